Context: an optimization exercise on an open-source flow, tuned for small area and a short achievable clock period. The choices shown serve that exercise and are no tape-out recipe. RTL that was checked went through simulation tests only; none was proved equivalent to the original. The runs stand in the order in which they began. Some may have run side by side, so a run need not build on the results above it, and the first need not be the original design. The series may have gaps, and a smaller design here may also do less where the tests do not look. No functional check of the RTL was part of run 2. No activity file was given, so power comes from the tool's default toggle rates.

==> design/flow/run.sh <==
#!/bin/bash
# synth_recipe.tcl (not shown) runs the flow's synth.tcl, then flattens the netlist and writes it again
# the make line also repeats each setting of config.mk as NAME=value (left out here)
make -C /OpenROAD-flow-scripts/flow DESIGN_CONFIG=/design/flow/config.mk WORK_HOME=/design/flow/orfs CLKGATE_MAP_FILE= SYNTH_SCRIPT=/design/flow/synth_recipe.tcl finish
==> design/flow/config.mk <==
export PLATFORM = sky130hd
export DESIGN_NAME = mips_single_cycle
export DESIGN_NICKNAME = mips_single_cycle
export VERILOG_FILES = /design/flow/design.v
export SDC_FILE = /design/flow/constraint.sdc
export NUM_CORES = 4
export LEC_CHECK = 0
export CAP_MARGIN = 20
export CORE_MARGIN = 2
export CORE_UTILIZATION = 40
export SLEW_MARGIN = 20
==> design/flow/constraint.sdc <==
create_clock -name core_clock -period 12.0 [get_ports {clk}]
set_input_delay 2.4000 -clock core_clock [delete_from_list [all_inputs] [get_ports {clk}]]
set_output_delay 2.4000 -clock core_clock [all_outputs]
set_load 0.01 [all_outputs]
==> design/flow/design.v <==
package definitions;
typedef enum logic[5:0]{
 RTYPE = 6'b000000,
 ADDI = 6'b000001,
 SUBI = 6'b000010,
 ANDI = 6'b000011,
 ORI = 6'b000100,
 XORI = 6'b000101,
 LUI = 6'b000110,
 LLI = 6'b000111,
 LWR = 6'b001000,
 SWR = 6'b001001,
 LWI = 6'b001010,
 SWI = 6'b001011,
 BEQ = 6'b001100,
 BNE = 6'b001101,
 J = 6'b001110,
 JAL = 6'b001111,
 RET = 6'b010000, 
 BNEG = 6'b010001  
} opcode;
typedef enum logic[3:0]{
 ALU_ADD = 4'b0000,
 ALU_SUB = 4'b0001,
 ALU_AND = 4'b0010,
 ALU_OR = 4'b0011,
 ALU_XOR = 4'b0100,
 ALU_SLL = 4'b0101,
 ALU_SRL = 4'b0110,
 ALU_SLA = 4'b0111,
 ALU_SRA = 4'b1000,
 ALU_LUI = 4'b1001,
 ALU_LLI = 4'b1010,
 ALU_NOT = 4'b1011,  
 ALU_Z = 4'b1111  
} operation;
endpackage
import definitions::*;
module controller
		#(parameter FUNC_SIZE=6)
		(input logic [5:0] op,
		 input logic[FUNC_SIZE-1:0] func,
		 output logic rf_we,
		 output logic sel_op_a,
		 output logic sel_op_b,
		 output logic zero_or_sign,
		 output logic [1:0] rd_sel,
		 output logic [1:0] rf_data_sel,
		 output logic mem_ad_sel,
		 output logic dm_we,
		 output logic beq,
		 output logic bne,
		 output logic[2:0] pc_sel,  
		 output logic rs_sel
		 );
always_comb
begin
	case(op)
		RTYPE:
		begin
			sel_op_b = 0;
			rf_we = 1;
			if(func==5 || func==6 || func==7 || func==8)
				sel_op_a = 1;
			else
				sel_op_a = 0;
			zero_or_sign=0;
			rd_sel = 0;
			rf_data_sel = 0;
			dm_we = 0;
			mem_ad_sel = 0;
			beq = 0;
			bne = 0;
			pc_sel = 0;
			rs_sel = 0;
		end
		ADDI:
		begin
			sel_op_a = 0;
			sel_op_b = 1;
			rf_we = 1;
			zero_or_sign = 1;
			rd_sel = 1;
			rf_data_sel = 0;
			dm_we = 0;
			mem_ad_sel = 0;
			beq = 0;
			bne = 0;
			pc_sel = 0;
			rs_sel = 0;
		end
		SUBI:
		begin
			sel_op_a = 0;
			sel_op_b = 1;
			rf_we = 1;
			zero_or_sign = 1;
			rd_sel = 1;
			rf_data_sel = 0;
			dm_we = 0;
			mem_ad_sel = 0;
			beq = 0;
			bne = 0;
			pc_sel = 0;
			rs_sel = 0;
		end
		ANDI:
		begin
			sel_op_a = 0;
			sel_op_b = 1;
			rf_we = 1;
			zero_or_sign = 0;
			rd_sel = 1;
			rf_data_sel = 0;
			dm_we = 0;
			mem_ad_sel = 0;
			beq = 0;
			bne = 0;
			pc_sel = 0;
			rs_sel = 0;
		end
		ORI:
		begin
			sel_op_a = 0;
			sel_op_b = 1;
			rf_we = 1;
			zero_or_sign = 0;
			rd_sel = 1;
			rf_data_sel = 0;
			dm_we = 0;
			mem_ad_sel = 0;
			beq = 0;
			bne = 0;
			pc_sel = 0;
			rs_sel = 0;
		end
		XORI:
		begin
			sel_op_a = 0;
			sel_op_b = 1;
			rf_we = 1;
			zero_or_sign = 0;
			rd_sel = 1;
			rf_data_sel = 0;
			dm_we = 0;
			mem_ad_sel = 0;
			beq = 0;
			bne = 0;
			pc_sel = 0;
			rs_sel = 0;
		end
		LUI:
		begin
			sel_op_a = 0;
			sel_op_b = 1;
			rf_we = 1;
			zero_or_sign = 0;  
			rd_sel = 1;
			rf_data_sel = 0;
			dm_we = 0;
			mem_ad_sel = 0;
			beq = 0;
			bne = 0;
			pc_sel = 0;
			rs_sel = 0;
		end
		LLI:
		begin
			sel_op_a = 0;
			sel_op_b = 1;
			rf_we = 1;
			zero_or_sign = 0;  
			rd_sel = 1;
			rf_data_sel = 0;
			dm_we = 0;
			mem_ad_sel = 0;
			beq = 0;
			bne = 0;
			pc_sel = 0;
			rs_sel = 0;
		end
		LWR:
		begin
			sel_op_a = 0;
			sel_op_b = 0;
			rf_we = 1;
			zero_or_sign = 0;
			rd_sel = 1;
			rf_data_sel = 1;
			dm_we = 0;
			mem_ad_sel = 0;
			beq = 0;
			bne = 0;
			pc_sel = 0;
			rs_sel = 0;
		end
		SWR:
		begin
			sel_op_a = 0;
			sel_op_b = 0;
			rf_we = 0;
			zero_or_sign = 0;
			rd_sel = 0;
			rf_data_sel = 0;
			dm_we = 1;
			mem_ad_sel = 0;
			beq = 0;
			bne = 0;
			pc_sel = 0;
			rs_sel = 0;
		end
		LWI:
		begin
			sel_op_a = 0;
			sel_op_b = 0;
			rf_we = 1;
			zero_or_sign = 0;
			rd_sel = 1;
			rf_data_sel = 1;
			dm_we = 0;
			mem_ad_sel = 1;
			beq = 0;
			bne = 0;
			pc_sel = 0;
			rs_sel = 0;
		end
		SWI:
		begin
			sel_op_a = 0;
			sel_op_b = 0;
			rf_we = 0;
			zero_or_sign = 0;
			rd_sel = 0;
			rf_data_sel = 0;
			dm_we = 1;
			mem_ad_sel = 1;
			beq = 0;
			bne = 0;
			pc_sel = 0;
			rs_sel = 0;
		end
		BEQ:
		begin
			sel_op_a = 0;
			sel_op_b = 0;
			rf_we = 0;
			zero_or_sign = 0;
			rd_sel = 0;
			rf_data_sel = 0;
			dm_we = 0;
			mem_ad_sel = 0;
			beq = 1;
			bne = 0;
			pc_sel = 1;
			rs_sel = 0;
		end
		BNE:
		begin
			sel_op_a = 0;
			sel_op_b = 0;
			rf_we = 0;
			zero_or_sign = 0;
			rd_sel = 0;
			rf_data_sel = 0;
			dm_we = 0;
			mem_ad_sel = 0;
			beq = 0;
			bne = 1;
			pc_sel = 1;
			rs_sel = 0;
		end
		J:
		begin
			sel_op_a = 0;
			sel_op_b = 0;
			rf_we = 0;
			zero_or_sign = 0;
			rd_sel = 0;
			rf_data_sel = 0;
			dm_we = 0;
			mem_ad_sel = 0;
			beq = 0;
			bne = 0;
			pc_sel = 2;
			rs_sel = 0;
		end
		JAL:
		begin
			sel_op_a = 0;
			sel_op_b = 0;
			rf_we = 1;
			zero_or_sign = 0;
			rd_sel = 2;
			rf_data_sel = 2;
			dm_we = 0;
			mem_ad_sel = 0;
			beq = 0;
			bne = 0;
			pc_sel = 2;
			rs_sel = 0;
		end
		RET:
		begin
			sel_op_a = 0;
			sel_op_b = 0;
			rf_we = 0;
			zero_or_sign = 0;
			rd_sel = 0;
			rf_data_sel = 0;
			dm_we = 0;
			mem_ad_sel = 0;
			beq = 0;
			bne = 0;
			pc_sel = 3;
			rs_sel = 1;
		end
		BNEG:
		begin
			sel_op_a = 0;
			sel_op_b = 0;
			rf_we = 0;
			zero_or_sign = 0;
			rd_sel = 0;
			rf_data_sel = 0;
			dm_we = 0;
			mem_ad_sel = 0;
			beq = 0;
			bne = 0;
			pc_sel = 4;
			rs_sel = 0;
		end
		default:
		begin
			sel_op_a = 0;
			sel_op_b = 0;
			rf_we = 0;
			zero_or_sign = 0;
			rd_sel = 0;
			rf_data_sel = 0;
			dm_we = 0;
			mem_ad_sel = 0;
			beq = 0;
			bne = 0;
			pc_sel = 0;
			rs_sel = 0;
		end
	endcase
end
endmodule
import definitions::*;
module instruction_decoder
	#(parameter FUNC_SIZE=6)
	 (input logic [5:0] op,
	  input logic[FUNC_SIZE-1:0] func,
	  output logic [3:0] alu_op
	 );
always_comb
begin
	case(op)
		RTYPE:
		begin
			alu_op = func[3:0];
		end
		ADDI:
		begin
			alu_op = ALU_ADD;  
		end
		SUBI:
		begin
			alu_op = ALU_SUB;  
		end
		ANDI:
		begin
			alu_op = ALU_AND;  
		end
		ORI:
		begin
			alu_op = ALU_OR;  
		end
		XORI:
		begin
			alu_op = ALU_XOR;  
		end
		LUI:
		begin
			alu_op = ALU_LUI;  
		end
		LLI:
		begin
			alu_op = ALU_LLI;  
		end
		LWR:
		begin
			alu_op = ALU_Z;
		end
		SWR:
		begin
			alu_op = ALU_Z;
		end
		LWI:
		begin
			alu_op = ALU_Z;
		end
		SWI:
		begin
			alu_op = ALU_Z;
		end
		BEQ:
		begin
			alu_op = ALU_SUB;  
		end
		BNE:
		begin
			alu_op = ALU_SUB;  
		end
		J:
		begin
			alu_op = ALU_Z;  
		end
		JAL:
		begin
			alu_op = ALU_Z;  
		end
		RET:
		begin
			alu_op = ALU_Z;  
		end
		BNEG:
		begin
			alu_op = ALU_ADD;  
		end
		default:
			alu_op = ALU_Z;
	endcase	
end
endmodule
import definitions::*;
module alu
	#(parameter DATA_SIZE=32)
	 (input logic signed[DATA_SIZE-1:0] a,
	  input logic signed[DATA_SIZE-1:0] b,
	  input logic [3:0] op,
	  output logic signed[DATA_SIZE-1:0] r,
	  output logic z, 
	  output logic n  
	);
always_comb
begin
	case(op)
		ALU_ADD: r = a + b;
		ALU_SUB: r = a - b;
		ALU_AND: r = a & b;
		ALU_OR: r = a | b;
		ALU_XOR: r = a ^ b;
		ALU_SLL: r = b << a;
		ALU_SRL: r = b >> a;
		ALU_SLA: r = b <<< a;
		ALU_SRA: r = b >>> a;
		ALU_LUI: r = {b[15:0],16'b0};
		ALU_LLI: r = {16'b0,b[15:0]};
		ALU_NOT: r = ~a;
		default: r = 0;
	endcase
	z = (r==0) ? 1'b1 : 1'b0;
	n = r[DATA_SIZE-1];
end
endmodule
module extender(input logic [4:0] sa,
		input logic [15:0] imm,
		input logic zero_or_sign,
		output logic [31:0] ext_sa,
		output logic [31:0] ext_imm 
		);
always_comb 
begin 
	if(sa[4]==0)
		ext_sa = {27'b0,sa[4:0]};
	else	
		ext_sa = {27'b1,sa[4:0]};
	if(zero_or_sign)  
	begin
		if(imm[15]==0)
			ext_imm = {16'b0,imm[15:0]};
		else	
			ext_imm = {16'hffff,imm[15:0]};	
	end
	else  
	begin
		ext_imm = {16'b0,imm[15:0]};
	end
end
endmodule
module regfile
	#(parameter DATA_SIZE=32, parameter SELEC_SIZE=5, parameter ADDRESSES=32)
	 (input logic[SELEC_SIZE-1:0] rs,
	  input logic[SELEC_SIZE-1:0] rt,
	  input logic[SELEC_SIZE-1:0] rd,
	  input logic[DATA_SIZE-1:0] D,
	  input logic we,
	  input logic clk,
	  output logic[DATA_SIZE-1:0] Qs,
	  output logic[DATA_SIZE-1:0] Qt
	 );
logic [DATA_SIZE-1:0] mem [ADDRESSES-1:0];
always_ff@(posedge clk) 
begin
    if(we)
    begin
        if(rd != 0)
		mem[rd] <= D;
    end
end
always_comb 
begin
    Qs = (rs == 0) ? '0 : mem[rs];
    Qt = (rt == 0) ? '0 : mem[rt];
end
endmodule
import definitions::*;
module mips_single_cycle
	#(parameter INS_SIZE=32)
	 (input logic clk,
	  input logic rst,  
	  input logic[INS_SIZE-1:0] instruction,
	  input logic[31:0] dm_q,
	  output logic dm_we,
	  output logic [15:0] dm_address,
	  output logic [31:0] dm_d,
	  output logic [31:0] pc_out
	 );
logic [5:0] ins_op;
logic[4:0] ins_rs;
logic[4:0] ins_rt;
logic[4:0] ins_rd;
logic[4:0] ins_sa;
logic[5:0] ins_func;
logic[15:0] ins_imm;
logic [3:0] alu_op;
logic rf_we;
logic sel_op_a;
logic sel_op_b;
logic zero_or_sign;
logic [1:0]rd_sel;
logic [1:0]rf_data_sel;
logic mem_ad_sel;
logic[31:0] operandA;
logic[31:0] operandB;
logic[31:0] result;
logic zero;
logic[31:0] ext_sa;
logic[31:0] ext_imm;
logic[31:0] Qs;
logic[31:0] Qt;
logic[31:0] D;
logic[4:0] rd;
logic beq;
logic bne;
logic[31:0] next_pc;
logic[31:0] pc;
logic[2:0] pc_sel;
logic[25:0] ins_addr;
logic rs_sel;
logic [4:0]rs;
logic negative;
logic dm_we_ctrl;
controller controller0
		(.op(ins_op),
		 .func(ins_func),
		 .rf_we(rf_we),
		 .sel_op_a(sel_op_a),
		 .sel_op_b(sel_op_b),
		 .zero_or_sign(zero_or_sign),
		 .rd_sel(rd_sel),
		 .rf_data_sel(rf_data_sel),
		 .mem_ad_sel(mem_ad_sel),
		 .dm_we(dm_we_ctrl),
		 .beq(beq),
		 .bne(bne),
		 .pc_sel(pc_sel),
		 .rs_sel(rs_sel)
		 );
regfile regfile0
	 (.rs(rs),
	  .rt(ins_rt),
	  .rd(rd),
	  .D(D),
	  .we(rf_we & ~rst),
	  .clk(clk),
	  .Qs(Qs),
	  .Qt(Qt)
	 );
alu alu0
	 (.a(operandA),
	  .b(operandB),
	  .op(alu_op),
	  .r(result),
	  .z(zero),
	  .n(negative)
	);
extender extender0
	(.sa(ins_sa),
	 .imm(ins_imm),
	 .zero_or_sign(zero_or_sign),
	 .ext_sa(ext_sa),
	 .ext_imm(ext_imm) 
	);
instruction_decoder instruction_decoder0
	 (.op(ins_op),
	  .func(ins_func),
	  .alu_op(alu_op)
	 );
always_comb
begin
	ins_op = instruction[31:26];
	ins_rs = instruction[25:21];
	ins_rt = instruction[20:16];
	ins_rd = instruction[15:11];
	ins_sa = instruction[10:6];
	ins_func = instruction[5:0];
	ins_imm = instruction[15:0];
	ins_addr = instruction[25:0];
	operandA = (sel_op_a) ? ext_sa : Qs;
	operandB = (sel_op_b) ? ext_imm : Qt;
	dm_address = (mem_ad_sel) ? ins_imm : Qs;
	rs = (rs_sel) ? 5'd31 : ins_rs; 
	dm_d = Qt;
	dm_we = dm_we_ctrl & ~rst;
	pc_out = pc;
	case(rd_sel)
		0:
		begin
			rd = ins_rd;
		end
		1:
		begin
			rd = ins_rt;
		end
		2:
		begin
			rd = 5'd31;
		end
		default:
		begin
			rd = ins_rd;
		end
	endcase
	case(rf_data_sel)
		0:
		begin
			D = result;
		end
		1:
		begin
			D = dm_q;
		end
		2:
		begin
			D = pc+1;
		end
		default:
		begin
			D =  result;
		end
	endcase 
	case(pc_sel)
		0:
		begin
			next_pc = pc +1;
		end
		1:
		begin
			if(beq)
			begin
				if(zero)
					next_pc = {16'b0,ins_imm};
				else
					next_pc = pc+1;
			end
			else
			begin
				if(bne)
				begin
					if(~(zero))
						next_pc = {16'b0,ins_imm};
					else
						next_pc = pc+1;
				end
				else
					next_pc = pc+1;
			end
		end
		2:
		begin
			next_pc = {6'b0,ins_addr};
		end
		3:
		begin
			next_pc = Qs;
		end
		4:  
		begin
			if(negative)
				next_pc = {16'b0,ins_imm};
			else
				next_pc = pc+1;
		end
		default:
			next_pc = pc+1;
	endcase
end
always_ff@(posedge clk)
begin
	if (rst)
		pc <= '0;
	else
		pc <= next_pc;
end
endmodule
==> results of run 1 <==
-- registers in the layout, summed over array words and instances, names as in the netlist --
signal,count
pc,32
regfile0.mem,1024
-- cells in the mapped netlist (22+ instances only) --
cell      number  area, µm²
edfxtp_1    1024      30700
mux2i_1      440       4400
nor2_1       378       1420
nand2_1      319       1200
mux4_2       294       6620
a21oi_1      260       1300
o21ai_0      226       1130
a22oi_1      174       1310
clkbuf_1     172        646
buf_2        133        666
nand3_1      122        611
ha_1         101       1260
inv_1         95        357
o22ai_1       85        532
mux2_2        81        912
a211oi_1      74        556
a221oi_1      73        639
nor3_1        71        355
xnor2_1       68        596
o211ai_1      51        383
o221ai_1      45        394
buf_1         43        161
nand2b_1      43        269
a31oi_1       39        244
buf_4         38        285
dfxtp_1       32        641
nand4_1       32        200
and2_1        31        194
and3_1        31        194
a21o_1        28        210
o21a_1        26        195
o32a_1        24        240
nor4_1        22        138
-- per-stage QoR --
| step | power, µW | hold slack, ns | setup WS, ns | utilization |
|---|---|---|---|---|
| 3_5_place_dp | 6770 | 0.612 | 0.389 | 0.441 |
| 4_1_cts | 10200 | 0.626 | 1.14 | 0.464 |
| 6_report | 10300 | 0.629 | 0.936 | 0.465 |
| 5_1_grt | 10500 | 0.666 | 0.731 | 0.464 |
| 3_3_place_gp | 6780 | 0.605 | 0.631 | 0.441 |
| 2_1_floorplan | 5610 | 0.487 | 1.66 | - |
-- logic make-up (layout without fill, tap and decap cells) --
group | Yosys count | in the layout
adder cells (fa/ha/maj) | 102 | 102
buffers and inverters | 512 | 857
other | 1 | 47
AO/OA/AOI/OAI | 1353 | 1353
XOR/XNOR | 81 | 81
AND/OR/NAND/NOR | 1187 | 1187
flip-flops | 1056 | 1056
multiplexers | 817 | 817
-- cell type report --
type                    count  area (µm²)
inverters                 108         410
clock inverters            67         813
clock buffers             130        2790
flip-flops and latches   1056       31400
multi-input cells        3572       29700
well taps                2058        2570
diodes                     15        37.5
repair buffers            552        4810
fillers                 14000       83500
-- metal layers --
| metal | global-route usage | wire [µm] | vias up |
|---|---|---|---|
| met5 | 0 | 83 | - |
| met4 | 0.297 | 29500 | 12 |
| met3 | 0.109 | 38800 | 1250 |
| met2 | 0.577 | 138000 | 4432 |
| met1 | 0.459 | 108000 | 26700 |
| li1 | - | - | 21000 |
-- path summary, 6_finish.rpt --
kind | startpoint | endpoint | slack [ns]
worst max register to register | regfile0.mem[31][4]$_DFFE_PP_ | pc[16]$_SDFF_PP0_ | 2.67
worst max-delay path | instruction[20] | pc[16]$_SDFF_PP0_ | 0.94
worst min register to register | pc[0]$_SDFF_PP0_ | pc[0]$_SDFF_PP0_ | 0.63
worst min-delay path | pc[0]$_SDFF_PP0_ | pc[0]$_SDFF_PP0_ | 0.63
-- power groups by stage --
stage / Sequential (µW) / Clock, µW / Combinational, µW
5_1_grt: 4240 / 3640 / 2640
3_3_place_gp: 4310 / 0 / 2460
3_5_place_dp: 4310 / 0 / 2460
2_1_floorplan: 4310 / 0 / 1300
6_report: 4240 / 3500 / 2580
4_1_cts: 4230 / 3510 / 2460
==> results.cfg, run 1 <==
[power]
p_leak_uw = 0.0254
clkPwrFrac = 0.339
p_seq_frac = 0.411
switching_share = 0.319
powerDensity_nw_per_um2 = 142
pwr-share-comb = 0.250
peakVddDrop_v = 0.000130
p_sw_uw = 3290
intPower_uw = 7020

[placed_design]
dp.cells = 7346
routabilityCongestion = 1.12
dpl.hpwl_um = 216000
place_area_um2 = 68800
portBuffers = 146

[synth]
synth_fa_ha_area_frac = 0.0204
synth-xor-area-share = 0.0114
async_reset_ff_frac = 0
synth_cells = 5109
synth_ff_type = edfxtp_1
synth_top_family_by_area = multiplexers
ys_seq_area_frac = 0.500
yosys.cell_types.count = 117
ys_seq_elements = 1056
synth_edf_count = 1024
yosys.area_share.simple = 0.0903
synthMuxAreaShare = 0.191
synth.avg_cell_area_um2 = 12.3
synth_warnings = 6
synth_area_um2 = 62800
synth_compound_area_frac = 0.149

[detailed_routing]
drt_iter0_markers = 8409
vias = 53400
antenna_left = 0
vias_per_cell = 7.06
dr.pass1.iters = 8
drc_errors = 0
wl_um = 315000
wire_per_inst_um = 41.6

[worst_setup_path]
ff2ff_path_depth = 33
cp-end-kind = register
crit_cells = 34
critPathBufInv = 6
cp_common_cell = buf_4
cp.required_ns = 12.63
crit_family = simple AND/OR/NAND/NOR gates
worst-path-max-fanout = 22
cp_slowest_cell = clkdlybuf4s50_1
slowest_delay_ns = 0.69
start_kind = primary input
cp.arrival_ns = 11.69
path_class = in2reg

[die]
die_area_um2 = 160000
ioPinCount = 147
die_y_um = 400
die_w_um = 400
fp-row-count = 145
core_area_um2 = 156000
initial_core_util = 0.403

[timing]
max_freq_mhz = 90.4
slew_headroom = 0.180
finalCriticalPeriod_ns = 11.06
fin_crit_sh = 0.922
finClkSkew_ns = 0.0435
worstMarginPinSlew_ns = 1.23
hold_viol_final = 0
finalSetupViolCount = 0
final_max_slew_viol_count = 0
finalSetupTns_ns = 0
rsz0062_at_grt = no

[worst_hold_path]
min-delay-path-class = reg2reg
holdPathStages = 1

[cts]
clock_latency_ns = 0.75
root_buffer = clkbuf_16
cts.htree.levels = 3
postCtsHoldBufs = 0
cts.sinks = 1056
cts_buffer_depth = 3
cts_tree = built
clk_pin_slew_worst_paths_ns = 0.06
cts_made_buffers = 107
post_cts_buffers = 0
post_cts_resized = 0

[global_route]
grt_max_degree = 102
antenna_found_initial = 20
track_usage = 0.382
globalRoute.totalOverflow = 0
grt_pass1_vias = 50300
grt_pass1_wl_um = 425000

[final_layout]
area_growth_pct = 15.4
drive_gt1_frac = 0.203
final_common_cell = edfxtp_1
fin_cells = 7558
final_cell_mix = 1024 x edfxtp_1, 439 x mux2i_1, 385 x buf_4
final_nets = 5565
final_cell_area_um2 = 72500

[status]
status = finished clean

[job]
maxCapViolations = 0
==> inputs of run 2 (changes only) <==
==> design/flow/design.v (replaced) <==
package definitions;
typedef enum logic[5:0]{
 RTYPE = 6'b000000,
 ADDI = 6'b000001,
 SUBI = 6'b000010,
 ANDI = 6'b000011,
 ORI = 6'b000100,
 XORI = 6'b000101,
 LUI = 6'b000110,
 LLI = 6'b000111,
 LWR = 6'b001000,
 SWR = 6'b001001,
 LWI = 6'b001010,
 SWI = 6'b001011,
 BEQ = 6'b001100,
 BNE = 6'b001101,
 J = 6'b001110,
 JAL = 6'b001111,
 RET = 6'b010000, 
 BNEG = 6'b010001  
} opcode;
typedef enum logic[3:0]{
 ALU_ADD = 4'b0000,
 ALU_SUB = 4'b0001,
 ALU_AND = 4'b0010,
 ALU_OR = 4'b0011,
 ALU_XOR = 4'b0100,
 ALU_SLL = 4'b0101,
 ALU_SRL = 4'b0110,
 ALU_SLA = 4'b0111,
 ALU_SRA = 4'b1000,
 ALU_LUI = 4'b1001,
 ALU_LLI = 4'b1010,
 ALU_NOT = 4'b1011,  
 ALU_Z = 4'b1111  
} operation;
endpackage
module rf_rd_bit
	 (input  logic [31:1] sel,
	  input  logic [31:1] d,
	  output logic        q
	 );
assign q = |(sel & d);
endmodule
module mips_single_cycle
	#(parameter INS_SIZE=32)
	 (input logic clk,
	  input logic rst,  
	  input logic[INS_SIZE-1:0] instruction,
	  input logic[31:0] dm_q,
	  output logic dm_we,
	  output logic [15:0] dm_address,
	  output logic [31:0] dm_d,
	  output logic [31:0] pc_out
	 );
logic [5:0]  op;
logic [4:0]  rs, rt, rd, sa;
logic [5:0]  func;
logic [15:0] imm;
assign op   = instruction[31:26];
assign rs   = instruction[25:21];
assign rt   = instruction[20:16];
assign rd   = instruction[15:11];
assign sa   = instruction[10:6];
assign func = instruction[5:0];
assign imm  = instruction[15:0];
logic op_r, op_imm, op_lw, op_sw, op_beq, op_bne, op_j, op_jal, op_ret, op_bneg;
logic sext, rf_we;
always_comb begin
	op_r    = (op == 6'd0);
	op_imm  = (op >= 6'd1) && (op <= 6'd7);
	op_lw   = (op == 6'd8) || (op == 6'd10);
	op_sw   = (op == 6'd9) || (op == 6'd11);
	op_beq  = (op == 6'd12);
	op_bne  = (op == 6'd13);
	op_j    = (op == 6'd14);
	op_jal  = (op == 6'd15);
	op_ret  = (op == 6'd16);
	op_bneg = (op == 6'd17);
	sext    = (op == 6'd1) || (op == 6'd2);
	rf_we   = op_r | op_imm | op_lw | op_jal;
end
logic [31:1][31:0] regs;
logic [31:0] qs, qt, wd;
logic [4:0]  wa;
logic [31:0] rs_oh, rt_oh, wa_oh;
assign wa = op_r ? rd : (op_jal ? 5'd31 : rt);
always_comb begin
	for (int i = 0; i < 32; i++) begin
		rs_oh[i] = (rs == i[4:0]);
		rt_oh[i] = (rt == i[4:0]);
		wa_oh[i] = (wa == i[4:0]);
	end
end
logic [31:0][31:1] col;  
always_comb
	for (int b = 0; b < 32; b++)
		for (int i = 1; i < 32; i++)
			col[b][i] = regs[i][b];
for (genvar b = 0; b < 32; b++) begin : g_rd
	rf_rd_bit u_s (.sel(rs_oh[31:1]), .d(col[b]), .q(qs[b]));
	rf_rd_bit u_t (.sel(rt_oh[31:1]), .d(col[b]), .q(qt[b]));
end
always_ff @(posedge clk) begin
	for (int i = 1; i < 32; i++)
		if (rf_we && !rst && wa_oh[i])
			regs[i] <= wd;
end
logic [3:0]  f;
logic [31:0] b, bx, sum, alu, sh_in, sh_out, sh_rev;
logic        sub, shamt_sel, sh_big, sh_left, sh_fill;
logic [4:0]  amt;
always_comb begin
	case (op[2:0])
		3'd1: f = 4'd0;   
		3'd2: f = 4'd1;   
		3'd3: f = 4'd2;   
		3'd4: f = 4'd3;   
		3'd5: f = 4'd4;   
		3'd6: f = 4'd9;   
		3'd7: f = 4'd10;  
		default: f = 4'd0;
	endcase
	if (op_r)
		f = func[3:0];
end
assign b   = (op_r | op_bneg) ? qt : {{16{imm[15] & sext}}, imm};
assign sub = (f == 4'd1) & ~op_bneg;
assign bx  = sub ? ~b : b;
assign sum = qs + bx + {31'd0, sub};
assign shamt_sel = op_r && (func == 6'd5 || func == 6'd6 || func == 6'd7 || func == 6'd8);
assign amt    = shamt_sel ? sa : qs[4:0];
assign sh_big = shamt_sel ? sa[4] : (|qs[31:5]);
assign sh_left = (f == 4'd5) || (f == 4'd7);
assign sh_fill = (f == 4'd8) & qt[31];
always_comb begin
	for (int i = 0; i < 32; i++)
		sh_in[i] = sh_left ? qt[31-i] : qt[i];
	sh_out = sh_in;
	if (amt[0]) sh_out = {{1{sh_fill}},  sh_out[31:1]};
	if (amt[1]) sh_out = {{2{sh_fill}},  sh_out[31:2]};
	if (amt[2]) sh_out = {{4{sh_fill}},  sh_out[31:4]};
	if (amt[3]) sh_out = {{8{sh_fill}},  sh_out[31:8]};
	if (amt[4]) sh_out = {{16{sh_fill}}, sh_out[31:16]};
	if (sh_big) sh_out = {32{sh_fill}};
	for (int i = 0; i < 32; i++)
		sh_rev[i] = sh_out[31-i];
end
always_comb begin
	case (f)
		4'd0, 4'd1: alu = sum;
		4'd2:       alu = qs & b;
		4'd3:       alu = qs | b;
		4'd4:       alu = qs ^ b;
		4'd5, 4'd7: alu = sh_rev;
		4'd6, 4'd8: alu = sh_out;
		4'd9:       alu = {b[15:0], 16'h0000};
		4'd10:      alu = {16'h0000, b[15:0]};
		4'd11:      alu = ~qs;
		default:    alu = '0;
	endcase
end
logic [31:0] pc, pc1, next_pc;
assign pc1 = pc + 32'd1;
assign wd  = op_lw ? dm_q : (op_jal ? pc1 : alu);
logic taken, eq;
assign eq    = (qs == qt);
assign taken = (op_beq & eq) | (op_bne & ~eq) | (op_bneg & sum[31]);
always_comb begin
	if (taken)
		next_pc = {16'h0000, imm};
	else if (op_j | op_jal)
		next_pc = {6'b0, instruction[25:0]};
	else if (op_ret)
		next_pc = regs[31];
	else
		next_pc = pc1;
end
always_ff @(posedge clk) begin
	if (rst)
		pc <= '0;
	else
		pc <= next_pc;
end
assign pc_out     = pc;
assign dm_we      = op_sw & ~rst;
assign dm_d       = qt;
assign dm_address = op[1] ? imm : qs[15:0];
endmodule
--- a/design/flow/config.mk
+++ b/design/flow/config.mk
@@ -11 +11,2 @@
 export SLEW_MARGIN = 20
+export SYNTH_HIERARCHICAL = 1
==> results.cfg, run 2 <==
[die]
die_area_um2 = 135000
fp-row-count = 133
die_y_um = 367
ioPinCount = 147
initial_core_util = 0.402
die_w_um = 367
core_area_um2 = 131000

[detailed_routing]
vias_per_cell = 7.15
wire_per_inst_um = 41.3
drc_errors = 0
vias = 46100
antenna_left = 0
wl_um = 266000
dr.pass1.iters = 10
drt_iter0_markers = 8480

[power]
p_seq_frac = 0.439
pwr-share-comb = 0.218
p_leak_uw = 0.0201
intPower_uw = 6570
clkPwrFrac = 0.343
switching_share = 0.312
p_sw_uw = 2990
peakVddDrop_v = 0.000135
powerDensity_nw_per_um2 = 155

[global_route]
grt_max_degree = 61
grt_pass1_wl_um = 359000
antenna_found_initial = 39
globalRoute.totalOverflow = 0
grt_pass1_vias = 42500
track_usage = 0.384

[synth]
synthTopCellsByArea = edfxtp_1 57%, a22oi_1 11%, ha_1 2.4%
synth_most_common_cell = edfxtp_1
synth_ff_type = edfxtp_1
synth.avg_cell_area_um2 = 12.3
ys_seq_elements = 1024
synth_area_um2 = 52600
yosys.cell_types.count = 101
synth.top_cell.area_share = 0.566
synth_edf_count = 992
async_reset_ff_frac = 0
ys_top_cells_by_count = 992 x edfxtp_1, 780 x a22oi_1, 240 x nor2_1, 207 x nand2_1, 203 x nand3_1
synth_warnings = 7
synth_cells = 4270
ys_seq_area_frac = 0.578
synth_top_area_cell = edfxtp_1

[job]
maxCapViolations = 0

[final_layout]
final_cell_mix = 992 x edfxtp_1, 780 x a22oi_1, 218 x buf_4
fin_cells = 6445
register_area_um2 = 30400
final_nets = 4764
largest_reg_flops = 992
post-route-util = 0.472
multiInputGateArea_um2 = 22000
final_cell_area_um2 = 61800
top_regs = regs: 992 flops, pc: 32 flops
area_growth_pct = 17.4
n_fill_cell = 11800
drive_gt1_frac = 0.136
final_common_cell = edfxtp_1
top_register = regs

[cts]
cts_made_buffers = 106
root_buffer = clkbuf_16
postCtsHoldBufs = 0
clock_latency_ns = 0.75
cts_buffer_depth = 3
post_cts_resized = 0
cts.htree.levels = 3
clk_pin_slew_worst_paths_ns = 0.06
post_cts_buffers = 0
cts.sinks = 1024
cts_tree = built

[timing]
hold_viol_final = 0
fin_crit_sh = 0.846
rsz0062_at_grt = no
finalSetupViolCount = 0
max_freq_mhz = 98.5
slew_headroom = 0.196
worstMarginPinSlew_ns = 1.20
finClkSkew_ns = 0.0713
final_max_slew_viol_count = 0
finalSetupTns_ns = 0
finalCriticalPeriod_ns = 10.15

[worst_setup_path]
critPathBufInv = 4
path_cells = clkdlybuf4s50_1 > buf_4 > or3_1 > nor2_2 > buf_4 > a22oi_1 > nand4_1 > or4_1 > mux2i_1 > xnor2_1 > ha_1 > nand3_1 > or3_1 > a211o_1 > a31oi_1 > nor2_1 > o31ai_1 > a21boi_0 > xnor2_1 > a221oi_1 > a21oi_4 > buf_4
cp.required_ns = 12.39
cp.arrival_ns = 10.54
cp-end-kind = register
slowest_delay_ns = 1.08
start_kind = primary input
cp_slowest_cell = clkdlybuf4s50_1
cp_common_cell = buf_4
crit_family = compound AO/OA/AOI/OAI gates
path_class = in2reg
worst-path-max-fanout = 32

[status]
status = finished clean

[placed_design]
place_area_um2 = 58300
dp.cells = 6240
dpl.hpwl_um = 188000
portBuffers = 146
routabilityCongestion = 1.05

[worst_hold_path]
min-delay-path-class = reg2reg
[run 2: worst reg2reg max path, stage by stage, from the launching register on]
cell,delay (ns)
edfxtp_1,0.50
a22oi_1,0.24
nand4_1,0.36
or4_1,0.88
mux2i_1,0.69
xnor2_1,0.15
ha_1,0.53
nand3_1,0.12
or3_1,0.42
a211o_1,0.39
a31oi_1,0.27
nor2_1,0.10
o31ai_1,0.62
a21boi_0,0.25
xnor2_1,0.21
a221oi_1,0.40
a21oi_4,0.09
buf_4,0.27
[run 2: modules after synthesis (local to each module, per instance)]
| module | cell area (µm²) | flops+latches |
|---|---|---|
| mips_single_cycle | 42800 | 1024 |
| rf_rd_bit | 154 | 0 |
[run 2: final timing paths]
check                                    startpoint                   to  slack (ns)  depth (start not counted)
worst max-delay path                instruction[20]  regs[474]$_DFFE_PP_        1.85                         22
worst min-delay path            regs[987]$_DFFE_PP_    pc[27]$_SDFF_PP0_        0.69                          2
worst max register to register  regs[973]$_DFFE_PP_  regs[474]$_DFFE_PP_        5.12                         17
worst min register to register  regs[987]$_DFFE_PP_    pc[27]$_SDFF_PP0_        0.69                          2
[run 2: metrics by stage]
stage               power [µW]  worst slack [ns]  hold slack, ns
finish                    9560              1.85           0.687
global route              9750              1.80           0.714
CTS                       9490              2.15           0.682
detailed placement        6250              1.49           0.674
global placement          6250              1.50           0.662
floorplan                 5180             0.965           0.594
[run 2: logic make-up (layout without fill, tap and decap cells)]
group,after synthesis,after routing,share of synthesized area
AOI/OAI and AO/OA,1621,1621,0.237
xor gates and xnor gates,121,121,0.0204
adders and majority gates,103,103,0.0246
buffers and inverters,243,649,0.0192
DFF,1024,1024,0.578
muxes,76,76,0.0163
other,0,14,0
and+or+nand+nor,1082,1082,0.104
[run 2: power groups by stage]
stage / Combinational, µW / Sequential, µW / Clock (µW)
finish: 2080 / 4200 / 3280
detailed placement: 1980 / 4270 / 0
CTS: 1990 / 4200 / 3310
global route: 2110 / 4200 / 3440
floorplan: 903 / 4280 / 0
global placement: 1980 / 4270 / 0
[run 2: area by class of cell]
class,count,area share
Sequential cell,1024,0.492
Multi-Input combinational cell,3003,0.356
Timing Repair Buffer,377,0.0549
Clock buffer,129,0.0450
Tap cell,1755,0.0355
Clock inverter,60,0.0105
Inverter,83,0.00504
Antenna cell,14,0.000567
[run 2: routing by layer]
layer | up-vias | wire, µm | track usage
met5 | - | 178 | 0
met4 | 24 | 21700 | 0.253
met3 | 763 | 35400 | 0.117
met2 | 3730 | 110000 | 0.549
met1 | 22900 | 98300 | 0.501
li1 | 18600 | - | -
==> inputs of run 3 (changes only) <==
==> design/flow/design.v (replaced) <==
package definitions;
typedef enum logic[5:0]{
 RTYPE = 6'b000000,
 ADDI = 6'b000001,
 SUBI = 6'b000010,
 ANDI = 6'b000011,
 ORI = 6'b000100,
 XORI = 6'b000101,
 LUI = 6'b000110,
 LLI = 6'b000111,
 LWR = 6'b001000,
 SWR = 6'b001001,
 LWI = 6'b001010,
 SWI = 6'b001011,
 BEQ = 6'b001100,
 BNE = 6'b001101,
 J = 6'b001110,
 JAL = 6'b001111,
 RET = 6'b010000, 
 BNEG = 6'b010001  
} opcode;
typedef enum logic[3:0]{
 ALU_ADD = 4'b0000,
 ALU_SUB = 4'b0001,
 ALU_AND = 4'b0010,
 ALU_OR = 4'b0011,
 ALU_XOR = 4'b0100,
 ALU_SLL = 4'b0101,
 ALU_SRL = 4'b0110,
 ALU_SLA = 4'b0111,
 ALU_SRA = 4'b1000,
 ALU_LUI = 4'b1001,
 ALU_LLI = 4'b1010,
 ALU_NOT = 4'b1011,  
 ALU_Z = 4'b1111  
} operation;
endpackage
module xor32
	 (input  logic [31:0] a,
	  input  logic [31:0] b,
	  output logic [31:0] y
	 );
assign y = a ^ b;
endmodule
module and32
	 (input  logic [31:0] a,
	  input  logic [31:0] b,
	  output logic [31:0] y
	 );
assign y = a & b;
endmodule
module pg32
	 (input  logic [31:0] a,
	  input  logic [31:0] b,
	  output logic [31:0] p,
	  output logic [31:0] g
	 );
assign p = a ^ b;
assign g = a & b;
endmodule
module br_cond
	 (input  logic [31:0] a,
	  input  logic [31:0] b,
	  output logic        eq,
	  output logic        neg
	 );
logic [31:0] g, p, G, P;
pg32 pg0 (.a(a), .b(b), .p(p), .g(g));
always_comb begin
	eq = ~|p;
	G = g;
	P = p;
	for (int d = 1; d < 32; d = d * 2)
		for (int i = 2 * d - 1; i < 32; i = i + 2 * d) begin
			G[i] = G[i] | (P[i] & G[i - d]);
			P[i] = P[i] & P[i - d];
		end
	neg = p[31] ^ (G[30] | (P[30] & (G[29] | (P[29] & (G[27] | (P[27] & (G[23] | (P[23] & G[15]))))))));
end
endmodule
module rf_dec
	 (input  logic [4:0]  a,
	  input  logic [31:1] blk,
	  output logic [31:1] sel
	 );
logic [3:0] lo;   
logic [7:0] hi;   
always_comb begin
	for (int j = 0; j < 4; j++)
		lo[j] = (a[1:0] == j[1:0]);
	for (int j = 0; j < 8; j++)
		hi[j] = (a[4:2] == j[2:0]);
	for (int i = 1; i < 32; i++)
		sel[i] = hi[i / 4] & lo[i % 4] & ~blk[i];
end
endmodule
module rf_wdec
	 (input  logic        we,
	  input  logic [4:0]  wa,
	  output logic [31:1] blk
	 );
always_comb
	for (int i = 1; i < 32; i++)
		blk[i] = we & (wa == i[4:0]);
endmodule
module add32
	 (input  logic [31:0] a,
	  input  logic [31:0] b,
	  input  logic        cin,
	  output logic [31:0] s,
	  output logic [31:0] p,
	  output logic [31:0] g
	 );
logic [31:0] G, P;
xor32 x0 (.a(a), .b(b), .y(p));
and32 n0 (.a(a), .b(b), .y(g));
always_comb begin
	G = g;
	P = p;
	G[0] = g[0] | (p[0] & cin);
	for (int l = 0; l < 5; l++)
		for (int i = 0; i < 32; i++)
			if (i[l]) begin
				G[i] = G[i] | (P[i] & G[((i >> l) << l) - 1]);
				P[i] = P[i] & P[((i >> l) << l) - 1];
			end
end
xor32 x1 (.a(p), .b({G[30:0], cin}), .y(s));
endmodule
module shr32
	 (input  logic [31:0] x,
	  input  logic [4:0]  amt,
	  input  logic        big,   
	  input  logic        fill,
	  output logic [31:0] y
	 );
always_comb begin
	y = x;
	if (amt[0]) y = {{1{fill}},  y[31:1]};
	if (amt[1]) y = {{2{fill}},  y[31:2]};
	if (amt[2]) y = {{4{fill}},  y[31:4]};
	if (amt[3]) y = {{8{fill}},  y[31:8]};
	if (amt[4]) y = {{16{fill}}, y[31:16]};
	if (big)    y = {32{fill}};
end
endmodule
module alu_bit
	 (input  logic [6:0] s,
	  input  logic [6:0] d,
	  output logic       r
	 );
assign r = |(s & d);
endmodule
module alu
	 (input  logic [31:0] a,
	  input  logic [31:0] b,
	  input  logic        cin,
	  input  logic        sel_sum,
	  input  logic        sel_shr,
	  input  logic        sel_shl,    
	  input  logic        sel_p,      
	  input  logic        sel_g,      
	  input  logic        sel_na,     
	  input  logic        sel_b_lo,   
	  input  logic        sel_b_hi,   
	  input  logic        fill_en,    
	  output logic [31:0] r
	 );
logic [31:0] sum, p, g, sh_in, sh_out;
add32 add0 (.a(a), .b(b), .cin(cin), .s(sum), .p(p), .g(g));
always_comb
	for (int i = 0; i < 32; i++)
		sh_in[i] = sel_shl ? b[31 - i] : b[i];
shr32 shr0 (.x(sh_in), .amt(a[4:0]), .big(|a[31:5]), .fill(fill_en & b[31]), .y(sh_out));
for (genvar i = 0; i < 32; i++) begin : g_r
	logic [6:0] s7, d7;
	assign s7 = {(i < 16) ? sel_b_lo : sel_b_hi, sel_na, sel_g, sel_p, sel_shl, sel_shr, sel_sum};
	assign d7 = {b[i], ~a[i], g[i], p[i], sh_out[31 - i], sh_out[i], sum[i]};
	alu_bit u (.s(s7), .d(d7), .r(r[i]));
end
endmodule
module rf_a22oi (input logic s0, d0, s1, d1, output logic y);
assign y = ~((s0 & d0) | (s1 & d1));
endmodule
module rf_nand2 (input logic a, b, output logic y);
assign y = ~(a & b);
endmodule
module rf_nand3 (input logic a, b, c, output logic y);
assign y = ~(a & b & c);
endmodule
module rf_nand4 (input logic a, b, c, d, output logic y);
assign y = ~(a & b & c & d);
endmodule
module rf_nor2 (input logic a, b, output logic y);
assign y = ~(a | b);
endmodule
module rf_o21ai (input logic a1, a2, b1, output logic y);
assign y = ~((a1 | a2) & b1);
endmodule
module rf_rd_tree_en
	 (input  logic [31:1] sel,
	  input  logic [31:1] d,
	  input  logic        en,
	  output logic        m0,
	  output logic        m1
	 );
logic [15:0] y;
logic [3:0]  n;
for (genvar j = 0; j < 15; j++) begin : g_l1
	rf_a22oi u (.s0(sel[2*j+1]), .d0(d[2*j+1]), .s1(sel[2*j+2]), .d1(d[2*j+2]), .y(y[j]));
end
rf_nand2 u_l1 (.a(sel[31]), .b(d[31]), .y(y[15]));
for (genvar k = 0; k < 4; k++) begin : g_l2
	rf_nand4 u (.a(y[4*k]), .b(y[4*k+1]), .c(y[4*k+2]), .d(y[4*k+3]), .y(n[k]));
end
rf_o21ai u_l3a (.a1(n[0]), .a2(n[1]), .b1(en), .y(m0));
rf_o21ai u_l3b (.a1(n[2]), .a2(n[3]), .b1(en), .y(m1));
endmodule
module rf_rd_tree
	 (input  logic [31:1] sel,
	  input  logic [31:1] d,
	  output logic        m0,
	  output logic        m1
	 );
logic [15:0] y;
logic [3:0]  n;
for (genvar j = 0; j < 15; j++) begin : g_l1
	rf_a22oi u (.s0(sel[2*j+1]), .d0(d[2*j+1]), .s1(sel[2*j+2]), .d1(d[2*j+2]), .y(y[j]));
end
rf_nand2 u_l1 (.a(sel[31]), .b(d[31]), .y(y[15]));
for (genvar k = 0; k < 4; k++) begin : g_l2
	rf_nand4 u (.a(y[4*k]), .b(y[4*k+1]), .c(y[4*k+2]), .d(y[4*k+3]), .y(n[k]));
end
rf_nor2 u_l3a (.a(n[0]), .b(n[1]), .y(m0));
rf_nor2 u_l3b (.a(n[2]), .b(n[3]), .y(m1));
endmodule
module rf_hold
	 (input  logic we,
	  input  logic nwe,
	  input  logic wd,
	  input  logic q,
	  output logic d
	 );
assign d = (we & wd) | (nwe & q);
endmodule
module mips_single_cycle
	#(parameter INS_SIZE=32)
	 (input logic clk,
	  input logic rst,  
	  input logic[INS_SIZE-1:0] instruction,
	  input logic[31:0] dm_q,
	  output logic dm_we,
	  output logic [15:0] dm_address,
	  output logic [31:0] dm_d,
	  output logic [31:0] pc_out
	 );
logic [5:0]  op;
logic [4:0]  rs, rt, rd, sa;
logic [5:0]  func;
logic [15:0] imm;
assign op   = instruction[31:26];
assign rs   = instruction[25:21];
assign rt   = instruction[20:16];
assign rd   = instruction[15:11];
assign sa   = instruction[10:6];
assign func = instruction[5:0];
assign imm  = instruction[15:0];
logic op_r, op_imm, op_lw, op_sw, op_lsi, op_beq, op_bne, op_j, op_jal, op_ret, op_bneg;
logic sext, rf_we, shamt_sel;
always_comb begin
	op_r    = (op == 6'd0);
	op_imm  = (op >= 6'd1) && (op <= 6'd7);
	op_lw   = (op == 6'd8) || (op == 6'd10);
	op_sw   = (op == 6'd9) || (op == 6'd11);
	op_lsi  = (op == 6'd10) || (op == 6'd11);   
	op_beq  = (op == 6'd12);
	op_bne  = (op == 6'd13);
	op_j    = (op == 6'd14);
	op_jal  = (op == 6'd15);
	op_ret  = (op == 6'd16);
	op_bneg = (op == 6'd17);
	sext    = (op == 6'd1) || (op == 6'd2);
	rf_we   = op_r | op_imm | op_lw | op_jal;
	shamt_sel = op_r && (func == 6'd5 || func == 6'd6 || func == 6'd7 || func == 6'd8);
end
logic        we_p;    
logic [4:0]  wa_p;    
logic [31:0] res_p;   
logic [31:1][31:0] regs;
logic [31:0] qs, qt;
logic [31:1] row_we, row_nwe, blk;
logic [31:1] rs_sel, rt_sel;
logic        hit_s, hit_t;
always_comb
	for (int i = 1; i < 32; i++) begin
		row_we[i]  = we_p & (wa_p == i[4:0]);
		row_nwe[i] = ~row_we[i];
	end
rf_wdec wdec (.we(we_p), .wa(wa_p), .blk(blk));
rf_dec dec_s (.a(rs), .blk(blk), .sel(rs_sel));
rf_dec dec_t (.a(rt), .blk(blk), .sel(rt_sel));
assign hit_s = we_p & (rs == wa_p) & ~op_lsi;
assign hit_t = we_p & (rt == wa_p);
for (genvar b = 0; b < 32; b++) begin : g_rd
	logic [31:1] col;  
	logic        sm0, sm1, tm0, tm1, snb, tnb;
	for (genvar i = 1; i < 32; i++) begin : g_c
		assign col[i] = regs[i][b];
	end
	rf_rd_tree u_t (.sel(rt_sel), .d(col), .m0(tm0), .m1(tm1));
	rf_nand2 u_sb (.a(hit_s), .b(res_p[b]), .y(snb));
	rf_nand2 u_tb (.a(hit_t), .b(res_p[b]), .y(tnb));
	rf_nand3 u_t3 (.a(tm0), .b(tm1), .c(tnb), .y(qt[b]));
	rf_nand3 u_t3o (.a(tm0), .b(tm1), .c(tnb), .y(dm_d[b]));
	if (b < 16) begin : g_imm
		logic sni;
		rf_rd_tree_en u_s (.sel(rs_sel), .d(col), .en(~op_lsi), .m0(sm0), .m1(sm1));
		rf_nand2 u_si (.a(op_lsi), .b(imm[b]), .y(sni));
		rf_nand4 u_s4 (.a(sm0), .b(sm1), .c(snb), .d(sni), .y(qs[b]));
		rf_nand4 u_s4o (.a(sm0), .b(sm1), .c(snb), .d(sni), .y(dm_address[b]));
	end else begin : g_noimm
		rf_rd_tree u_s (.sel(rs_sel), .d(col), .m0(sm0), .m1(sm1));
		rf_nand3 u_s3 (.a(sm0), .b(sm1), .c(snb), .y(qs[b]));
	end
end
logic [31:1][31:0] regs_d;
for (genvar i = 1; i < 32; i++) begin : g_wr
	for (genvar b = 0; b < 32; b++) begin : g_b
		rf_hold u_h (.we(row_we[i]), .nwe(row_nwe[i]), .wd(res_p[b]), .q(regs[i][b]), .d(regs_d[i][b]));
	end
end
always_ff @(posedge clk)
	regs <= regs_d;
logic [31:0] pc, pc1, next_pc, next_seq;
logic [3:0]  f;
logic [31:0] a_n, b_n;
logic [4:0]  wa;
logic        pass, sub;
assign pc1 = pc + 32'd1;
assign wa  = op_r ? rd : (op_jal ? 5'd31 : rt);
always_comb begin
	case (op[2:0])
		3'd1: f = 4'd0;   
		3'd2: f = 4'd1;   
		3'd3: f = 4'd2;   
		3'd4: f = 4'd3;   
		3'd5: f = 4'd4;   
		3'd6: f = 4'd9;   
		3'd7: f = 4'd10;  
		default: f = 4'd0;
	endcase
	if (op_r)
		f = func[3:0];
end
assign pass = ~op_r & ~op_imm;
assign sub  = ~pass & (f == 4'd1);
always_comb begin
	if (shamt_sel)
		a_n = {26'd0, sa[4], sa};
	else if (~pass & (f == 4'd9))
		a_n = 32'd16;
	else
		a_n = qs;
end
always_comb begin
	if (op_r)
		b_n = qt;
	else if (op_lw)
		b_n = dm_q;
	else if (op_jal)
		b_n = pc1;
	else
		b_n = {{16{imm[15] & sext}}, imm};
	if (sub)
		b_n = ~b_n;
end
logic [31:0] res_n;
alu alu0 (.a(a_n), .b(b_n), .cin(sub),
          .sel_sum(~pass & ((f == 4'd0) | (f == 4'd1))),
          .sel_shr(~pass & ((f == 4'd6) | (f == 4'd8))),
          .sel_shl(~pass & ((f == 4'd5) | (f == 4'd7) | (f == 4'd9))),
          .sel_p(~pass & ((f == 4'd3) | (f == 4'd4))),
          .sel_g(~pass & ((f == 4'd2) | (f == 4'd3))),
          .sel_na(~pass & (f == 4'd11)),
          .sel_b_lo(pass | (f == 4'd10)),
          .sel_b_hi(pass),
          .fill_en(~pass & (f == 4'd8)),
          .r(res_n));
always_ff @(posedge clk) begin
	we_p  <= rf_we & ~rst & (wa != 5'd0);
	wa_p  <= wa;
	res_p <= res_n;
end
logic eq, neg, taken;
logic [31:0] r31;
br_cond br0 (.a(qs), .b(qt), .eq(eq), .neg(neg));
assign taken = (op_beq & eq) | (op_bne & ~eq) | (op_bneg & neg);
assign r31   = row_we[31] ? res_p : regs[31];
always_comb begin
	if (op_j | op_jal)
		next_seq = {6'b0, instruction[25:0]};
	else if (op_ret)
		next_seq = r31;
	else
		next_seq = pc1;
	next_pc = taken ? {16'h0000, imm} : next_seq;
end
always_ff @(posedge clk) begin
	if (rst)
		pc <= '0;
	else
		pc <= next_pc;
end
assign pc_out     = pc;
assign dm_we      = op_sw & ~rst;
endmodule
==> design/flow/flow/run.sh (new file) <==
#!/bin/bash
# Standard ORFS layout with: synthesis sized for light loads (the layout's
# repair sizes up what timing needs), small buffers on the ports, and setup
# repair pushed past the 12 ns clock (after clock tree synthesis and again
# after global routing).
set -euo pipefail
V=("ABC_LOAD_IN_FF=1" "BUFFER_PORTS_ARGS=-buffer_cell sky130_fd_sc_hd__buf_2")
bash standard.sh cts "${V[@]}" SETUP_SLACK_MARGIN=5 TNS_END_PERCENT=100 > flow_to_cts.log 2>&1
bash standard.sh finish "${V[@]}" SETUP_SLACK_MARGIN=4.8 TNS_END_PERCENT=100 > flow_finish.log 2>&1
==> design/flow/standard.sh (new file) <==
#!/bin/bash
# synth_recipe.tcl (not shown) runs the flow's synth.tcl, then flattens the netlist and writes it again
# the make line also repeats each setting of config.mk as NAME=value (left out here)
make -C /OpenROAD-flow-scripts/flow DESIGN_CONFIG=/design/flow/config.mk WORK_HOME=/design/flow/orfs CLKGATE_MAP_FILE= SYNTH_SCRIPT=/design/flow/synth_recipe.tcl "${@:-finish}"
--- a/design/flow/config.mk
+++ b/design/flow/config.mk
@@ -9,3 +9,6 @@
 export CORE_MARGIN = 2
-export CORE_UTILIZATION = 40
+export CORE_UTILIZATION = 60
+export CTS_BUF_LIST = sky130_fd_sc_hd__clkbuf_8
+export CTS_CLUSTER_DIAMETER = 50
+export CTS_CLUSTER_SIZE = 16
 export SLEW_MARGIN = 20
removed: design/flow/run.sh
==> results.cfg, run 3 <==
[status]
status = finished clean

[power]
p_sw_uw = 2410
clkPwrFrac = 0.352
switching_share = 0.314
pwr-share-comb = 0.140
intPower_uw = 5250
powerDensity_nw_per_um2 = 130
peakVddDrop_v = 0.000149
p_seq_frac = 0.508
p_leak_uw = 0.0225

[job]
maxCapViolations = 0

[cts]
cts_made_buffers = 105
postCtsHoldBufs = 0
root_buffer = clkbuf_8
cts_buffer_depth = 3
clock_latency_ns = 0.87
cts_tree = built
cts.htree.levels = 3
cts.sinks = 1062
clk_pin_slew_worst_paths_ns = 0.08

[final_layout]
largest_reg_flops = 992
top_register = regs
final_nets = 5710
fin_cells = 6835
final_cell_area_um2 = 58900
final_cell_mix = 1052 x dfxtp_1, 1034 x a22oi_1, 998 x a22o_1
final_common_cell = dfxtp_1
drive_gt1_frac = 0.152
top_regs = regs: 992 flops, pc: 32 flops, res_p: 32 flops
area_growth_pct = 16.2

[timing]
rsz0062_at_grt = yes
slew_headroom = 0.143
fin_crit_sh = 0.626
max_freq_mhz = 133
hold_ws_ns = 0.506
finalSetupTns_ns = 0
finClkSkew_ns = 0.0718
timing.final.ws_setup_ns = 4.49
finalCriticalPeriod_ns = 7.51
worstMarginPinSlew_ns = 1.29
hold_viol_final = 0
finalSetupViolCount = 0
final_max_slew_viol_count = 0

[die]
die_area_um2 = 86900
die_w_um = 295
fp-row-count = 106
die_y_um = 295
initial_core_util = 0.606
core_area_um2 = 83700
ioPinCount = 147

[synth]
synth_top_area_cell = dfxtp_1
synth_area_um2 = 50700
synth_cells = 5198
ys_seq_area_frac = 0.419
synth_ff_type = dfxtp_1
synth_most_common_cell = dfxtp_1
synth.top_cell.area_share = 0.419
yosys.cell_types.count = 93
ys_seq_elements = 1062
synth_edf_count = 0
synth.avg_cell_area_um2 = 9.76
synth_warnings = 13
synthTopCellsByArea = dfxtp_1 42%, a22o_1 17%, a22oi_1 15%
async_reset_ff_frac = 0
ys_top_cells_by_count = 1062 x dfxtp_1, 1041 x a22oi_1, 999 x a22o_1, 315 x nand4_1, 309 x nand2_1

[worst_setup_path]
worst-path-max-fanout = 7
cp.arrival_ns = 5.11
cp-end-kind = primary output
cp.required_ns = 9.60
start_kind = primary input
path_class = in2out

[global_route]
busiest_layer = met2
grt_util_met1 = 0.687
grt_pass1_vias = 49200
grt_pass1_wl_um = 349000
track_usage = 0.541
use_met2 = 0.715
grt_max_degree = 65
globalRoute.totalOverflow = 0
antenna_found_initial = 14
use_met3 = 0.282

[worst_hold_path]
min-delay-path-class = reg2reg

[placed_design]
portBuffers = 146
dpl.hpwl_um = 151000
place_area_um2 = 54500
dp.cells = 6562
routabilityCongestion = 1.12
dp_slack_ns = 3.18

[detailed_routing]
antenna_left = 0
dr.pass1.iters = 13
wire_per_inst_um = 35.9
vias_per_cell = 8.11
vias = 55400
drt_iter0_markers = 10900
drc_errors = 0
wl_um = 245000
==> run 3: final cells by class <==
| cell class | instances | area (µm²) |
|---|---|---|
| multi-input combinational | 3961 | 30200 |
| fill | 6479 | 24700 |
| sequential | 1062 | 21300 |
| timing repair buffer | 398 | 3260 |
| clock buffer | 114 | 1570 |
| tap | 1134 | 1420 |
| clock inverter | 76 | 928 |
| inverter | 83 | 315 |
| antenna | 7 | 17.5 |
==> run 3: worst max-delay path, cell delays in order <==
cell     delay (ns)
buf_16         0.13
or3b_4         0.28
buf_6          0.12
nor3_4         0.06
buf_12         0.18
a22oi_1        0.18
nand4_1        0.45
o21ai_4        0.53
nand4_1        0.45
buf_2          0.30
==> run 3: power groups by stage <==
stage | Combinational [µW] | Sequential (µW) | Clock (µW)
2_1_floorplan | 545 | 3930 | 0
3_3_place_gp | 938 | 3950 | 0
3_5_place_dp | 941 | 3950 | 0
4_1_cts | 971 | 3880 | 2660
5_1_grt | 1090 | 3910 | 2800
6_report | 1070 | 3890 | 2700
==> run 3: final timing paths <==
kind / start / to / slack (ns) / cells past startpoint
worst min-delay path: regs[956]$_DFF_P_ / regs[956]$_DFF_P_ / 0.51 / 1
worst min register to register: regs[956]$_DFF_P_ / regs[956]$_DFF_P_ / 0.51 / 1
worst max register to register: wa_p[0]$_DFF_P_ / pc[3]$_SDFF_PP0_ / 4.96 / 22
worst max-delay path: instruction[21] / dm_address[11] / 4.49 / 10
==> run 3: modules after synthesis, one instance, submodules excluded, a selection <==
module / cell area, µm² / cells / flops+latches
xor32: 280 / 32 / 0
rf_dec: 312 / 49 / 0
rf_nor2: 3.75 / 1 / 0
rf_o21ai: 5.00 / 1 / 0
pg32: 400 / 32 / 0
mips_single_cycle: 25000 / 1719 / 1062
==> run 3: cell families (layout without fill, tap and decap cells) <==
| group | count (synthesis) | count (layout) | synth area share |
|---|---|---|---|
| simple gates | 1274 | 1275 | 0.129 |
| buf+inv | 177 | 671 | 0.0172 |
| xor+xnor | 137 | 137 | 0.0237 |
| mux | 97 | 97 | 0.0248 |
| compound gates | 2418 | 2419 | 0.378 |
| fa+ha+maj | 33 | 33 | 0.00814 |
| other cells | 0 | 7 | 0 |
| flops | 1062 | 1062 | 0.419 |
==> run 3: through the flow <==
| step | util | total power (µW) |
|---|---|---|
| after floorplan | - | 4470 |
| after global placement | 0.651 | 4890 |
| after detailed placement | 0.651 | 4890 |
| after CTS | 0.697 | 7510 |
| after global routing | 0.704 | 7790 |
| final | 0.704 | 7660 |
==> run 3: routing by layer <==
layer  vias up  wire length [µm]
li1      22500                 -
met1     26200             83500
met2      5550             93100
met3      1190             47700
met4        24             20200
met5         -               604
==> run 3: timing repair <==
item / CTS / global route
resized for setup: 216 / 61
cloned: 6 / 5
pin swaps: 56 / 34
setup buffers: 36 / 29
setup endpoints to repair: 109 / 76
==> inputs of run 4 (changes only) <==
--- a/design/flow/design.v
+++ b/design/flow/design.v
@@ -85,11 +85,16 @@
 	 );
-logic [3:0] lo;   
-logic [7:0] hi;   
-always_comb begin
-	for (int j = 0; j < 4; j++)
-		lo[j] = (a[1:0] == j[1:0]);
-	for (int j = 0; j < 8; j++)
-		hi[j] = (a[4:2] == j[2:0]);
-	for (int i = 1; i < 32; i++)
-		sel[i] = hi[i / 4] & lo[i % 4] & ~blk[i];
+logic [4:0] an;      
+logic [3:0] lo_n;    
+logic [7:0] hi_n;    
+for (genvar k = 0; k < 5; k++) begin : g_inv
+	rf_inv u (.a(a[k]), .y(an[k]));
+end
+for (genvar j = 0; j < 4; j++) begin : g_lo
+	rf_nand2 u (.a(j[1] ? a[1] : an[1]), .b(j[0] ? a[0] : an[0]), .y(lo_n[j]));
+end
+for (genvar j = 0; j < 8; j++) begin : g_hi
+	rf_nand3 u (.a(j[2] ? a[4] : an[4]), .b(j[1] ? a[3] : an[3]), .c(j[0] ? a[2] : an[2]), .y(hi_n[j]));
+end
+for (genvar i = 1; i < 32; i++) begin : g_sel
+	rf_nor3 u (.a(hi_n[i / 4]), .b(lo_n[i % 4]), .c(blk[i]), .y(sel[i]));
 end
@@ -193,2 +198,8 @@
 endmodule
+module rf_inv (input logic a, output logic y);
+assign y = ~a;
+endmodule
+module rf_nor3 (input logic a, b, c, output logic y);
+assign y = ~(a | b | c);
+endmodule
 module rf_nor2 (input logic a, b, output logic y);
==> results.cfg, run 4 <==
[global_route]
antenna_found_initial = 9
globalRoute.totalOverflow = 0
track_usage = 0.529
grt_pass1_vias = 48700
grt_max_degree = 65
grt_pass1_wl_um = 341000

[synth]
synth_area_um2 = 50600
ys_top_cells_by_count = 1062 x dfxtp_1, 1041 x a22oi_1, 999 x a22o_1, 315 x nand4_1, 313 x nand2_1
async_reset_ff_frac = 0
synth_ff_type = dfxtp_1
synthTopCellsByArea = dfxtp_1 42%, a22o_1 17%, a22oi_1 15%
ys_seq_area_frac = 0.420
synth_most_common_cell = dfxtp_1
synth_warnings = 12
synth_top_area_cell = dfxtp_1
synth_cells = 5196
synth_edf_count = 0
ys_seq_elements = 1062
synth.avg_cell_area_um2 = 9.73
synth.top_cell.area_share = 0.420
yosys.cell_types.count = 89

[worst_setup_path]
path_class = in2out
cp-end-kind = primary output
cp.arrival_ns = 5.01
start_kind = primary input
cp.required_ns = 9.60
ff2ff_path_depth = 19
regToRegSetupSlack_ns = 5.07
worst-path-max-fanout = 32

[cts]
cts.htree.levels = 3
postCtsHoldBufs = 0
cts_tree = built
clock_latency_ns = 0.86
cts_made_buffers = 105
cts.sinks = 1062
cts_buffer_depth = 3
clk_pin_slew_worst_paths_ns = 0.09
root_buffer = clkbuf_8

[status]
status = finished clean

[timing]
finClkSkew_ns = 0.0681
worstMarginPinSlew_ns = 1.12
hold_viol_final = 0
slew_headroom = 0.254
rsz0062_at_grt = yes
fin_crit_sh = 0.617
finalSetupViolCount = 0
timing.final.ws_setup_ns = 4.59
finalCriticalPeriod_ns = 7.41
max_freq_mhz = 135
finalSetupTns_ns = 0
final_max_slew_viol_count = 0

[placed_design]
dpl.hpwl_um = 146000
dp_slack_ns = 3.32
routabilityCongestion = 1.14
portBuffers = 146

[detailed_routing]
vias_per_cell = 8.12
drt_iter0_markers = 11500
drc_errors = 0
wl_um = 243000
dr.pass1.iters = 10
antenna_left = 0
wire_per_inst_um = 35.8
vias = 55100

[final_layout]
register_area_um2 = 21300
top_register = regs
final_cell_mix = 1061 x dfxtp_1, 1031 x a22oi_1, 998 x a22o_1
drive_gt1_frac = 0.157
top_regs = regs: 992 flops, pc: 32 flops, res_p: 32 flops
multiInputGateArea_um2 = 30300
final_common_cell = dfxtp_1
largest_reg_flops = 992
final_nets = 5721
area_growth_pct = 17.2
n_fill_cell = 6453

[die]
die_area_um2 = 86600
fp-row-count = 106
die_w_um = 294
ioPinCount = 147
core_area_um2 = 83600
initial_core_util = 0.605
die_y_um = 294

[power]
p_leak_uw = 0.0228
peakVddDrop_v = 0.000170
powerDensity_nw_per_um2 = 129
report.power.total_uw = 7660

[job]
maxCapViolations = 0

[worst_hold_path]
min-delay-path-class = reg2reg
holdPathStages = 1
==> run 4: cell types whose count changed in the layout (fill, tap and decap cells not counted), moves of 6 or more <==
cell,previous run,this run
dfxtp_2,10,1
buf_6,36,24
or3b_4,6,0
dfxtp_1,1052,1061
nand3_4,3,16
nand3b_1,6,0
buf_12,18,29
diode_2,7,1
nor3_4,52,66
nor4_4,14,0
clkinvlp_4,13,21
nand2b_4,8,0
==> run 4: final timing paths <==
kind                     start                end
min reg2reg  regs[444]$_DFF_P_  regs[444]$_DFF_P_
max            instruction[20]            dm_d[5]
min          regs[444]$_DFF_P_  regs[444]$_DFF_P_
max reg2reg       we_p$_DFF_P_   res_p[9]$_DFF_P_
==> run 4: cell type report <==
cell class / instances / share of cell area
clock inverter: 79 / 0.0176
multi-input combinational: 3957 / 0.511
inverter: 93 / 0.00642
antenna: 1 / 0.0000422
clock buffer: 109 / 0.0253
tap: 1080 / 0.0228
sequential: 1062 / 0.359
timing repair buffer: 403 / 0.0582
==> run 4: logic make-up after synthesis <==
group,count (synthesis),synth area share
XOR/XNOR,137,0.0237
multiplexers,97,0.0248
AND/OR/NAND/NOR,1270,0.127
AO/OA/AOI/OAI,2418,0.379
flip-flops,1062,0.420
buffers and inverters,179,0.0163
adder cells (fa/ha/maj),33,0.00817
==> run 4: routing by layer <==
| metal | share of wire | track usage |
|---|---|---|
| met5 | 0.00090 | 0.000567 |
| met4 | 0.090 | 0.331 |
| met3 | 0.19 | 0.229 |
| met2 | 0.38 | 0.708 |
| met1 | 0.34 | 0.693 |
==> run 4: worst max-delay path, cell delays in order <==
cell,delay (ns)
buf_6,0.17
clkinvlp_4,0.17
buf_12,0.16
nand3_4,0.13
nor3_4,0.06
buf_6,0.22
a22oi_1,0.25
nand4_1,0.44
nor2_4,0.56
nand3_1,0.20
buf_2,0.19
==> run 4: timing repair <==
action                                  4_1_cts  5_1_grt
buffers inserted                             14       49
resized for setup                           253       76
pin swaps                                    52       50
gates cloned                                  7        9
endpoints found under the setup margin       97       75
==> run 4: per-module statistics from Yosys (local to each module, per instance), excerpt <==
module	cell area (µm²)	flip-flops and latches	cells inside
rf_nand2	3.75	0	1
mips_single_cycle	25000	1062	1719
pg32	400	0	32
rf_wdec	230	0	46
rf_o21ai	5.00	0	1
rf_a22oi	7.51	0	1
rf_nor2	3.75	0	1
alu_bit	30.0	0	4
alu	616	0	78
br_cond	402	0	66
and32	200	0	32
xor32	280	0	32
shr32	1970	0	257
add32	563	0	86
==> run 4: power breakdown <==
| group | internal, µW | switching [µW] |
|---|---|---|
| Clock | 1230 | 1500 |
| Combinational | 354 | 734 |
| Sequential | 3690 | 159 |
==> run 4: through the flow <==
step | hold WS, ns | util | instance area [µm²] | instances
5_1_grt | 0.517 | 0.710 | 59300 | 6784
6_report | 0.505 | 0.710 | 59300 | 6784
3_3_place_gp | 0.475 | 0.650 | 54300 | 6516
4_1_cts | 0.504 | 0.697 | 58200 | 6725
3_5_place_dp | 0.479 | 0.650 | 54300 | 6516
2_1_floorplan | 0.463 | - | 51100 | 5196
==> inputs of run 5 (changes only) <==
--- a/design/flow/design.v
+++ b/design/flow/design.v
@@ -51,31 +51,2 @@
 endmodule
-module pg32
-	 (input  logic [31:0] a,
-	  input  logic [31:0] b,
-	  output logic [31:0] p,
-	  output logic [31:0] g
-	 );
-assign p = a ^ b;
-assign g = a & b;
-endmodule
-module br_cond
-	 (input  logic [31:0] a,
-	  input  logic [31:0] b,
-	  output logic        eq,
-	  output logic        neg
-	 );
-logic [31:0] g, p, G, P;
-pg32 pg0 (.a(a), .b(b), .p(p), .g(g));
-always_comb begin
-	eq = ~|p;
-	G = g;
-	P = p;
-	for (int d = 1; d < 32; d = d * 2)
-		for (int i = 2 * d - 1; i < 32; i = i + 2 * d) begin
-			G[i] = G[i] | (P[i] & G[i - d]);
-			P[i] = P[i] & P[i - d];
-		end
-	neg = p[31] ^ (G[30] | (P[30] & (G[29] | (P[29] & (G[27] | (P[27] & (G[23] | (P[23] & G[15]))))))));
-end
-endmodule
 module rf_dec
@@ -171,5 +142,9 @@
 	  input  logic        fill_en,    
-	  output logic [31:0] r
+	  output logic [31:0] r,
+	  output logic        eq,    
+	  output logic        neg    
 	 );
 logic [31:0] sum, p, g, sh_in, sh_out;
+assign eq  = ~|p;
+assign neg = sum[31];
 add32 add0 (.a(a), .b(b), .cin(cin), .s(sum), .p(p), .g(g));
@@ -376,3 +351,3 @@
 always_comb begin
-	if (op_r)
+	if (op_r | op_beq | op_bne | op_bneg)
 		b_n = qt;
@@ -388,2 +363,3 @@
 logic [31:0] res_n;
+logic        eq, neg;
 alu alu0 (.a(a_n), .b(b_n), .cin(sub),
@@ -398,3 +374,3 @@
           .fill_en(~pass & (f == 4'd8)),
-          .r(res_n));
+          .r(res_n), .eq(eq), .neg(neg));
 always_ff @(posedge clk) begin
@@ -404,5 +380,4 @@
 end
-logic eq, neg, taken;
+logic taken;
 logic [31:0] r31;
-br_cond br0 (.a(qs), .b(qt), .eq(eq), .neg(neg));
 assign taken = (op_beq & eq) | (op_bne & ~eq) | (op_bneg & neg);
--- a/design/flow/flow/run.sh
+++ b/design/flow/flow/run.sh
@@ -6,3 +6,3 @@
 set -euo pipefail
-V=("ABC_LOAD_IN_FF=1" "BUFFER_PORTS_ARGS=-buffer_cell sky130_fd_sc_hd__buf_2")
+V=("ABC_LOAD_IN_FF=1" "BUFFER_PORTS_ARGS=-buffer_cell sky130_fd_sc_hd__buf_1")
 bash standard.sh cts "${V[@]}" SETUP_SLACK_MARGIN=5 TNS_END_PERCENT=100 > flow_to_cts.log 2>&1
==> results.cfg, run 5 <==
[synth]
synthMuxAreaShare = 0.0267
synth_ff_type = dfxtp_1
synth_compound_area_frac = 0.379
synth_top_family_by_area = compound AO/OA/AOI/OAI gates
ys_top_cells_by_count = 1062 x dfxtp_1, 1060 x a22oi_1, 999 x a22o_1, 329 x nand2_1, 306 x nand4_1
synth.avg_cell_area_um2 = 9.75
synth_most_common_cell = dfxtp_1
synth_warnings = 11
synth-xor-area-share = 0.0240
ys_seq_elements = 1062
synth_edf_count = 0
synth_cells = 5128
ys_seq_area_frac = 0.425
synth.top_cell.area_share = 0.425
synth_fa_ha_area_frac = 0.000250
async_reset_ff_frac = 0
synthTopCellsByArea = dfxtp_1 43%, a22o_1 18%, a22oi_1 16%
yosys.area_share.simple = 0.128
synth_top_area_cell = dfxtp_1
synth_area_um2 = 50000
yosys.cell_types.count = 86

[placed_design]
routabilityCongestion = 1.07
dpl.hpwl_um = 152000
dp.cells = 6433
portBuffers = 146
dp_slack_ns = 2.23

[worst_setup_path]
path_cells = buf_12 > inv_4 > nand2_8 > buf_12 > nor3_4 > buf_12 > clkbuf_4 > a22oi_2 > nand4_1 > o21ai_4 > nand4_1 > buf_2
cp_slowest_cell = o21ai_4
path_class = in2out
regToRegSetupSlack_ns = 4.66
ff2ff_path_depth = 23
worstReg2RegStart = wa_p[1]$_DFF_P_
crit_path_start = instruction[22]
start_kind = primary input
cp.required_ns = 9.60
worst-path-max-fanout = 7
r2r-end = pc[7]$_SDFF_PP0_
cp_common_cell = buf_12
slowest_delay_ns = 0.60
worstSetupEndpoint = dm_address[5]
cp.arrival_ns = 5.06
cp-end-kind = primary output

[status]
status = finished clean

[cts]
root_buffer = clkbuf_8
cts_buffer_depth = 3
cts_made_buffers = 103
cts_tree = built
clk_pin_slew_worst_paths_ns = 0.08
cts.sinks = 1062
cts.htree.levels = 3
clock_latency_ns = 0.86

[final_layout]
n_fill_cell = 5739
top_register = regs
top_regs = regs: 992 flops, pc: 32 flops, res_p: 32 flops
final_common_cell = dfxtp_1
final_nets = 5799
final_cell_mix = 1057 x dfxtp_1, 1007 x a22oi_1, 997 x a22o_1
register_area_um2 = 21300
area_growth_pct = 22.8
largest_reg_flops = 992
fin_cells = 6891
drive_gt1_frac = 0.183
post-route-util = 0.746
multiInputGateArea_um2 = 30600

[detailed_routing]
vias_per_cell = 8.29
drc_errors = 0
vias = 57100
drt_iter0_markers = 12800
antenna_left = 0
wire_per_inst_um = 37.0
wl_um = 255000
dr.pass1.iters = 14

[die]
fp-row-count = 105
core_area_um2 = 82200
initial_core_util = 0.608
die_area_um2 = 85600
ioPinCount = 147
die_y_um = 293
die_w_um = 293

[global_route]
grt_pass1_wl_um = 357000
grt_pass1_vias = 51000
grt_max_degree = 65
antenna_found_initial = 7
track_usage = 0.560
globalRoute.totalOverflow = 0

[power]
peakVddDrop_v = 0.000121
p_leak_uw = 0.0232
powerDensity_nw_per_um2 = 127

[timing]
finalSetupTns_ns = 0
max_freq_mhz = 134
finClkSkew_ns = 0.0750
worstMarginPinSlew_ns = 1.18
final_max_slew_viol_count = 0
finalSetupViolCount = 0
fin_crit_sh = 0.622
finalCriticalPeriod_ns = 7.46
slew_headroom = 0.215
rsz0062_at_grt = yes
hold_ws_ns = 0.507
timing.final.ws_setup_ns = 4.54
hold_viol_final = 0

[worst_hold_path]
min-delay-path-class = reg2reg

[job]
maxCapViolations = 0
==> run 5: changes by cell type after synthesis, moves of 14 or more <==
cell / previous run / this run
a21oi_1: 66 / 52
nand2_1: 313 / 329
o221ai_1: 16 / 2
ha_1: 33 / 1
xnor2_1: 55 / 34
a22oi_1: 1041 / 1060
a21o_1: 39 / 25
xor2_1: 82 / 103
nor2_1: 217 / 199
==> run 5: modules after synthesis (local to each module, per instance), a selection <==
module	cells inside	area, µm²	times used	flip-flops and latches
rf_o21ai	1	5.00	32	0
rf_nand4	1	6.26	288	0
xor32	32	280	2	0
shr32	257	1970	1	0
rf_hold	1	8.76	992	0
alu_bit	4	30.0	32	0
rf_nor3	1	5.00	62	0
rf_nand2	1	3.75	152	0
==> run 5: critical path, delay by kind of cell <==
family / cells / cell delay [ns]
AO/OA/AOI/OAI: 2 / 0.82
AND/OR/NAND/NOR: 4 / 0.94
buffers and inverters: 6 / 0.89
==> run 5: cell families (layout without fill, tap and decap cells) <==
group / count (synthesis) / count (layout)
buf+inv: 179 / 857
compound gates: 2381 / 2384
other cells: 0 / 8
fa+ha+maj: 1 / 1
flops: 1062 / 1062
xor+xnor: 137 / 137
mux: 105 / 105
simple gates: 1263 / 1267
==> run 5: worst min path at each step <==
stage / endpoint / depth (start not counted) / slack, ns / start
floorplan: regs[0]$_DFF_P_ / 1 / 0.46 / regs[0]$_DFF_P_
global placement: regs[900]$_DFF_P_ / 1 / 0.48 / regs[900]$_DFF_P_
detailed placement: regs[392]$_DFF_P_ / 1 / 0.48 / regs[392]$_DFF_P_
CTS: regs[429]$_DFF_P_ / 1 / 0.50 / regs[429]$_DFF_P_
global route: regs[937]$_DFF_P_ / 1 / 0.52 / regs[937]$_DFF_P_
finish: regs[295]$_DFF_P_ / 1 / 0.51 / regs[295]$_DFF_P_
==> run 5: power breakdown <==
part	switching [µW]	leakage (µW)	internal, µW
registers	190	0.00861	3700
logic	818	0.0133	412
clock network	1480	0.00125	1180
total	2490	0.0232	5290
==> run 5: routing by layer <==
layer / track usage / up-vias / part of all wire
met2: 0.766 / 6020 / 0.38
met1: 0.690 / 26900 / 0.33
met3: 0.282 / 1726 / 0.19
met5: 0.0159 / - / 0.00068
met4: 0.357 / 10 / 0.10
li1: - / 22500 / -
==> run 5: timing repair <==
item,in CTS,in global routing
resized for setup,423,128
pin swaps,144,120
hold endpoints to repair,0,0
hold buffers,0,0
endpoints found under the setup margin,112,74
setup buffers,167,61
cloned,28,8
==> run 5: area by class of cell <==
| type | count | area share |
|---|---|---|
| multi-input combinational | 3894 | 0.499 |
| sequential | 1062 | 0.346 |
| timing repair buffer | 578 | 0.0865 |
| clock buffer | 110 | 0.0247 |
| tap | 1070 | 0.0218 |
| clock inverter | 76 | 0.0153 |
| inverter | 92 | 0.00626 |
| antenna | 8 | 0.000326 |
| timing repair inverter | 1 | 0.0000815 |
==> run 5: through the flow <==
step,total power (µW),instance area (µm²)
4_1_cts,7580,60100
5_1_grt,7900,61400
3_3_place_gp,4910,53700
2_1_floorplan,4500,50900
3_5_place_dp,4930,53700
6_report,7780,61400
==> inputs of run 6 (changes only) <==
--- a/design/flow/design.v
+++ b/design/flow/design.v
@@ -51,2 +51,31 @@
 endmodule
+module pg32
+	 (input  logic [31:0] a,
+	  input  logic [31:0] b,
+	  output logic [31:0] p,
+	  output logic [31:0] g
+	 );
+assign p = a ^ b;
+assign g = a & b;
+endmodule
+module br_cond
+	 (input  logic [31:0] a,
+	  input  logic [31:0] b,
+	  output logic        eq,
+	  output logic        neg
+	 );
+logic [31:0] g, p, G, P;
+pg32 pg0 (.a(a), .b(b), .p(p), .g(g));
+always_comb begin
+	eq = ~|p;
+	G = g;
+	P = p;
+	for (int d = 1; d < 32; d = d * 2)
+		for (int i = 2 * d - 1; i < 32; i = i + 2 * d) begin
+			G[i] = G[i] | (P[i] & G[i - d]);
+			P[i] = P[i] & P[i - d];
+		end
+	neg = p[31] ^ (G[30] | (P[30] & (G[29] | (P[29] & (G[27] | (P[27] & (G[23] | (P[23] & G[15]))))))));
+end
+endmodule
 module rf_dec
@@ -142,9 +171,5 @@
 	  input  logic        fill_en,    
-	  output logic [31:0] r,
-	  output logic        eq,    
-	  output logic        neg    
+	  output logic [31:0] r
 	 );
 logic [31:0] sum, p, g, sh_in, sh_out;
-assign eq  = ~|p;
-assign neg = sum[31];
 add32 add0 (.a(a), .b(b), .cin(cin), .s(sum), .p(p), .g(g));
@@ -285,4 +310,7 @@
 rf_wdec wdec (.we(we_p), .wa(wa_p), .blk(blk));
-rf_dec dec_s (.a(rs), .blk(blk), .sel(rs_sel));
-rf_dec dec_t (.a(rt), .blk(blk), .sel(rt_sel));
+logic [31:1] rs_sel_hi, rt_sel_hi;
+rf_dec dec_s  (.a(rs), .blk(blk), .sel(rs_sel));
+rf_dec dec_t  (.a(rt), .blk(blk), .sel(rt_sel));
+rf_dec dec_sh (.a(rs), .blk(blk), .sel(rs_sel_hi));
+rf_dec dec_th (.a(rt), .blk(blk), .sel(rt_sel_hi));
 assign hit_s = we_p & (rs == wa_p) & ~op_lsi;
@@ -295,3 +323,5 @@
 	end
-	rf_rd_tree u_t (.sel(rt_sel), .d(col), .m0(tm0), .m1(tm1));
+	logic [31:1] tsel;
+	assign tsel = (b < 16) ? rt_sel : rt_sel_hi;
+	rf_rd_tree u_t (.sel(tsel), .d(col), .m0(tm0), .m1(tm1));
 	rf_nand2 u_sb (.a(hit_s), .b(res_p[b]), .y(snb));
@@ -307,3 +337,3 @@
 	end else begin : g_noimm
-		rf_rd_tree u_s (.sel(rs_sel), .d(col), .m0(sm0), .m1(sm1));
+		rf_rd_tree u_s (.sel(rs_sel_hi), .d(col), .m0(sm0), .m1(sm1));
 		rf_nand3 u_s3 (.a(sm0), .b(sm1), .c(snb), .y(qs[b]));
@@ -351,3 +381,3 @@
 always_comb begin
-	if (op_r | op_beq | op_bne | op_bneg)
+	if (op_r)
 		b_n = qt;
@@ -363,3 +393,2 @@
 logic [31:0] res_n;
-logic        eq, neg;
 alu alu0 (.a(a_n), .b(b_n), .cin(sub),
@@ -374,3 +403,3 @@
           .fill_en(~pass & (f == 4'd8)),
-          .r(res_n), .eq(eq), .neg(neg));
+          .r(res_n));
 always_ff @(posedge clk) begin
@@ -380,4 +409,5 @@
 end
-logic taken;
+logic eq, neg, taken;
 logic [31:0] r31;
+br_cond br0 (.a(qs), .b(qt), .eq(eq), .neg(neg));
 assign taken = (op_beq & eq) | (op_bne & ~eq) | (op_bneg & neg);
--- a/design/flow/flow/run.sh
+++ b/design/flow/flow/run.sh
@@ -6,3 +6,3 @@
 set -euo pipefail
-V=("ABC_LOAD_IN_FF=1" "BUFFER_PORTS_ARGS=-buffer_cell sky130_fd_sc_hd__buf_1")
+V=("ABC_LOAD_IN_FF=1" "BUFFER_PORTS_ARGS=-buffer_cell sky130_fd_sc_hd__buf_2")
 bash standard.sh cts "${V[@]}" SETUP_SLACK_MARGIN=5 TNS_END_PERCENT=100 > flow_to_cts.log 2>&1
==> results.cfg, run 6 <==
[final_layout]
top_regs = regs: 992 flops, pc: 32 flops, res_p: 32 flops
final_cell_mix = 1062 x dfxtp_1, 1041 x a22oi_1, 998 x a22o_1
final_nets = 5827
drive_gt1_frac = 0.156
final_common_cell = dfxtp_1
largest_reg_flops = 992
top_register = regs
area_growth_pct = 14.8

[synth]
synth_most_common_cell = dfxtp_1
synth_area_um2 = 51000
ys_top_cells_by_count = 1062 x dfxtp_1, 1041 x a22oi_1, 999 x a22o_1, 321 x nand2_1, 315 x nand4_1
synth_cells = 5292
ys_seq_area_frac = 0.417
async_reset_ff_frac = 0
synthTopCellsByArea = dfxtp_1 42%, a22o_1 17%, a22oi_1 15%
synth_ff_type = dfxtp_1
synth_top_area_cell = dfxtp_1
synth.top_cell.area_share = 0.417
ys_seq_elements = 1062
synth.avg_cell_area_um2 = 9.64
yosys.cell_types.count = 89
synth_edf_count = 0
synth_warnings = 12

[timing]
max_freq_mhz = 136
timing.final.ws_setup_ns = 4.67
finalCriticalPeriod_ns = 7.33
final_max_slew_viol_count = 0
fin_crit_sh = 0.611
finalSetupViolCount = 0
finClkSkew_ns = 0.0695
slew_headroom = 0.122
worstMarginPinSlew_ns = 1.30
rsz0062_at_grt = yes
hold_viol_final = 0
finalSetupTns_ns = 0
hold_ws_ns = 0.500

[power]
p_leak_uw = 0.0225
powerDensity_nw_per_um2 = 130
report.power.total_uw = 7590
peakVddDrop_v = 0.000127

[die]
ioPinCount = 147
die_area_um2 = 87400
initial_core_util = 0.608
die_y_um = 296
core_area_um2 = 84000
die_w_um = 296
fp-row-count = 106

[job]
maxCapViolations = 0

[status]
status = finished clean

[cts]
postCtsHoldBufs = 0
cts.sinks = 1062
cts_tree = built
clock_latency_ns = 0.85
cts_buffer_depth = 3
cts_made_buffers = 106
root_buffer = clkbuf_8
clk_pin_slew_worst_paths_ns = 0.09
cts.htree.levels = 3

[detailed_routing]
drt_iter0_markers = 10100
antenna_left = 0
drc_errors = 0
wl_um = 239000
dr.pass1.iters = 10
wire_per_inst_um = 34.4
vias_per_cell = 7.98
vias = 55500

[worst_setup_path]
worst-path-max-fanout = 17
path_class = in2reg
cp.required_ns = 12.76
cp-end-kind = register
cp.arrival_ns = 8.09
start_kind = primary input

[global_route]
grt_pass1_vias = 50900
track_usage = 0.525
globalRoute.totalOverflow = 0
grt_pass1_wl_um = 342000
grt_max_degree = 66
antenna_found_initial = 18

[worst_hold_path]
min-delay-path-class = reg2reg

[placed_design]
dpl.hpwl_um = 158000
portBuffers = 146
routabilityCongestion = 1.09
dp_slack_ns = 3.37
## run 6: kinds of logic (layout without fill, tap and decap cells)
family	Yosys count	count (layout)	share of synthesized area
and+or+nand+nor	1356	1358	0.134
buffers and inverters	189	711	0.0168
DFF	1062	1062	0.417
AOI/OAI and AO/OA	2418	2419	0.376
muxes	97	97	0.0246
other	0	5	0
adders and majority gates	33	33	0.00809
xor gates and xnor gates	137	137	0.0235
## run 6: area by class of cell
class,count,area [µm²]
Tap cell,1134,1420
Clock inverter,86,966
Clock buffer,111,1530
Fill cell,6663,25400
Sequential cell,1062,21300
Multi-Input combinational cell,4044,30200
Inverter,103,394
Timing Repair inverter,1,5.00
Timing Repair Buffer,410,2820
Antenna cell,5,12.5
## run 6: through the flow
| step | util | cell area [µm²] | std cells |
|---|---|---|---|
| 2_1_floorplan | - | 51000 | 5292 |
| 4_1_cts | 0.695 | 58300 | 6940 |
| 3_3_place_gp | 0.657 | 55200 | 6723 |
| 6_report | 0.698 | 58600 | 6956 |
| 3_5_place_dp | 0.658 | 55200 | 6724 |
| 5_1_grt | 0.698 | 58600 | 6953 |
## run 6: path summary, 6_finish.rpt
check                    start           endpoint  slack (ns)  cells after the start
min reg2reg  regs[140]$_DFF_P_  regs[140]$_DFF_P_        0.50                      1
max reg2reg    wa_p[1]$_DFF_P_   res_p[8]$_DFF_P_        5.21                     18
max            instruction[19]   res_p[8]$_DFF_P_        4.67                     19
min          regs[140]$_DFF_P_  regs[140]$_DFF_P_        0.50                      1
## run 6: per-module statistics from Yosys, one instance, submodules excluded, a selection
module | cells | times used | flops+latches | area [µm²]
and32 | 32 | 1 | 0 | 200
rf_nor2 | 1 | 96 | 0 | 3.75
mips_single_cycle | 1719 | 1 | 1062 | 25000
rf_nor3 | 1 | 124 | 0 | 5.00
rf_wdec | 46 | 1 | 0 | 230
shr32 | 257 | 1 | 0 | 1970
rf_inv | 1 | 20 | 0 | 3.75
rf_a22oi | 1 | 960 | 0 | 7.51
rf_nand4 | 1 | 288 | 0 | 6.26
rf_nand3 | 1 | 112 | 0 | 5.00
alu_bit | 4 | 32 | 0 | 30.0
pg32 | 32 | 1 | 0 | 400
xor32 | 32 | 2 | 0 | 280
add32 | 86 | 1 | 0 | 563
## run 6: routing by layer
| metal | GRT usage | routed length [µm] | share of wire | up-vias |
|---|---|---|---|---|
| li1 | - | - | - | 22800 |
| met1 | 0.632 | 80700 | 0.34 | 26100 |
| met2 | 0.745 | 95800 | 0.40 | 5256 |
| met3 | 0.231 | 40700 | 0.17 | 1376 |
| met4 | 0.373 | 21400 | 0.090 | 26 |
| met5 | 0.0139 | 322 | 0.0013 | - |
## run 6: worst max-delay path: stages
cell	delay, ns
buf_4	0.30
inv_1	0.19
nand3_1	0.22
nor3_2	0.07
buf_4	0.24
a22oi_1	0.23
nand4_1	0.31
nor2_2	0.47
nand3_1	0.32
o221ai_1	0.30
xnor2_1	0.14
buf_4	0.24
and2_0	0.79
nor2_1	0.28
a222oi_1	0.39
o311ai_0	0.38
o21ai_0	0.50
a22oi_1	0.16
nand3_1	0.11
## run 6: power breakdown
part	switching, µW	internal (µW)
clock	1510	1170
combinational	715	346
sequential	155	3690
total	2380	5210
## run 6: timing repair
item,CTS,global route
gates cloned,4,0
pin swaps,17,10
buffers inserted,15,11
resized for setup,102,33
setup endpoints to repair,111,50
==> inputs of run 7 (changes only) <==
--- a/design/flow/design.v
+++ b/design/flow/design.v
@@ -302,3 +302,2 @@
 logic [31:1] row_we, row_nwe, blk;
-logic [31:1] rs_sel, rt_sel;
 logic        hit_s, hit_t;
@@ -310,7 +309,7 @@
 rf_wdec wdec (.we(we_p), .wa(wa_p), .blk(blk));
-logic [31:1] rs_sel_hi, rt_sel_hi;
-rf_dec dec_s  (.a(rs), .blk(blk), .sel(rs_sel));
-rf_dec dec_t  (.a(rt), .blk(blk), .sel(rt_sel));
-rf_dec dec_sh (.a(rs), .blk(blk), .sel(rs_sel_hi));
-rf_dec dec_th (.a(rt), .blk(blk), .sel(rt_sel_hi));
+logic [3:0][31:1] rs_selq, rt_selq;
+for (genvar q = 0; q < 4; q++) begin : g_dec
+	rf_dec dec_s (.a(rs), .blk(blk), .sel(rs_selq[q]));
+	rf_dec dec_t (.a(rt), .blk(blk), .sel(rt_selq[q]));
+end
 assign hit_s = we_p & (rs == wa_p) & ~op_lsi;
@@ -323,4 +322,5 @@
 	end
-	logic [31:1] tsel;
-	assign tsel = (b < 16) ? rt_sel : rt_sel_hi;
+	logic [31:1] tsel, ssel;
+	assign tsel = rt_selq[b / 8];
+	assign ssel = rs_selq[b / 8];
 	rf_rd_tree u_t (.sel(tsel), .d(col), .m0(tm0), .m1(tm1));
@@ -332,3 +332,3 @@
 		logic sni;
-		rf_rd_tree_en u_s (.sel(rs_sel), .d(col), .en(~op_lsi), .m0(sm0), .m1(sm1));
+		rf_rd_tree_en u_s (.sel(ssel), .d(col), .en(~op_lsi), .m0(sm0), .m1(sm1));
 		rf_nand2 u_si (.a(op_lsi), .b(imm[b]), .y(sni));
@@ -337,3 +337,3 @@
 	end else begin : g_noimm
-		rf_rd_tree u_s (.sel(rs_sel_hi), .d(col), .m0(sm0), .m1(sm1));
+		rf_rd_tree u_s (.sel(ssel), .d(col), .m0(sm0), .m1(sm1));
 		rf_nand3 u_s3 (.a(sm0), .b(sm1), .c(snb), .y(qs[b]));
==> results.cfg, run 7 <==
[synth]
synth.top_cell.area_share = 0.409
yosys.cell_types.count = 89
synth_edf_count = 0
synth_cells = 5484
synth_most_common_cell = dfxtp_1
synth_area_um2 = 51900
synth_compound_area_frac = 0.369
synth_warnings = 12
synth_top_area_cell = dfxtp_1
synth-xor-area-share = 0.0231
synthTopCellsByArea = dfxtp_1 41%, a22o_1 17%, a22oi_1 15%
synthMuxAreaShare = 0.0242
synth_top_family_by_area = compound AO/OA/AOI/OAI gates
ys_top_cells_by_count = 1062 x dfxtp_1, 1041 x a22oi_1, 999 x a22o_1, 337 x nand2_1, 315 x nand4_1
ys_seq_area_frac = 0.409
yosys.area_share.simple = 0.148
ys_seq_elements = 1062
synth_ff_type = dfxtp_1
async_reset_ff_frac = 0
synth.avg_cell_area_um2 = 9.47
synth_fa_ha_area_frac = 0.00795

[worst_setup_path]
crit_family = simple AND/OR/NAND/NOR gates
path_class = in2reg
critPathBufInv = 4
cp_slowest_cell = nor4_1
path_cells = buf_6 > inv_1 > nand3_1 > nor3_4 > buf_4 > a22oi_1 > nand4_1 > nor2_1 > nand3_1 > ha_1 > nor4_1 > nand4_1 > nor2_1 > xor2_1 > o21ai_0 > o21ai_2 > buf_4 > or2_2 > a311oi_1
slowest_delay_ns = 0.81
cp-end-kind = register
worst-path-max-fanout = 34
start_kind = primary input
cp.arrival_ns = 8.11
cp.required_ns = 12.76

[final_layout]
final_nets = 5986
largest_reg_flops = 992
final_cell_mix = 1053 x dfxtp_1, 1040 x a22oi_1, 998 x a22o_1
final_common_cell = dfxtp_1
drive_gt1_frac = 0.151
top_register = regs
top_regs = regs: 992 flops, pc: 32 flops, res_p: 32 flops
final_cell_area_um2 = 59500
area_growth_pct = 14.5

[detailed_routing]
drc_errors = 0
wl_um = 246000
vias = 57500
drt_iter0_markers = 11600
dr.pass1.iters = 14
wire_per_inst_um = 34.6
vias_per_cell = 8.08
antenna_left = 0

[cts]
cts.sinks = 1062
clock_latency_ns = 0.86
cts_tree = built
clk_pin_slew_worst_paths_ns = 0.10
cts.htree.levels = 3
cts_made_buffers = 105
postCtsHoldBufs = 0
root_buffer = clkbuf_8
cts_buffer_depth = 3

[global_route]
grt_max_degree = 66
grt_pass1_vias = 52800
antenna_found_initial = 8
globalRoute.totalOverflow = 0
grt_pass1_wl_um = 355000
track_usage = 0.528

[timing]
finClkSkew_ns = 0.0528
max_freq_mhz = 136
rsz0062_at_grt = yes
finalSetupTns_ns = 0
hold_ws_ns = 0.505
finalCriticalPeriod_ns = 7.36
finalSetupViolCount = 0
final_max_slew_viol_count = 0
fin_crit_sh = 0.613
worstMarginPinSlew_ns = 1.26
slew_headroom = 0.151
hold_viol_final = 0

[power]
p_leak_uw = 0.0226
peakVddDrop_v = 0.000132
powerDensity_nw_per_um2 = 127

[status]
status = finished clean

[placed_design]
place_area_um2 = 55300
portBuffers = 146
routabilityCongestion = 1.07
dpl.hpwl_um = 170000

[die]
ioPinCount = 147
fp-row-count = 107
die_area_um2 = 88900
die_y_um = 298
core_area_um2 = 85400
initial_core_util = 0.608
die_w_um = 298

[worst_hold_path]
min-delay-path-class = reg2reg

[job]
maxCapViolations = 0
run 7: cell count changes after synthesis:
cell	previous run	this run
inv_1	102	122
nand2_1	321	337
nor3_1	148	272
nand3_1	189	221
run 7: Yosys stat by module (local to each module, per instance), a selection:
module    area [µm²]  copies in the design  cells  flops+latches
rf_hold         8.76                   992      1              0
and32            200                     1     32              0
alu_bit         30.0                    32      4              0
add32            563                     1     86              0
xor32            280                     2     32              0
rf_wdec          230                     1     46              0
rf_nand2        3.75                   176      1              0
rf_a22oi        7.51                   960      1              0
rf_inv          3.75                    40      1              0
rf_nand4        6.26                   288      1              0
shr32           1970                     1    257              0
br_cond          402                     1     66              0
rf_nor3         5.00                   248      1              0
alu              616                     1     78              0
rf_o21ai        5.00                    32      1              0
pg32             400                     1     32              0
run 7: logic make-up (layout without fill, tap and decap cells):
family / Yosys count / after routing
AOI/OAI and AO/OA: 2418 / 2418
other: 0 / 5
xor gates and xnor gates: 137 / 137
buffers and inverters: 209 / 694
and+or+nand+nor: 1528 / 1529
muxes: 97 / 97
adders and majority gates: 33 / 33
DFF: 1062 / 1062
run 7: layer usage:
layer / routed length, µm / GRT usage / up-vias / share of wire
li1: - / - / 23500 / -
met1: 85500 / 0.681 / 27000 / 0.35
met2: 97300 / 0.738 / 5629 / 0.40
met3: 40700 / 0.184 / 1413 / 0.17
met4: 22700 / 0.364 / 10 / 0.092
met5: 108 / 0.00271 / - / 0.00044
run 7: worst reg2reg max path, delay by kind of cell (launching register included):
| kind | cells | cell delay, ns |
|---|---|---|
| AO/OA/AOI/OAI | 6 | 1.77 |
| flip-flops | 1 | 0.72 |
| buffers and inverters | 3 | 0.89 |
| AND/OR/NAND/NOR | 10 | 3.00 |
| adder cells (fa/ha/maj) | 1 | 0.48 |
run 7: what timing repair did:
action	CTS	global route
endpoints found under the setup margin	94	64
setup buffers	6	18
pin swaps	5	11
cloned	1	0
resized for setup	213	100
run 7: final cells by class:
cell class | count | area (µm²)
multi-input combinational | 4214 | 31300
fill | 6788 | 25900
sequential | 1062 | 21300
timing repair buffer | 381 | 2630
clock buffer | 118 | 1620
tap | 1144 | 1430
clock inverter | 72 | 783
inverter | 123 | 465
antenna | 5 | 12.5
run 7: stage by stage:
stage                     utilization  std cells  setup slack [ns]  power (µW)
after floorplan                     -       5484              4.97        4480
after global placement          0.647       6890              3.41        4880
after detailed placement        0.648       6896              3.22        4890
final                           0.696       7119              4.64        7520
after global routing            0.696       7116              4.74        7680
after CTS                       0.688       7093              4.96        7400
run 7: worst paths after layout:
kind	from	to	slack [ns]	depth (start not counted)
worst min-delay path	regs[304]$_DFF_P_	regs[304]$_DFF_P_	0.51	1
worst min register to register	regs[304]$_DFF_P_	regs[304]$_DFF_P_	0.51	1
worst max register to register	wa_p[3]$_DFF_P_	pc[17]$_SDFF_PP0_	5.02	20
worst max-delay path	instruction[18]	pc[28]$_SDFF_PP0_	4.64	19
run 7: power by group:
group / switching (µW) / internal, µW
combinational: 716 / 348
clock: 1480 / 1110
sequential: 184 / 3690
==> inputs of run 8 (changes only) <==
--- a/design/flow/design.v
+++ b/design/flow/design.v
@@ -302,2 +302,3 @@
 logic [31:1] row_we, row_nwe, blk;
+logic [31:1] rs_sel, rt_sel;
 logic        hit_s, hit_t;
@@ -309,7 +310,7 @@
 rf_wdec wdec (.we(we_p), .wa(wa_p), .blk(blk));
-logic [3:0][31:1] rs_selq, rt_selq;
-for (genvar q = 0; q < 4; q++) begin : g_dec
-	rf_dec dec_s (.a(rs), .blk(blk), .sel(rs_selq[q]));
-	rf_dec dec_t (.a(rt), .blk(blk), .sel(rt_selq[q]));
-end
+logic [31:1] rs_sel_hi, rt_sel_hi;
+rf_dec dec_s  (.a(rs), .blk(blk), .sel(rs_sel));
+rf_dec dec_t  (.a(rt), .blk(blk), .sel(rt_sel));
+rf_dec dec_sh (.a(rs), .blk(blk), .sel(rs_sel_hi));
+rf_dec dec_th (.a(rt), .blk(blk), .sel(rt_sel_hi));
 assign hit_s = we_p & (rs == wa_p) & ~op_lsi;
@@ -322,5 +323,4 @@
 	end
-	logic [31:1] tsel, ssel;
-	assign tsel = rt_selq[b / 8];
-	assign ssel = rs_selq[b / 8];
+	logic [31:1] tsel;
+	assign tsel = (b < 16) ? rt_sel : rt_sel_hi;
 	rf_rd_tree u_t (.sel(tsel), .d(col), .m0(tm0), .m1(tm1));
@@ -332,3 +332,3 @@
 		logic sni;
-		rf_rd_tree_en u_s (.sel(ssel), .d(col), .en(~op_lsi), .m0(sm0), .m1(sm1));
+		rf_rd_tree_en u_s (.sel(rs_sel), .d(col), .en(~op_lsi), .m0(sm0), .m1(sm1));
 		rf_nand2 u_si (.a(op_lsi), .b(imm[b]), .y(sni));
@@ -337,3 +337,3 @@
 	end else begin : g_noimm
-		rf_rd_tree u_s (.sel(ssel), .d(col), .m0(sm0), .m1(sm1));
+		rf_rd_tree u_s (.sel(rs_sel_hi), .d(col), .m0(sm0), .m1(sm1));
 		rf_nand3 u_s3 (.a(sm0), .b(sm1), .c(snb), .y(qs[b]));
--- a/design/flow/flow/run.sh
+++ b/design/flow/flow/run.sh
@@ -8,2 +8,2 @@
 bash standard.sh cts "${V[@]}" SETUP_SLACK_MARGIN=5 TNS_END_PERCENT=100 > flow_to_cts.log 2>&1
-bash standard.sh finish "${V[@]}" SETUP_SLACK_MARGIN=4.8 TNS_END_PERCENT=100 > flow_finish.log 2>&1
+bash standard.sh finish "${V[@]}" SETUP_SLACK_MARGIN=5.0 TNS_END_PERCENT=100 > flow_finish.log 2>&1
==> results.cfg, run 8 <==
[worst_setup_path]
cp-end-kind = primary output
path_cells = buf_6 > inv_1 > nand3_1 > nor3_2 > buf_4 > a22oi_1 > nand4_1 > nor2_4 > nand3_4 > buf_2
start_kind = primary input
cp_slowest_cell = nand4_1
path_class = in2out
slowest_delay_ns = 0.42
cp.arrival_ns = 4.78
cp.required_ns = 9.60
worst-path-max-fanout = 16
ff2ff_path_depth = 19

[placed_design]
dp.cells = 6724
dpl.hpwl_um = 158000
routabilityCongestion = 1.09
portBuffers = 146
place_area_um2 = 55200

[final_layout]
final_nets = 5871
top_regs = regs: 992 flops, pc: 32 flops, res_p: 32 flops
fin_cells = 7000
final_cell_area_um2 = 59500
final_cell_mix = 1062 x dfxtp_1, 1030 x a22oi_1, 998 x a22o_1
drive_gt1_frac = 0.170
final_common_cell = dfxtp_1
top_register = regs
area_growth_pct = 16.6
largest_reg_flops = 992

[timing]
final_max_slew_viol_count = 0
hold_ws_ns = 0.503
slew_headroom = 0.107
hold_viol_final = 0
fin_crit_sh = 0.598
finalSetupTns_ns = 0
finClkSkew_ns = 0.0723
finalSetupViolCount = 0
worstMarginPinSlew_ns = 1.32
rsz0062_at_grt = yes
max_freq_mhz = 139
finalCriticalPeriod_ns = 7.18

[detailed_routing]
wire_per_inst_um = 34.4
wl_um = 241000
antenna_left = 0
drt_iter0_markers = 9872
vias_per_cell = 7.99
vias = 55900
drc_errors = 0
dr.pass1.iters = 11

[cts]
root_buffer = clkbuf_8
clock_latency_ns = 0.86
cts_buffer_depth = 3
cts.htree.levels = 3
cts.sinks = 1062
cts_tree = built
cts_made_buffers = 106
clk_pin_slew_worst_paths_ns = 0.09

[synth]
ys_seq_elements = 1062
yosys.cell_types.count = 89
synth_warnings = 12
synthTopCellsByArea = dfxtp_1 42%, a22o_1 17%, a22oi_1 15%
ys_top_cells_by_count = 1062 x dfxtp_1, 1041 x a22oi_1, 999 x a22o_1, 321 x nand2_1, 315 x nand4_1
synth_ff_type = dfxtp_1
synth_most_common_cell = dfxtp_1
synth.top_cell.area_share = 0.417
synth_edf_count = 0
synth.avg_cell_area_um2 = 9.64
async_reset_ff_frac = 0
synth_area_um2 = 51000
synth_top_area_cell = dfxtp_1
ys_seq_area_frac = 0.417
synth_cells = 5292

[power]
pwr-share-comb = 0.143
report.power.total_uw = 7610
switching_share = 0.314
p_leak_uw = 0.0229
peakVddDrop_v = 0.000127
p_seq_frac = 0.505
clkPwrFrac = 0.352
intPower_uw = 5230
powerDensity_nw_per_um2 = 128
p_sw_uw = 2390

[job]
maxCapViolations = 0

[global_route]
track_usage = 0.525
grt_max_degree = 66
grt_pass1_vias = 50900
globalRoute.totalOverflow = 0
grt_pass1_wl_um = 342000
antenna_found_initial = 10

[worst_hold_path]
min-delay-path-class = reg2reg
holdPathStages = 1

[die]
die_y_um = 296
die_w_um = 296
fp-row-count = 106
initial_core_util = 0.608
core_area_um2 = 84000
die_area_um2 = 87400
ioPinCount = 147

[status]
status = finished clean
run 8: cell types whose count changed after synthesis:
| cell | change |
|---|---|
| inv_1 | -20 |
| nand2_1 | -16 |
| nor3_1 | -124 |
| nand3_1 | -32 |
run 8: cell type report:
class                      instances  area, µm²
tap                             1134       1420
multi-input combinational       4046      30600
inverter                         103        405
sequential                      1062      21300
antenna                            5       12.5
timing repair buffer             452       3320
fill                            6529      24400
clock inverter                    86        966
timing repair inverter             1       5.00
clock buffer                     111       1530
run 8: per-module statistics from Yosys (local to each module, per instance), excerpt:
module / cells / cell area (µm²) / copies in the design
alu_bit: 4 / 30.0 / 32
rf_nand2: 1 / 3.75 / 160
shr32: 257 / 1970 / 1
rf_nand4: 1 / 6.26 / 288
rf_wdec: 46 / 230 / 1
mips_single_cycle: 1719 / 25000 / 1
rf_nand3: 1 / 5.00 / 112
rf_nor3: 1 / 5.00 / 124
rf_nor2: 1 / 3.75 / 96
xor32: 32 / 280 / 2
rf_o21ai: 1 / 5.00 / 32
and32: 32 / 200 / 1
rf_a22oi: 1 / 7.51 / 960
run 8: final timing paths:
check	startpoint	end	slack [ns]
setup / recovery	instruction[18]	dm_d[19]	4.82
hold / removal	regs[140]$_DFF_P_	regs[140]$_DFF_P_	0.50
setup reg to reg	we_p$_DFF_P_	pc[30]$_SDFF_PP0_	5.19
hold reg to reg	regs[140]$_DFF_P_	regs[140]$_DFF_P_	0.50
run 8: worst max-delay path, delay by kind of cell:
| kind | cells | cell delay (ns) |
|---|---|---|
| AO/OA/AOI/OAI | 1 | 0.23 |
| buffers and inverters | 4 | 0.85 |
| AND/OR/NAND/NOR | 5 | 1.29 |
run 8: kinds of logic (layout without fill, tap and decap cells):
group | after synthesis | after routing | share of synthesized area
buffers and inverters | 189 | 753 | 0.0168
other | 0 | 5 | 0
AND/OR/NAND/NOR | 1356 | 1359 | 0.134
XOR/XNOR | 137 | 137 | 0.0235
AO/OA/AOI/OAI | 2418 | 2420 | 0.376
multiplexers | 97 | 97 | 0.0246
flip-flops | 1062 | 1062 | 0.417
adder cells (fa/ha/maj) | 33 | 33 | 0.00809
run 8: repair_timing:
| item | in CTS | in global routing |
|---|---|---|
| endpoints found under the setup margin | 111 | 107 |
| setup buffers | 15 | 52 |
| pin swaps | 17 | 39 |
| hold buffers | 0 | 0 |
| resized for setup | 102 | 146 |
| gates cloned | 4 | 3 |
run 8: layer usage:
layer	wire length, µm	global-route usage	share of wire	vias to the layer above
met5	241	0.0139	0.0010	-
met4	22600	0.373	0.094	14
met3	41500	0.231	0.17	1484
met2	96100	0.745	0.40	5391
met1	80100	0.632	0.33	26100
li1	-	-	-	22900
run 8: through the flow:
step	util	worst slack, ns
6_report	0.709	4.82
5_1_grt	0.709	4.90
4_1_cts	0.695	4.99
3_5_place_dp	0.658	3.37
3_3_place_gp	0.657	3.49
2_1_floorplan	-	4.97
run 8: power groups by stage:
stage	logic, µW	registers [µW]	clock network [µW]
after floorplan	535	3930	0
final	1090	3850	2680
after detailed placement	962	3920	0
after global routing	1100	3860	2790
after CTS	988	3840	2650
after global placement	953	3910	0

[port drivers added, routing unchanged]
The flow's constraints put no driver on any port. The routed layouts listed below were extracted and timed again, unchanged, in two steps.
Step 1, drivers: a clkbuf_16 drives clk and a buf_2 each remaining input, both assumed.
Step 2 moves the port delays by t, midway between the first and last clock arrival at a register: inputs arrive t later, outputs are due t later. That takes back most of the time a late clock gives input paths.
Slacks: no drivers / after step 1 / after step 2; pairs: no drivers / after step 1.
run | t, ns | setup slack, ns | worst hold slack (ns) | latest minus earliest clock arrival (ns)
run 1 | 0.802 | 0.936 / 0.988 / 0.186 | 0.629 / 0.629 / 0.629 | 0.044 / 0.044
run 2 | 0.791 | 1.849 / 1.840 / 1.107 | 0.687 / 0.687 / 0.687 | 0.071 / 0.071
run 3 | 0.902 | 4.493 / 4.307 / 3.731 | 0.506 / 0.506 / 0.506 | 0.072 / 0.072
run 4 | 0.902 | 4.592 / 4.549 / 3.831 | 0.505 / 0.505 / 0.505 | 0.068 / 0.068
run 5 | 0.902 | 4.536 / 4.346 / 3.572 | 0.507 / 0.507 / 0.507 | 0.075 / 0.075
run 6 | 0.893 | 4.668 / 4.540 / 3.713 | 0.500 / 0.500 / 0.500 | 0.081 / 0.081
run 7 | 0.912 | 4.642 / 4.596 / 3.724 | 0.505 / 0.505 / 0.505 | 0.052 / 0.053
run 8 | 0.892 | 4.820 / 4.686 / 3.859 | 0.503 / 0.503 / 0.503 | 0.080 / 0.080
After both steps setup and hold are still met in every run listed. For run 5, which loses most, drivers alone change the setup slack by -0.190 ns; drivers and shift together by -0.964 ns.
